Context: an optimization exercise on an open-source flow, tuned for small area, a short achievable clock period and few clock cycles per item. The choices shown serve that exercise and are no tape-out recipe.
In this exercise RTL edits were held to simulation tests only and were not proved equivalent to the original.
Runs are listed by start time; runs that overlapped did not see each other's results, and the first one shown may already differ from the original design.
Not every run is shown, and edits may drop behaviour that the tests do not exercise.
Power figures rest on the tool's default switching activity, not on a simulated workload.

==> design.v <==
`timescale 1ns / 1ps
module evaluate(input wire [2:0] t0, input wire [2:0] t1, input wire [2:0] t2,
                input wire [2:0] t3, output wire [11:0] key);
function [9:0] w;  
  input [2:0] t;
  case (t)
    3'd7: w = {2'b10, 8'd0};
    3'd6: w = {2'b01, 8'd0};
    3'd5: w = {2'b00, 8'd32};
    3'd4: w = {2'b00, 8'd48};
    3'd3: w = {2'b00, 8'd8};
    3'd2: w = {2'b00, 8'd2};
    3'd1: w = {2'b00, 8'd1};
    default: w = 10'd0;
  endcase
endfunction
wire [9:0] w0 = w(t0), w1 = w(t1), w2 = w(t2), w3 = w(t3);
wire [2:0] n7 = w0[9] + w1[9] + w2[9] + w3[9];
wire [2:0] n6 = w0[8] + w1[8] + w2[8] + w3[8];
wire [7:0] low = w0[7:0] + w1[7:0] + w2[7:0] + w3[7:0];
reg [3:0] rank;
always @* begin
  case (n7)
    3'd0: rank = {1'b0, n6};
    3'd1: rank = 4'd5 + n6;
    3'd2: rank = 4'd9 + n6;
    3'd3: rank = 4'd12 + n6;
    default: rank = 4'd14;
  endcase
end
assign key = {rank, low};
endmodule
`timescale 1ns / 1ps
module judgeChessForm(input wire [7:0] h, input wire [7:0] a, output wire [2:0] tA, output wire [2:0] tH);
wire new_n23;
wire new_n24;
wire new_n25;
wire new_n26;
wire new_n27;
wire new_n28;
wire new_n29;
wire new_n30;
wire new_n31;
wire new_n32;
wire new_n33;
wire new_n34;
wire new_n35;
wire new_n36;
wire new_n37;
wire new_n38;
wire new_n39;
wire new_n40;
wire new_n41;
wire new_n42;
wire new_n43;
wire new_n44;
wire new_n45;
wire new_n46;
wire new_n47;
wire new_n48;
wire new_n49;
wire new_n50;
wire new_n51;
wire new_n52;
wire new_n53;
wire new_n54;
wire new_n55;
wire new_n56;
wire new_n57;
wire new_n58;
wire new_n59;
wire new_n60;
wire new_n61;
wire new_n62;
wire new_n63;
wire new_n64;
wire new_n65;
wire new_n66;
wire new_n67;
wire new_n68;
wire new_n69;
wire new_n70;
wire new_n71;
wire new_n72;
wire new_n73;
wire new_n74;
wire new_n75;
wire new_n76;
wire new_n77;
wire new_n78;
wire new_n79;
wire new_n80;
wire new_n81;
wire new_n82;
wire new_n83;
wire new_n84;
wire new_n85;
wire new_n86;
wire new_n87;
wire new_n88;
wire new_n89;
wire new_n90;
wire new_n91;
wire new_n92;
wire new_n93;
wire new_n94;
wire new_n95;
wire new_n96;
wire new_n97;
wire new_n98;
wire new_n99;
wire new_n100;
wire new_n101;
wire new_n102;
wire new_n103;
wire new_n104;
wire new_n105;
wire new_n106;
wire new_n107;
wire new_n108;
wire new_n109;
wire new_n110;
wire new_n111;
wire new_n112;
wire new_n113;
wire new_n114;
wire new_n115;
wire new_n116;
wire new_n117;
wire new_n118;
wire new_n119;
wire new_n120;
wire new_n121;
wire new_n122;
wire new_n123;
wire new_n124;
wire new_n125;
wire new_n126;
wire new_n127;
wire new_n128;
wire new_n129;
wire new_n130;
wire new_n131;
wire new_n132;
wire new_n133;
wire new_n134;
wire new_n135;
wire new_n136;
wire new_n137;
wire new_n138;
wire new_n139;
wire new_n140;
wire new_n141;
wire new_n142;
wire new_n143;
wire new_n144;
wire new_n145;
wire new_n146;
wire new_n147;
wire new_n148;
wire new_n149;
wire new_n150;
wire new_n151;
wire new_n152;
wire new_n153;
wire new_n154;
wire new_n155;
wire new_n156;
wire new_n157;
wire new_n158;
wire new_n159;
wire new_n160;
wire new_n161;
wire new_n162;
wire new_n163;
wire new_n164;
wire new_n165;
wire new_n166;
wire new_n167;
wire new_n168;
wire new_n169;
wire new_n170;
wire new_n171;
wire new_n172;
wire new_n173;
wire new_n174;
wire new_n175;
wire new_n176;
wire new_n177;
wire new_n178;
wire new_n179;
wire new_n180;
wire new_n181;
wire new_n182;
wire new_n183;
wire new_n185;
wire new_n186;
wire new_n187;
wire new_n188;
wire new_n189;
wire new_n190;
wire new_n191;
wire new_n192;
wire new_n193;
wire new_n194;
wire new_n195;
wire new_n196;
wire new_n197;
wire new_n198;
wire new_n199;
wire new_n200;
wire new_n201;
wire new_n202;
wire new_n203;
wire new_n204;
wire new_n206;
wire new_n208;
wire new_n209;
wire new_n210;
wire new_n211;
wire new_n212;
wire new_n213;
wire new_n214;
wire new_n215;
wire new_n216;
wire new_n217;
wire new_n218;
wire new_n219;
wire new_n220;
wire new_n221;
wire new_n222;
wire new_n223;
wire new_n224;
wire new_n225;
wire new_n226;
wire new_n227;
wire new_n228;
wire new_n229;
wire new_n230;
wire new_n231;
wire new_n232;
wire new_n233;
wire new_n234;
wire new_n235;
wire new_n236;
wire new_n237;
wire new_n238;
wire new_n239;
wire new_n240;
wire new_n241;
wire new_n242;
wire new_n243;
wire new_n244;
wire new_n245;
wire new_n246;
wire new_n247;
wire new_n248;
wire new_n249;
wire new_n250;
wire new_n251;
wire new_n252;
wire new_n253;
wire new_n254;
wire new_n255;
wire new_n256;
wire new_n257;
wire new_n258;
wire new_n259;
wire new_n260;
wire new_n261;
wire new_n262;
wire new_n263;
wire new_n264;
wire new_n265;
wire new_n266;
wire new_n267;
wire new_n268;
wire new_n269;
wire new_n270;
wire new_n271;
wire new_n272;
wire new_n273;
wire new_n274;
wire new_n275;
wire new_n276;
wire new_n277;
wire new_n278;
wire new_n279;
wire new_n280;
wire new_n281;
wire new_n282;
wire new_n283;
wire new_n284;
wire new_n285;
wire new_n286;
wire new_n287;
wire new_n288;
wire new_n289;
wire new_n290;
wire new_n291;
wire new_n292;
wire new_n293;
wire new_n294;
wire new_n295;
wire new_n296;
wire new_n297;
wire new_n298;
wire new_n299;
wire new_n300;
wire new_n301;
wire new_n302;
wire new_n303;
wire new_n304;
wire new_n305;
wire new_n306;
wire new_n307;
wire new_n308;
wire new_n309;
wire new_n310;
wire new_n311;
wire new_n312;
wire new_n313;
wire new_n314;
wire new_n315;
wire new_n316;
wire new_n317;
wire new_n318;
wire new_n319;
wire new_n320;
wire new_n321;
wire new_n322;
wire new_n323;
wire new_n324;
wire new_n325;
wire new_n326;
wire new_n327;
wire new_n328;
wire new_n329;
wire new_n330;
wire new_n331;
wire new_n332;
wire new_n333;
wire new_n334;
wire new_n335;
wire new_n336;
wire new_n337;
wire new_n338;
wire new_n339;
wire new_n340;
wire new_n341;
wire new_n342;
wire new_n343;
wire new_n344;
wire new_n345;
wire new_n346;
wire new_n347;
wire new_n348;
wire new_n349;
wire new_n350;
wire new_n351;
wire new_n352;
wire new_n353;
wire new_n354;
wire new_n355;
wire new_n357;
wire new_n358;
wire new_n359;
wire new_n360;
wire new_n361;
wire new_n362;
wire new_n363;
wire new_n364;
wire new_n365;
wire new_n366;
wire new_n367;
wire new_n368;
wire new_n369;
wire new_n370;
wire new_n371;
wire new_n372;
wire new_n373;
wire new_n374;
wire new_n376;
wire new_n377;
wire new_n378;
wire new_n379;
wire new_n380;
wire new_n381;
wire new_n382;
wire new_n383;
wire new_n384;
wire new_n385;
wire new_n386;
assign new_n23 = ~h[2] & ~h[3];
assign new_n24 = ~h[1] & new_n23;
assign new_n25 = h[0] & a[2];
assign new_n26 = new_n24 & ~new_n25;
assign new_n27 = ~h[5] & a[5];
assign new_n28 = ~h[2] & a[2];
assign new_n29 = ~new_n27 & ~new_n28;
assign new_n30 = ~h[4] & ~h[5];
assign new_n31 = new_n23 & new_n30;
assign new_n32 = ~new_n29 & new_n31;
assign new_n33 = ~h[6] & new_n30;
assign new_n34 = h[7] & a[5];
assign new_n35 = new_n33 & ~new_n34;
assign new_n36 = ~new_n32 & ~new_n35;
assign new_n37 = ~new_n26 & new_n36;
assign new_n38 = h[7] & a[6];
assign new_n39 = ~h[6] & ~new_n38;
assign new_n40 = ~h[3] & ~a[3];
assign new_n41 = h[0] & a[1];
assign new_n42 = ~h[1] & ~new_n41;
assign new_n43 = a[2] & ~new_n42;
assign new_n44 = new_n23 & ~new_n43;
assign new_n45 = ~new_n40 & ~new_n44;
assign new_n46 = new_n39 & ~new_n45;
assign new_n47 = ~a[2] & ~a[3];
assign new_n48 = h[1] & a[0];
assign new_n49 = ~a[1] & ~new_n48;
assign new_n50 = h[2] & ~new_n49;
assign new_n51 = new_n47 & ~new_n50;
assign new_n52 = ~new_n40 & ~new_n51;
assign new_n53 = new_n28 & ~new_n52;
assign new_n54 = a[1] & new_n24;
assign new_n55 = ~h[0] & a[0];
assign new_n56 = new_n24 & new_n55;
assign new_n57 = ~new_n54 & ~new_n56;
assign new_n58 = ~new_n53 & new_n57;
assign new_n59 = a[1] & a[3];
assign new_n60 = ~a[2] & ~new_n59;
assign new_n61 = ~new_n58 & ~new_n60;
assign new_n62 = ~h[7] & a[7];
assign new_n63 = new_n33 & new_n62;
assign new_n64 = a[4] & new_n63;
assign new_n65 = a[6] & new_n33;
assign new_n66 = ~h[4] & ~a[4];
assign new_n67 = new_n27 & new_n66;
assign new_n68 = ~new_n65 & ~new_n67;
assign new_n69 = ~new_n64 & new_n68;
assign new_n70 = a[4] & a[6];
assign new_n71 = ~a[5] & ~new_n70;
assign new_n72 = ~new_n69 & ~new_n71;
assign new_n73 = ~new_n61 & new_n72;
assign new_n74 = new_n46 & new_n73;
assign new_n75 = h[0] & ~h[1];
assign new_n76 = ~h[2] & ~new_n75;
assign new_n77 = ~new_n40 & ~new_n76;
assign new_n78 = h[1] & ~a[3];
assign new_n79 = new_n23 & new_n78;
assign new_n80 = ~new_n30 & ~new_n66;
assign new_n81 = ~new_n79 & ~new_n80;
assign new_n82 = ~new_n77 & new_n81;
assign new_n83 = new_n61 & new_n82;
assign new_n84 = ~new_n74 & ~new_n83;
assign new_n85 = ~new_n37 & ~new_n84;
assign new_n86 = ~new_n61 & ~new_n72;
assign new_n87 = ~new_n37 & ~new_n86;
assign new_n88 = new_n84 & ~new_n87;
assign new_n89 = ~new_n85 & ~new_n88;
assign new_n90 = ~new_n61 & ~new_n63;
assign new_n91 = new_n72 & ~new_n90;
assign new_n92 = a[2] & new_n54;
assign new_n93 = a[5] & new_n65;
assign new_n94 = ~new_n92 & ~new_n93;
assign new_n95 = ~a[1] & ~a[2];
assign new_n96 = new_n56 & ~new_n95;
assign new_n97 = new_n62 & new_n65;
assign new_n98 = ~new_n96 & ~new_n97;
assign new_n99 = new_n94 & new_n98;
assign new_n100 = ~new_n91 & new_n99;
assign new_n101 = ~new_n39 & new_n45;
assign new_n102 = ~new_n46 & ~new_n101;
assign new_n103 = ~new_n54 & new_n65;
assign new_n104 = ~new_n102 & new_n103;
assign new_n105 = a[4] & a[5];
assign new_n106 = ~new_n39 & new_n105;
assign new_n107 = ~new_n80 & ~new_n106;
assign new_n108 = ~new_n42 & ~new_n107;
assign new_n109 = new_n42 & new_n107;
assign new_n110 = ~new_n108 & ~new_n109;
assign new_n111 = new_n54 & ~new_n110;
assign new_n112 = ~new_n104 & ~new_n111;
assign new_n113 = ~new_n63 & ~new_n65;
assign new_n114 = new_n58 & new_n113;
assign new_n115 = new_n86 & ~new_n114;
assign new_n116 = new_n112 & new_n115;
assign new_n117 = new_n100 & ~new_n116;
assign new_n118 = ~new_n89 & new_n117;
assign new_n119 = ~h[4] & a[4];
assign new_n120 = ~h[3] & a[3];
assign new_n121 = ~new_n119 & ~new_n120;
assign new_n122 = new_n55 & new_n92;
assign new_n123 = a[5] & new_n97;
assign new_n124 = ~new_n122 & ~new_n123;
assign new_n125 = ~new_n92 & new_n102;
assign new_n126 = new_n92 & new_n110;
assign new_n127 = ~new_n94 & ~new_n126;
assign new_n128 = ~new_n125 & new_n127;
assign new_n129 = new_n124 & new_n128;
assign new_n130 = new_n121 & ~new_n129;
assign new_n131 = ~new_n118 & new_n130;
assign new_n132 = new_n73 & ~new_n102;
assign new_n133 = new_n119 & new_n120;
assign new_n134 = ~new_n28 & new_n120;
assign new_n135 = ~new_n27 & new_n119;
assign new_n136 = ~new_n134 & ~new_n135;
assign new_n137 = ~new_n133 & ~new_n136;
assign new_n138 = new_n61 & ~new_n110;
assign new_n139 = new_n137 & ~new_n138;
assign new_n140 = ~new_n132 & new_n139;
assign new_n141 = ~a[1] & new_n47;
assign new_n142 = ~new_n58 & ~new_n141;
assign new_n143 = new_n69 & ~new_n142;
assign new_n144 = h[1] & h[6];
assign new_n145 = new_n31 & ~new_n144;
assign new_n146 = ~h[2] & ~h[5];
assign new_n147 = ~h[5] & ~h[6];
assign new_n148 = h[7] & new_n147;
assign new_n149 = ~new_n146 & ~new_n148;
assign new_n150 = new_n82 & new_n149;
assign new_n151 = ~new_n145 & ~new_n150;
assign new_n152 = new_n143 & ~new_n151;
assign new_n153 = new_n140 & ~new_n152;
assign new_n154 = a[3] & new_n92;
assign new_n155 = ~new_n29 & new_n133;
assign new_n156 = new_n65 & new_n105;
assign new_n157 = ~new_n155 & ~new_n156;
assign new_n158 = ~new_n154 & new_n157;
assign new_n159 = ~new_n121 & ~new_n137;
assign new_n160 = new_n158 & new_n159;
assign new_n161 = ~new_n86 & new_n160;
assign new_n162 = new_n56 & new_n59;
assign new_n163 = a[6] & new_n64;
assign new_n164 = ~new_n162 & ~new_n163;
assign new_n165 = new_n94 & new_n164;
assign new_n166 = new_n137 & ~new_n165;
assign new_n167 = ~new_n155 & new_n164;
assign new_n168 = ~new_n94 & new_n155;
assign new_n169 = ~new_n136 & ~new_n168;
assign new_n170 = ~new_n167 & ~new_n169;
assign new_n171 = ~new_n166 & ~new_n170;
assign new_n172 = ~new_n161 & new_n171;
assign new_n173 = ~new_n45 & new_n107;
assign new_n174 = new_n37 & ~new_n173;
assign new_n175 = ~new_n37 & new_n173;
assign new_n176 = new_n160 & ~new_n175;
assign new_n177 = ~new_n174 & new_n176;
assign new_n178 = new_n45 & ~new_n107;
assign new_n179 = ~new_n158 & ~new_n178;
assign new_n180 = ~new_n173 & new_n179;
assign new_n181 = ~new_n177 & ~new_n180;
assign new_n182 = new_n172 & new_n181;
assign new_n183 = ~new_n153 & new_n182;
assign tA[0] = ~(~new_n131 & new_n183);
assign new_n185 = ~new_n84 & new_n137;
assign new_n186 = new_n160 & new_n175;
assign new_n187 = new_n124 & ~new_n179;
assign new_n188 = ~new_n186 & new_n187;
assign new_n189 = new_n172 & new_n188;
assign new_n190 = ~new_n185 & new_n189;
assign new_n191 = new_n86 & new_n173;
assign new_n192 = ~new_n112 & new_n191;
assign new_n193 = new_n100 & ~new_n192;
assign new_n194 = ~new_n85 & new_n193;
assign new_n195 = ~new_n128 & ~new_n194;
assign new_n196 = ~new_n177 & ~new_n195;
assign new_n197 = new_n190 & ~new_n196;
assign new_n198 = ~new_n37 & ~new_n151;
assign new_n199 = new_n143 & ~new_n198;
assign new_n200 = new_n165 & ~new_n199;
assign new_n201 = new_n140 & new_n200;
assign new_n202 = ~new_n158 & new_n173;
assign new_n203 = ~new_n170 & ~new_n202;
assign new_n204 = ~new_n201 & new_n203;
assign tA[1] = ~(~new_n197 & new_n204);
assign new_n206 = new_n128 & new_n173;
assign tA[2] = ~(new_n190 & ~new_n206);
assign new_n208 = h[3] & ~a[3];
assign new_n209 = h[4] & ~a[4];
assign new_n210 = ~new_n208 & ~new_n209;
assign new_n211 = h[2] & ~a[2];
assign new_n212 = h[1] & new_n141;
assign new_n213 = new_n211 & ~new_n212;
assign new_n214 = new_n208 & ~new_n213;
assign new_n215 = ~a[4] & ~a[5];
assign new_n216 = h[5] & new_n215;
assign new_n217 = new_n209 & ~new_n216;
assign new_n218 = new_n214 & ~new_n217;
assign new_n219 = h[6] & ~a[6];
assign new_n220 = new_n215 & new_n219;
assign new_n221 = h[4] & new_n220;
assign new_n222 = ~new_n217 & ~new_n221;
assign new_n223 = ~new_n214 & ~new_n222;
assign new_n224 = ~new_n218 & ~new_n223;
assign new_n225 = ~new_n210 & new_n224;
assign new_n226 = h[2] & new_n212;
assign new_n227 = new_n208 & ~new_n226;
assign new_n228 = ~new_n209 & new_n227;
assign new_n229 = new_n217 & ~new_n227;
assign new_n230 = ~new_n228 & ~new_n229;
assign new_n231 = ~new_n225 & new_n230;
assign new_n232 = h[2] & new_n47;
assign new_n233 = h[0] & ~a[0];
assign new_n234 = new_n141 & new_n233;
assign new_n235 = h[3] & ~new_n234;
assign new_n236 = new_n232 & ~new_n235;
assign new_n237 = ~new_n23 & new_n212;
assign new_n238 = ~new_n236 & ~new_n237;
assign new_n239 = ~a[6] & ~a[7];
assign new_n240 = h[7] & new_n239;
assign new_n241 = h[4] & ~new_n240;
assign new_n242 = new_n216 & ~new_n241;
assign new_n243 = ~new_n221 & ~new_n242;
assign new_n244 = new_n238 & new_n243;
assign new_n245 = h[5] & new_n220;
assign new_n246 = ~new_n235 & new_n237;
assign new_n247 = ~new_n245 & ~new_n246;
assign new_n248 = new_n215 & new_n240;
assign new_n249 = h[4] & new_n248;
assign new_n250 = h[6] & new_n249;
assign new_n251 = new_n247 & ~new_n250;
assign new_n252 = ~new_n244 & new_n251;
assign new_n253 = ~h[6] & ~a[6];
assign new_n254 = ~new_n239 & ~new_n253;
assign new_n255 = ~new_n52 & ~new_n254;
assign new_n256 = new_n52 & new_n254;
assign new_n257 = ~new_n255 & ~new_n256;
assign new_n258 = new_n238 & ~new_n257;
assign new_n259 = h[5] & new_n254;
assign new_n260 = new_n215 & ~new_n259;
assign new_n261 = ~new_n66 & ~new_n260;
assign new_n262 = new_n49 & ~new_n261;
assign new_n263 = ~new_n49 & new_n261;
assign new_n264 = ~new_n262 & ~new_n263;
assign new_n265 = ~new_n238 & ~new_n264;
assign new_n266 = ~new_n258 & ~new_n265;
assign new_n267 = new_n252 & new_n266;
assign new_n268 = ~new_n231 & ~new_n267;
assign new_n269 = ~h[3] & ~new_n212;
assign new_n270 = ~new_n235 & ~new_n269;
assign new_n271 = ~h[4] & new_n220;
assign new_n272 = ~new_n249 & ~new_n271;
assign new_n273 = ~new_n270 & new_n272;
assign new_n274 = ~new_n52 & ~new_n261;
assign new_n275 = a[0] & ~a[1];
assign new_n276 = a[5] & new_n275;
assign new_n277 = a[2] & ~a[6];
assign new_n278 = a[7] & new_n277;
assign new_n279 = ~a[2] & a[6];
assign new_n280 = a[1] & ~a[5];
assign new_n281 = new_n279 & new_n280;
assign new_n282 = ~new_n278 & ~new_n281;
assign new_n283 = ~new_n276 & new_n282;
assign new_n284 = new_n274 & new_n283;
assign new_n285 = new_n273 & new_n284;
assign new_n286 = ~new_n252 & ~new_n285;
assign new_n287 = new_n268 & ~new_n286;
assign new_n288 = new_n52 & new_n261;
assign new_n289 = ~new_n274 & ~new_n288;
assign new_n290 = new_n230 & ~new_n289;
assign new_n291 = ~new_n224 & ~new_n290;
assign new_n292 = ~new_n287 & new_n291;
assign new_n293 = new_n240 & new_n245;
assign new_n294 = h[4] & new_n293;
assign new_n295 = ~new_n209 & ~new_n233;
assign new_n296 = ~new_n227 & ~new_n295;
assign new_n297 = h[4] & new_n216;
assign new_n298 = ~new_n296 & ~new_n297;
assign new_n299 = ~new_n211 & ~new_n219;
assign new_n300 = new_n208 & ~new_n299;
assign new_n301 = ~new_n298 & new_n300;
assign new_n302 = ~new_n294 & ~new_n301;
assign new_n303 = new_n225 & ~new_n244;
assign new_n304 = new_n302 & ~new_n303;
assign new_n305 = ~new_n292 & new_n304;
assign new_n306 = a[1] & ~new_n23;
assign new_n307 = h[2] & a[0];
assign new_n308 = new_n47 & ~new_n307;
assign new_n309 = ~new_n306 & new_n308;
assign new_n310 = h[5] & a[7];
assign new_n311 = h[4] & a[6];
assign new_n312 = new_n215 & ~new_n311;
assign new_n313 = ~new_n310 & new_n312;
assign new_n314 = ~new_n309 & ~new_n313;
assign new_n315 = ~new_n274 & new_n314;
assign new_n316 = new_n274 & ~new_n314;
assign new_n317 = ~new_n315 & ~new_n316;
assign new_n318 = new_n225 & new_n317;
assign new_n319 = ~new_n262 & new_n314;
assign new_n320 = new_n262 & ~new_n314;
assign new_n321 = ~new_n238 & ~new_n320;
assign new_n322 = ~new_n319 & new_n321;
assign new_n323 = ~new_n147 & new_n248;
assign new_n324 = new_n216 & new_n232;
assign new_n325 = ~h[1] & ~h[2];
assign new_n326 = new_n234 & ~new_n325;
assign new_n327 = ~new_n324 & ~new_n326;
assign new_n328 = ~new_n323 & new_n327;
assign new_n329 = ~a[3] & ~new_n279;
assign new_n330 = ~new_n278 & new_n329;
assign new_n331 = a[3] & ~new_n239;
assign new_n332 = new_n216 & ~new_n331;
assign new_n333 = ~new_n330 & new_n332;
assign new_n334 = new_n328 & ~new_n333;
assign new_n335 = ~new_n322 & new_n334;
assign new_n336 = new_n226 & new_n233;
assign new_n337 = ~new_n293 & ~new_n336;
assign new_n338 = ~new_n247 & new_n337;
assign new_n339 = ~new_n335 & ~new_n338;
assign new_n340 = new_n246 & new_n264;
assign new_n341 = ~new_n246 & new_n257;
assign new_n342 = ~new_n340 & ~new_n341;
assign new_n343 = ~new_n247 & ~new_n342;
assign new_n344 = new_n220 & new_n257;
assign new_n345 = ~new_n220 & new_n234;
assign new_n346 = ~new_n212 & ~new_n248;
assign new_n347 = ~new_n345 & new_n346;
assign new_n348 = ~new_n344 & new_n347;
assign new_n349 = new_n212 & ~new_n264;
assign new_n350 = new_n244 & ~new_n349;
assign new_n351 = ~new_n348 & new_n350;
assign new_n352 = ~new_n343 & ~new_n351;
assign new_n353 = ~new_n339 & new_n352;
assign new_n354 = new_n210 & ~new_n353;
assign new_n355 = ~new_n318 & ~new_n354;
assign tH[0] = ~(new_n305 & new_n355);
assign new_n357 = new_n230 & ~new_n274;
assign new_n358 = ~new_n224 & ~new_n357;
assign new_n359 = ~new_n238 & ~new_n262;
assign new_n360 = new_n238 & ~new_n255;
assign new_n361 = ~new_n244 & ~new_n360;
assign new_n362 = ~new_n359 & new_n361;
assign new_n363 = new_n251 & ~new_n362;
assign new_n364 = ~new_n231 & new_n284;
assign new_n365 = new_n363 & ~new_n364;
assign new_n366 = ~new_n247 & new_n274;
assign new_n367 = new_n342 & new_n366;
assign new_n368 = new_n231 & new_n337;
assign new_n369 = ~new_n367 & new_n368;
assign new_n370 = ~new_n365 & ~new_n369;
assign new_n371 = ~new_n358 & ~new_n370;
assign new_n372 = new_n305 & new_n371;
assign new_n373 = ~new_n224 & ~new_n230;
assign new_n374 = new_n363 & new_n373;
assign tH[2] = ~new_n372 & ~new_n374;
assign new_n376 = new_n274 & new_n353;
assign new_n377 = new_n231 & ~new_n376;
assign new_n378 = ~new_n273 & ~new_n377;
assign new_n379 = ~new_n314 & ~new_n365;
assign new_n380 = ~new_n318 & new_n328;
assign new_n381 = ~new_n343 & new_n380;
assign new_n382 = ~new_n379 & new_n381;
assign new_n383 = ~new_n378 & new_n382;
assign new_n384 = ~tH[2] & ~new_n383;
assign new_n385 = ~new_n268 & new_n358;
assign new_n386 = new_n302 & ~new_n385;
assign tH[1] = ~(~new_n384 & new_n386);
endmodule
`timescale 1ns / 1ps
module aiGo(reset,clk,humanIn,enable,AIOut,finish,x,y);
input wire clk,enable;
input wire reset;
input wire [224:0] humanIn;
output wire [224:0] AIOut;
output wire finish;
output reg [3:0] x,y;
reg [224:0] AI;
reg firstIn, isFinished;
reg [3:0] row;               
reg [3:0] lastRow;           
reg [1:0] ph;                
reg [134:0] W;               
reg [134:0] AW;              
reg [32:0] bestA, bestD;     
assign AIOut = AI;
assign finish = isFinished;
wire busy = !firstIn && !isFinished;
wire start = !firstIn && isFinished;
genvar g, c, d, k;
wire [224:0] occ = humanIn | AI;
wire [14:0] rowAny;
generate
  for (g = 0; g < 15; g = g + 1) begin : ra
    assign rowAny[g] = |occ[g*15 +: 15];
  end
endgenerate
reg [3:0] lastNext;
integer j;
always @* begin
  lastNext = 4'd14;
  for (j = 0; j < 11; j = j + 1)
    if (rowAny[j]) lastNext = j + 4;
  if (rowAny[14:11] != 4'd0) lastNext = 4'd14;
end
reg [14:0] hIn, aIn;
always @* begin
  hIn = 15'h7fff;
  aIn = 15'h7fff;
  for (j = 0; j < 10; j = j + 1)
    if (row == j) begin
      hIn = humanIn[(j + 5)*15 +: 15];
      aIn = AI[(j + 5)*15 +: 15];
    end
end
wire [25*15-1:0] cls;
generate
  for (c = 0; c < 15; c = c + 1) begin : col
    wire [2:0] tA [0:3];
    wire [2:0] tH [0:3];
    for (d = 0; d < 4; d = d + 1) begin : dir
      wire [7:0] hl, al;
      for (k = 0; k < 8; k = k + 1) begin : cl
        localparam integer OFS = (k < 4) ? k - 4 : k - 3;
        localparam integer DI = (d == 0) ? 0 : 1;
        localparam integer DC = (d == 0) ? 1 : (d == 1) ? 0 : (d == 2) ? 1 : -1;
        localparam integer J = 4 + DI*OFS;
        localparam integer CC = c + DC*OFS;
        if (CC < 0 || CC > 14) begin : offb
          assign hl[k] = 1'b1;
          assign al[k] = 1'b1;
        end else begin : onb
          assign hl[k] = W[J*15 + CC];
          assign al[k] = AW[J*15 + CC];
        end
      end
      judgeChessForm jd(hl, al, tA[d], tH[d]);
    end
    wire emp = !W[4*15 + c] && !AW[4*15 + c];
    assign cls[c*25 +: 25] = {emp, tA[3], tA[2], tA[1], tA[0], tH[3], tH[2], tH[1], tH[0]};
  end
endgenerate
reg [15*25+4:0] CR;
always @(posedge clk)
  CR <= {busy && ph == 2'd0, row, cls};
wire [25*15-1:0] kp;
generate
  for (c = 0; c < 15; c = c + 1) begin : key
    wire [24:0] cc = CR[c*25 +: 25];
    wire [11:0] kA, kH;
    evaluate eA(cc[14:12], cc[17:15], cc[20:18], cc[23:21], kA);
    evaluate eH(cc[2:0], cc[5:3], cc[8:6], cc[11:9], kH);
    assign kp[c*25 +: 25] = {cc[24], kA, kH};
  end
endgenerate
wire [28:0] eA [0:14];
wire [28:0] eD [0:14];
generate
  for (c = 0; c < 15; c = c + 1) begin : ent
    wire [3:0] cc = c;
    assign eA[c] = {kp[c*25 + 24], kp[c*25 +: 24], cc};
    assign eD[c] = {kp[c*25 + 24], kp[c*25 +: 12], kp[c*25 + 12 +: 12], cc};
  end
endgenerate
wire [224:0] bA, bD;
generate
  for (c = 0; c < 15; c = c + 1) begin : pi
    for (k = 0; k < 15; k = k + 1) begin : pj
      if (c / 4 == k / 4 && c < k) begin : pr
        wire [24:0] pl = kp[c*25 +: 25];
        wire [24:0] pr = kp[k*25 +: 25];
        wire gtA = pr[23:12] > pl[23:12];
        wire eqA = pr[23:12] == pl[23:12];
        wire gtH = pr[11:0] > pl[11:0];
        wire eqH = pr[11:0] == pl[11:0];
        assign bA[c*15 + k] = pr[24] && (!pl[24] || gtA || (eqA && gtH));
        assign bD[c*15 + k] = pr[24] && (!pl[24] || gtH || (eqH && gtA));
      end else begin : np
        assign bA[c*15 + k] = 1'b0;
        assign bD[c*15 + k] = 1'b0;
      end
    end
  end
endgenerate
reg [14:0] wA, wD;
reg [28:0] gA [0:3];
reg [28:0] gD [0:3];
integer p, q;
always @* begin
  for (p = 0; p < 15; p = p + 1) begin
    wA[p] = 1'b1;
    wD[p] = 1'b1;
    for (q = 0; q < 15; q = q + 1)
      if (p / 4 == q / 4) begin
        if (q > p) begin
          wA[p] = wA[p] & !bA[p*15 + q];
          wD[p] = wD[p] & !bD[p*15 + q];
        end
        if (q < p) begin
          wA[p] = wA[p] & bA[q*15 + p];
          wD[p] = wD[p] & bD[q*15 + p];
        end
      end
  end
  for (q = 0; q < 4; q = q + 1) begin
    gA[q] = 29'd0;
    gD[q] = 29'd0;
  end
  for (p = 0; p < 15; p = p + 1) begin
    gA[p / 4] = gA[p / 4] | ({29{wA[p]}} & eA[p]);
    gD[p / 4] = gD[p / 4] | ({29{wD[p]}} & eD[p]);
  end
end
reg [8*29+4:0] GR;
always @(posedge clk)
  GR <= {CR[15*25+4:15*25], gA[0], gA[1], gA[2], gA[3], gD[0], gD[1], gD[2], gD[3]};
wire [28:0] qA [0:3];
wire [28:0] qD [0:3];
generate
  for (g = 0; g < 4; g = g + 1) begin : gq
    assign qA[g] = GR[(7-g)*29 +: 29];
    assign qD[g] = GR[(3-g)*29 +: 29];
  end
endgenerate
reg [15:0] hA, hD;
reg [3:0] vA, vD;
reg [28:0] rA, rD;
always @* begin
  hA = 16'd0;
  hD = 16'd0;
  for (p = 0; p < 4; p = p + 1)
    for (q = p + 1; q < 4; q = q + 1) begin
      hA[p*4 + q] = qA[q][28:4] > qA[p][28:4];
      hD[p*4 + q] = qD[q][28:4] > qD[p][28:4];
    end
  for (p = 0; p < 4; p = p + 1) begin
    vA[p] = 1'b1;
    vD[p] = 1'b1;
    for (q = 0; q < 4; q = q + 1) begin
      if (q > p) begin
        vA[p] = vA[p] & !hA[p*4 + q];
        vD[p] = vD[p] & !hD[p*4 + q];
      end
      if (q < p) begin
        vA[p] = vA[p] & hA[q*4 + p];
        vD[p] = vD[p] & hD[q*4 + p];
      end
    end
  end
  rA = 29'd0;
  rD = 29'd0;
  for (p = 0; p < 4; p = p + 1) begin
    rA = rA | ({29{vA[p]}} & qA[p]);
    rD = rD | ({29{vD[p]}} & qD[p]);
  end
end
reg [2*29+4:0] RW;
always @(posedge clk)
  RW <= {GR[8*29+4:8*29], rA, rD};
wire rwValid = RW[2*29+4];
wire [3:0] rwRow = RW[2*29 +: 4];
wire [28:0] rowA = RW[29 +: 29];
wire [28:0] rowD = RW[0 +: 29];
wire mA = rwValid && (rowA[28:4] > bestA[32:8]);
wire mD = rwValid && (rowD[28:4] > bestD[32:8]);
wire c_bb = bestA[31:20] > bestD[31:20];
wire c_br = bestA[31:20] > rowD[27:16];
wire c_rb = rowA[27:16] > bestD[31:20];
wire c_rr = rowA[27:16] > rowD[27:16];
wire useA = mA ? (mD ? c_rr : c_rb) : (mD ? c_br : c_bb);
wire [7:0] posA = mA ? {rowA[3:0], rwRow} : bestA[7:0];
wire [7:0] posD = mD ? {rowD[3:0], rwRow} : bestD[7:0];
wire [3:0] mvRow = useA ? posA[3:0] : posD[3:0];
wire [3:0] mvCol = useA ? posA[7:4] : posD[7:4];
wire [224:0] setMask;
generate
  for (g = 0; g < 225; g = g + 1) begin : dec
    assign setMask[g] = (mvRow == g / 15) && (mvCol == g % 15);
  end
endgenerate
wire play = enable && busy && ph == 2'd3;
always @(posedge clk or negedge reset)
begin
  if (!reset) begin
    firstIn <= 1'b1;
    AI <= 225'd0;
    AI[112] <= 1'b1;
    isFinished <= 1'b0;
  end else begin
    AI <= AI | (setMask & {225{play}});
    if (enable) begin
      if (firstIn) begin
        isFinished <= 1'b1;
        firstIn <= 1'b0;
      end else if (isFinished) begin
        isFinished <= 1'b0;
      end else if (ph == 2'd3) begin
        isFinished <= 1'b1;
      end
    end
  end
end
always @(posedge clk)
begin
  if (enable) begin
    if (firstIn) begin
      x <= 4'd7;
      y <= 4'd7;
    end else if (start) begin
      row <= 4'd0;
      ph <= 2'd0;
      lastRow <= lastNext;
      W <= {humanIn[74:0], {60{1'b1}}};
      AW <= {AI[74:0], {60{1'b1}}};
    end else if (busy) begin
      if (ph == 2'd0) begin
        W <= {hIn, W[134:15]};
        AW <= {aIn, AW[134:15]};
        if (row == lastRow) ph <= 2'd1;
        row <= row + 4'd1;
      end else if (ph != 2'd3) begin
        ph <= ph + 2'd1;
      end else begin
        x <= mvRow;
        y <= mvCol;
      end
    end
  end
end
always @(posedge clk)
begin
  if (enable && start) begin
    bestA <= 33'd0;
    bestD <= 33'd0;
  end else if (rwValid) begin
    if (rowA[28:4] > bestA[32:8]) bestA <= {rowA, rwRow};
    if (rowD[28:4] > bestD[32:8]) bestD <= {rowD, rwRow};
  end
end
endmodule
==> run.sh <==
#!/bin/bash
# synth_recipe.tcl (not shown) runs the flow's synth.tcl, then flattens the netlist and writes it again
# the make line also repeats each setting of config.mk as NAME=value (left out here)
make -C /OpenROAD-flow-scripts/flow DESIGN_CONFIG=/design/flow/config.mk WORK_HOME=/design/flow/orfs CLKGATE_MAP_FILE= SYNTH_SCRIPT=/design/flow/synth_recipe.tcl finish
==> config.mk <==
export PLATFORM = sky130hd
export DESIGN_NAME = aiGo
export DESIGN_NICKNAME = aiGo
export VERILOG_FILES = /design/flow/design.v
export SDC_FILE = /design/flow/constraint.sdc
export NUM_CORES = 4
export LEC_CHECK = 0
export ABC_AREA = 1
export CAP_MARGIN = 20
export CORE_MARGIN = 2
export CORE_UTILIZATION = 40
export PLACE_DENSITY = 0.6
export SLEW_MARGIN = 20
==> constraint.sdc <==
create_clock -name core_clock -period 15.0 [get_ports {clk}]
set_input_delay 3.0000 -clock core_clock [delete_from_list [all_inputs] [get_ports {clk}]]
set_output_delay 3.0000 -clock core_clock [all_outputs]
set_load 0.01 [all_outputs]
==> flow_metrics.py, run 1 <==
metrics = {
    "outcome": {
        "status": "complete, no violations",
    },
    "yosys": {
        "yosysTopAreaCellShare_pct": 13.7,
        "syn_avg_cell_area_sq_um": 6.08,
        "syn_nets": 28900,
        "ys_seq_area_share_pct": 17.8,
        "synth_ff_type": "dfxtp_1",
        "ys_top_cells_by_area": "nand2_1, ha_1, inv_1, dfxtp_1, nor2_1",
        "synth_warnings": 6,
        "synth_edf_count": 288,
        "synth.top_cells.by_count": "nand2_1, inv_1, nor2_1, o21ai_0, nand3_1",
        "synth_top_area_cell": "nand2_1",
        "synth_most_common_cell": "nand2_1",
        "synth_cells": 26900,
        "ys_ff_latch": 1251,
        "yosysUniqueCellTypes": 85,
        "synthArstFlopShare_pct": 18.1,
        "synth_area_sq_um": 164000,
    },
    "layout": {
        "final_util_pct": 44.9,
        "layout-drive-gt1-share_pct": 4.26,
        "design_area_sq_um": 182000,
        "syn_to_final_growth_pct": 11.5,
        "fillers": 43600,
        "nets": 29300,
    },
    "clock_network": {
        "numCtsBuffers": 169,
        "cts_num_sinks": 1251,
        "cts_tree": "yes",
        "clock-root-buffer": "clkbuf_16",
        "cts-hold-fix-buffers": 0,
        "ctsHtreeMaxLevel": 4,
        "cts_repair_resize_count": 0,
        "clock_latency_ps": 990,
        "cts.clk_slew.worst_paths_ps": 60,
        "clk_path_buf_depth": 4,
        "cts_setup_buffers": 0,
    },
    "sta": {
        "hold_viol_final": 0,
        "rsz0062_at_grt": "false",
        "fin_crit_sh_pct": 43.4,
        "tns_ps": 0,
        "setup_viol": 0,
        "fmax_mhz": 154,
        "slew_viol_final": 0,
        "tightest_slew_ps": 1390,
        "relSlewSlack_pct": 7.21,
        "skew_ps": 98.2,
        "fin_crit_ps": 6510,
    },
    "routing": {
        "drc": 0,
        "postRouteAntennaNets": 0,
        "via_per_inst": 6.28,
        "routed_wl_mm": 1070,
        "drt_iter0_drc": 31700,
        "vias": 208000,
        "dr.pass1.iters": 10,
        "wl_per_cell_microns": 32.2,
    },
    "worst_setup_path": {
        "end_kind": "flop",
        "max_stage_delay_ps": 1010,
        "cp_num_cells": 21,
        "crit_fanout": 26,
        "cp.required_ps": 15870,
        "cpLargestDelayFamily": "simple AND/OR/NAND/NOR gates",
        "crit_top_cell": "nand2_1",
        "critPathLaunchType": "flop",
        "crit_buf_inv": 3,
        "cp_cell_sequence": "inv_1 -> nor3_1 -> fa_1 -> fa_1 -> ha_1 -> fa_1 -> nand3_1 -> nand2_1 -> a21oi_1 -> o21ai_0 -> inv_1 -> ha_1 -> nand2_1 -> nor2_1 -> nand4_1 -> nand3b_1 -> nand2_1 -> nand2_1 -> inv_1 -> nand4_1 -> nand3_1",
        "rr_worst_depth": 21,
        "slowest_stage": "inv_1",
        "worst_ep_arrival_time_ps": 7370,
        "crit_type": "reg2reg",
    },
    "floorplan": {
        "placementRows": 234,
        "dieHeight_microns": 643,
        "die_area_sq_um": 414000,
        "die_w_microns": 643,
        "start_util_pct": 40.2,
        "coreArea_sq_um": 407000,
        "io_pins": 462,
    },
    "pwr": {
        "ir_drop_v": 0.000171,
        "power_w": 0.0357,
        "power_density_nw_per_um2": 196,
        "pwr-share-comb_pct": 71.4,
        "pwr-share-seq_pct": 16.1,
        "p_switching_w": 0.0219,
        "cellLeakagePower_nw": 90.0,
        "swShare_pct": 61.2,
        "p_int_w": 0.0138,
        "p_clk_share_pct": 12.5,
    },
    "placed_design": {
        "placed_area_sq_um": 176000,
        "portBuffers": 461,
        "gp_congestion": 1.15,
        "dpl.hpwl_mm": 867,
    },
    "run": {
        "cap_violations": 0,
    },
    "worst_hold_path": {
        "min_path_type": "reg2reg",
        "whs_path_depth": 0,
    },
    "global_routing": {
        "grt_pass1_vias": 189000,
        "grt_pass1_wl_mm": 1460,
        "antenna_found_initial": 233,
        "grt_max_degree": 119,
        "grt_use_total_pct": 49.2,
        "grt.overflow.total": 0,
    },
}
[worst paths after layout]
path | slack, ps | startpoint | to
worst max-delay path | 8490 | CR[10]$_DFF_P_ | GR[112]$_DFF_P_
worst min-delay path | 290 | CR[378]$_DFF_P_ | GR[235]$_DFF_P_
worst max register to register | 8490 | CR[10]$_DFF_P_ | GR[112]$_DFF_P_
worst min register to register | 290 | CR[378]$_DFF_P_ | GR[235]$_DFF_P_
max in group asynchronous | 10740 | reset | AI[57]$_DFF_PN0_
min in group asynchronous | 2020 | reset | AI[1]$_DFF_PN0_
[per-layer routing]
layer  track usage (%)  part of all wire (%)  vias up
met5            0.0694                 0.097        -
met4              45.8                    11      126
met3              19.7                    14     4366
met2              68.3                    39    16000
met1              57.4                    36    96500
li1                  -                     -    91300
[power by group through the flow]
stage	logic (W)	clock network (W)	registers, W
2_1_floorplan	0.0154	0	0.00483
3_3_place_gp	0.0238	0	0.00563
3_5_place_dp	0.0241	0	0.00565
4_1_cts	0.0242	0.00444	0.00558
5_1_grt	0.0272	0.00455	0.00576
6_report	0.0255	0.00445	0.00576
[area by class of cell]
cell class / instances / area (sq um) / area share, %
flip-flops and latches: 1251 / 29100 / 15.9
multi-input cells: 20300 / 114000 / 62.5
well taps: 5428 / 6790 / 3.72
repair buffers: 987 / 8670 / 4.75
inverters: 4609 / 17300 / 9.49
clock buffers: 205 / 4590 / 2.51
diodes: 348 / 871 / 0.477
clock inverters: 102 / 1180 / 0.649
[placed cells by master (no fill, tap or decap), types with 145 or more instances in the layout]
master | Yosys | final
a21oi_1 | 1538 | 1535
a31oi_1 | 162 | 161
buf_4 | 32 | 513
clkbuf_16 | 0 | 171
clkdlybuf4s50_1 | 0 | 460
dfrtp_1 | 225 | 225
dfxtp_1 | 736 | 733
diode_2 | 0 | 348
edfxtp_1 | 288 | 288
fa_1 | 330 | 330
ha_1 | 1421 | 1421
inv_1 | 4533 | 4532
nand2_1 | 5975 | 5975
nand3_1 | 1701 | 1701
nand4_1 | 827 | 827
nor2_1 | 2972 | 2950
nor3_1 | 818 | 816
nor4_1 | 189 | 186
o211ai_1 | 361 | 361
o21ai_0 | 1986 | 1959
o221ai_1 | 190 | 190
o22ai_1 | 207 | 205
xor2_1 | 145 | 145
[worst reg2reg max path, delay by kind of cell, from the launching register on]
family / cells / cell delay, ps
AO/OA/AOI/OAI: 2 / 710
adder cells (fa/ha/maj): 5 / 1840
buffers and inverters: 3 / 1310
flip-flops: 1 / 400
AND/OR/NAND/NOR: 11 / 2180
[per-stage QoR]
step                hold slack (ps)  instances  worst slack [ps]
floorplan                       310      26900              4100
global placement                310      32500              8550
finish                          289      33200              8490
CTS                             280      32800              8710
detailed placement              312      32500              8500
global route                    290      32900              8060
[flip-flops by register name, indices dropped and copies added, names as in the netlist, 33 cells and up]
| signal | count |
|---|---|
| bestA | 33 |
| GR | 227 |
| AI | 225 |
| W | 135 |
| RW | 63 |
| CR | 380 |
| AW | 135 |
| bestD | 33 |
[logic make-up after synthesis]
family | synth area share (%)
simple gates | 34.1
compound gates | 19.6
fa+ha+maj | 14.9
flops | 17.8
xor+xnor | 0.905
buf+inv | 12.7
Testbench counts, summed over its fixed seeds: cycles 49,049, moves 2,936.
==> run 2: changes to the inputs <==
==> design.v (replaced) <==
`timescale 1ns / 1ps
module evaluate(input wire [2:0] t0, input wire [2:0] t1, input wire [2:0] t2, input wire [2:0] t3, output wire [11:0] key);
wire new_n25;
wire new_n26;
wire new_n27;
wire new_n28;
wire new_n29;
wire new_n30;
wire new_n31;
wire new_n32;
wire new_n33;
wire new_n34;
wire new_n35;
wire new_n36;
wire new_n37;
wire new_n38;
wire new_n39;
wire new_n40;
wire new_n42;
wire new_n43;
wire new_n44;
wire new_n45;
wire new_n46;
wire new_n47;
wire new_n48;
wire new_n49;
wire new_n50;
wire new_n51;
wire new_n52;
wire new_n53;
wire new_n54;
wire new_n55;
wire new_n56;
wire new_n57;
wire new_n58;
wire new_n59;
wire new_n60;
wire new_n61;
wire new_n62;
wire new_n63;
wire new_n64;
wire new_n65;
wire new_n66;
wire new_n67;
wire new_n69;
wire new_n70;
wire new_n71;
wire new_n72;
wire new_n73;
wire new_n74;
wire new_n75;
wire new_n77;
wire new_n78;
wire new_n79;
wire new_n80;
wire new_n81;
wire new_n82;
wire new_n83;
wire new_n84;
wire new_n85;
wire new_n86;
wire new_n87;
wire new_n88;
wire new_n89;
wire new_n90;
wire new_n91;
wire new_n92;
wire new_n93;
wire new_n95;
wire new_n96;
wire new_n97;
wire new_n98;
wire new_n99;
wire new_n100;
wire new_n101;
wire new_n102;
wire new_n103;
wire new_n104;
wire new_n105;
wire new_n106;
wire new_n107;
wire new_n108;
wire new_n109;
wire new_n110;
wire new_n111;
wire new_n112;
wire new_n113;
wire new_n114;
wire new_n115;
wire new_n116;
wire new_n117;
wire new_n119;
wire new_n120;
wire new_n121;
wire new_n122;
wire new_n123;
wire new_n124;
wire new_n125;
wire new_n126;
wire new_n127;
wire new_n128;
wire new_n129;
wire new_n130;
wire new_n131;
wire new_n132;
wire new_n133;
wire new_n134;
wire new_n135;
wire new_n136;
wire new_n137;
wire new_n138;
wire new_n139;
wire new_n140;
wire new_n142;
wire new_n143;
wire new_n144;
wire new_n145;
wire new_n146;
wire new_n147;
wire new_n148;
wire new_n149;
wire new_n150;
wire new_n151;
wire new_n152;
wire new_n153;
wire new_n154;
wire new_n155;
wire new_n158;
wire new_n159;
wire new_n160;
wire new_n161;
wire new_n162;
wire new_n163;
wire new_n164;
wire new_n165;
wire new_n166;
wire new_n167;
wire new_n168;
wire new_n169;
wire new_n170;
wire new_n171;
wire new_n172;
wire new_n173;
wire new_n174;
wire new_n175;
wire new_n176;
wire new_n177;
wire new_n178;
wire new_n179;
wire new_n180;
wire new_n181;
wire new_n182;
wire new_n183;
wire new_n184;
wire new_n185;
wire new_n186;
wire new_n188;
wire new_n189;
wire new_n190;
wire new_n191;
wire new_n192;
wire new_n193;
wire new_n194;
wire new_n195;
wire new_n196;
wire new_n197;
wire new_n199;
wire new_n200;
wire new_n201;
wire new_n202;
wire new_n203;
wire new_n204;
wire new_n205;
wire new_n206;
wire new_n207;
wire new_n208;
wire new_n209;
wire new_n210;
wire new_n211;
wire new_n212;
wire new_n213;
wire new_n214;
wire new_n216;
wire new_n217;
wire new_n218;
assign new_n25 = ~t0[1] & ~t0[2];
assign new_n26 = t0[0] & new_n25;
assign new_n27 = t1[0] & ~t1[1];
assign new_n28 = ~t1[2] & new_n27;
assign new_n29 = ~new_n26 & new_n28;
assign new_n30 = new_n26 & ~new_n28;
assign new_n31 = ~new_n29 & ~new_n30;
assign new_n32 = t2[0] & ~t2[1];
assign new_n33 = ~t2[2] & new_n32;
assign new_n34 = ~new_n31 & new_n33;
assign new_n35 = new_n31 & ~new_n33;
assign new_n36 = ~new_n34 & ~new_n35;
assign new_n37 = t3[0] & ~t3[1];
assign new_n38 = ~t3[2] & new_n37;
assign new_n39 = ~new_n36 & new_n38;
assign new_n40 = new_n36 & ~new_n38;
assign key[0] = ~(~new_n39 & ~new_n40);
assign new_n42 = ~t2[0] & t2[1];
assign new_n43 = ~new_n31 & new_n32;
assign new_n44 = ~new_n42 & ~new_n43;
assign new_n45 = ~t2[2] & ~new_n44;
assign new_n46 = ~t1[0] & t1[1];
assign new_n47 = new_n25 & new_n27;
assign new_n48 = ~new_n46 & ~new_n47;
assign new_n49 = t0[0] & ~new_n48;
assign new_n50 = t0[1] & ~t0[2];
assign new_n51 = new_n46 & ~new_n50;
assign new_n52 = ~new_n49 & ~new_n51;
assign new_n53 = ~t1[2] & ~new_n52;
assign new_n54 = ~t1[2] & new_n46;
assign new_n55 = ~t0[0] & t0[1];
assign new_n56 = ~t0[2] & new_n55;
assign new_n57 = ~new_n54 & new_n56;
assign new_n58 = ~new_n53 & ~new_n57;
assign new_n59 = ~t3[0] & t3[1];
assign new_n60 = new_n36 & new_n37;
assign new_n61 = ~new_n59 & ~new_n60;
assign new_n62 = ~t3[2] & ~new_n61;
assign new_n63 = new_n58 & ~new_n62;
assign new_n64 = ~new_n58 & new_n62;
assign new_n65 = ~new_n63 & ~new_n64;
assign new_n66 = new_n45 & new_n65;
assign new_n67 = ~new_n45 & ~new_n65;
assign key[1] = ~new_n66 & ~new_n67;
assign new_n69 = new_n54 & new_n56;
assign new_n70 = ~new_n45 & ~new_n62;
assign new_n71 = ~new_n58 & ~new_n70;
assign new_n72 = new_n45 & new_n62;
assign new_n73 = ~new_n71 & ~new_n72;
assign new_n74 = ~new_n69 & new_n73;
assign new_n75 = new_n69 & ~new_n73;
assign key[2] = ~new_n74 & ~new_n75;
assign new_n77 = t3[0] & t3[1];
assign new_n78 = ~t3[2] & new_n77;
assign new_n79 = t2[0] & t2[1];
assign new_n80 = ~t2[2] & new_n79;
assign new_n81 = t1[0] & t1[1];
assign new_n82 = ~t1[2] & new_n81;
assign new_n83 = ~new_n80 & new_n82;
assign new_n84 = new_n80 & ~new_n82;
assign new_n85 = ~new_n83 & ~new_n84;
assign new_n86 = t0[0] & t0[1];
assign new_n87 = ~t0[2] & new_n86;
assign new_n88 = ~new_n85 & new_n87;
assign new_n89 = new_n85 & ~new_n87;
assign new_n90 = ~new_n88 & ~new_n89;
assign new_n91 = new_n78 & new_n90;
assign new_n92 = ~new_n78 & ~new_n90;
assign new_n93 = ~new_n75 & new_n92;
assign key[3] = ~new_n91 & ~new_n93;
assign new_n95 = ~t0[1] & t0[2];
assign new_n96 = ~t0[0] & new_n95;
assign new_n97 = ~new_n88 & ~new_n96;
assign new_n98 = ~t3[1] & t3[2];
assign new_n99 = ~t3[0] & new_n98;
assign new_n100 = ~new_n91 & ~new_n99;
assign new_n101 = ~t2[1] & t2[2];
assign new_n102 = ~t2[0] & new_n101;
assign new_n103 = t1[1] & ~t1[2];
assign new_n104 = new_n80 & new_n103;
assign new_n105 = ~new_n102 & ~new_n104;
assign new_n106 = t1[0] & ~new_n105;
assign new_n107 = ~t1[1] & t1[2];
assign new_n108 = new_n102 & new_n107;
assign new_n109 = ~t1[0] & new_n107;
assign new_n110 = ~new_n102 & ~new_n109;
assign new_n111 = ~new_n108 & ~new_n110;
assign new_n112 = ~new_n106 & ~new_n111;
assign new_n113 = new_n100 & ~new_n112;
assign new_n114 = ~new_n100 & new_n112;
assign new_n115 = ~new_n113 & ~new_n114;
assign new_n116 = new_n97 & new_n115;
assign new_n117 = ~new_n97 & ~new_n115;
assign key[4] = ~new_n116 & ~new_n117;
assign new_n119 = new_n101 & ~new_n107;
assign new_n120 = ~new_n101 & new_n107;
assign new_n121 = ~new_n119 & ~new_n120;
assign new_n122 = new_n95 & new_n121;
assign new_n123 = ~new_n95 & ~new_n121;
assign new_n124 = ~new_n122 & ~new_n123;
assign new_n125 = new_n98 & new_n124;
assign new_n126 = ~new_n98 & ~new_n124;
assign new_n127 = ~new_n125 & ~new_n126;
assign new_n128 = ~new_n100 & ~new_n112;
assign new_n129 = new_n102 & new_n109;
assign new_n130 = new_n100 & new_n112;
assign new_n131 = ~new_n97 & ~new_n130;
assign new_n132 = new_n129 & ~new_n131;
assign new_n133 = ~new_n128 & ~new_n132;
assign new_n134 = new_n127 & ~new_n133;
assign new_n135 = new_n127 & new_n131;
assign new_n136 = new_n97 & ~new_n128;
assign new_n137 = ~new_n130 & ~new_n136;
assign new_n138 = ~new_n127 & ~new_n137;
assign new_n139 = ~new_n135 & ~new_n138;
assign new_n140 = ~new_n129 & ~new_n139;
assign key[5] = ~(~new_n134 & ~new_n140);
assign new_n142 = ~new_n98 & new_n124;
assign new_n143 = new_n98 & ~new_n124;
assign new_n144 = ~new_n129 & ~new_n143;
assign new_n145 = ~new_n137 & new_n144;
assign new_n146 = ~new_n142 & ~new_n145;
assign new_n147 = ~new_n97 & new_n129;
assign new_n148 = ~new_n100 & new_n147;
assign new_n149 = new_n101 & new_n107;
assign new_n150 = ~new_n95 & ~new_n149;
assign new_n151 = ~new_n101 & ~new_n107;
assign new_n152 = ~new_n150 & ~new_n151;
assign new_n153 = ~new_n148 & new_n152;
assign new_n154 = new_n146 & new_n153;
assign new_n155 = ~new_n146 & ~new_n152;
assign key[6] = ~new_n154 & ~new_n155;
assign key[7] = new_n146 & new_n152;
assign new_n158 = t3[1] & t3[2];
assign new_n159 = ~t3[0] & new_n158;
assign new_n160 = t2[2] & new_n42;
assign new_n161 = new_n159 & ~new_n160;
assign new_n162 = ~new_n159 & new_n160;
assign new_n163 = ~new_n161 & ~new_n162;
assign new_n164 = t1[2] & new_n81;
assign new_n165 = t2[2] & new_n79;
assign new_n166 = new_n164 & new_n165;
assign new_n167 = t0[2] & new_n86;
assign new_n168 = t3[0] & new_n158;
assign new_n169 = new_n167 & new_n168;
assign new_n170 = ~new_n166 & ~new_n169;
assign new_n171 = ~new_n164 & ~new_n165;
assign new_n172 = ~new_n167 & ~new_n168;
assign new_n173 = ~new_n171 & ~new_n172;
assign new_n174 = ~new_n170 & new_n173;
assign new_n175 = new_n171 & new_n172;
assign new_n176 = ~new_n174 & ~new_n175;
assign new_n177 = new_n163 & ~new_n176;
assign new_n178 = ~new_n163 & new_n176;
assign new_n179 = ~new_n177 & ~new_n178;
assign new_n180 = t1[2] & new_n46;
assign new_n181 = t0[2] & new_n55;
assign new_n182 = new_n180 & ~new_n181;
assign new_n183 = ~new_n180 & new_n181;
assign new_n184 = ~new_n182 & ~new_n183;
assign new_n185 = ~new_n179 & ~new_n184;
assign new_n186 = new_n179 & new_n184;
assign key[8] = ~(~new_n185 & ~new_n186);
assign new_n188 = new_n166 & new_n169;
assign new_n189 = new_n159 & new_n160;
assign new_n190 = ~new_n178 & ~new_n189;
assign new_n191 = new_n180 & new_n181;
assign new_n192 = ~new_n179 & ~new_n191;
assign new_n193 = ~new_n180 & ~new_n181;
assign new_n194 = ~new_n192 & ~new_n193;
assign new_n195 = ~new_n190 & new_n194;
assign new_n196 = new_n190 & ~new_n194;
assign new_n197 = ~new_n195 & ~new_n196;
assign key[9] = ~(~new_n188 & ~new_n197);
assign new_n199 = new_n171 & ~new_n172;
assign new_n200 = ~new_n171 & new_n172;
assign new_n201 = ~new_n199 & ~new_n200;
assign new_n202 = ~new_n178 & new_n180;
assign new_n203 = ~new_n177 & new_n202;
assign new_n204 = ~new_n181 & ~new_n203;
assign new_n205 = ~new_n163 & ~new_n180;
assign new_n206 = new_n176 & new_n205;
assign new_n207 = new_n163 & ~new_n180;
assign new_n208 = ~new_n176 & new_n207;
assign new_n209 = ~new_n206 & ~new_n208;
assign new_n210 = ~new_n190 & new_n209;
assign new_n211 = ~new_n204 & new_n210;
assign new_n212 = new_n170 & ~new_n211;
assign new_n213 = ~new_n201 & ~new_n212;
assign new_n214 = new_n201 & new_n212;
assign key[10] = ~new_n213 & ~new_n214;
assign new_n216 = ~new_n172 & ~new_n212;
assign new_n217 = new_n171 & ~new_n216;
assign new_n218 = new_n172 & new_n212;
assign key[11] = ~new_n217 & ~new_n218;
endmodule
`timescale 1ns / 1ps
module judgeChessForm(input wire [7:0] h, input wire [7:0] a, output wire [2:0] tA, output wire [2:0] tH);
wire new_n23;
wire new_n24;
wire new_n25;
wire new_n26;
wire new_n27;
wire new_n28;
wire new_n29;
wire new_n30;
wire new_n31;
wire new_n32;
wire new_n33;
wire new_n34;
wire new_n35;
wire new_n36;
wire new_n37;
wire new_n38;
wire new_n39;
wire new_n40;
wire new_n41;
wire new_n42;
wire new_n43;
wire new_n44;
wire new_n45;
wire new_n46;
wire new_n47;
wire new_n48;
wire new_n49;
wire new_n50;
wire new_n51;
wire new_n52;
wire new_n53;
wire new_n54;
wire new_n55;
wire new_n56;
wire new_n57;
wire new_n58;
wire new_n59;
wire new_n60;
wire new_n61;
wire new_n62;
wire new_n63;
wire new_n64;
wire new_n65;
wire new_n66;
wire new_n67;
wire new_n68;
wire new_n69;
wire new_n70;
wire new_n71;
wire new_n72;
wire new_n73;
wire new_n74;
wire new_n75;
wire new_n76;
wire new_n77;
wire new_n78;
wire new_n79;
wire new_n80;
wire new_n81;
wire new_n82;
wire new_n83;
wire new_n84;
wire new_n85;
wire new_n86;
wire new_n87;
wire new_n88;
wire new_n89;
wire new_n90;
wire new_n91;
wire new_n92;
wire new_n93;
wire new_n94;
wire new_n95;
wire new_n96;
wire new_n97;
wire new_n98;
wire new_n99;
wire new_n100;
wire new_n101;
wire new_n102;
wire new_n103;
wire new_n104;
wire new_n105;
wire new_n106;
wire new_n107;
wire new_n108;
wire new_n109;
wire new_n110;
wire new_n111;
wire new_n112;
wire new_n113;
wire new_n114;
wire new_n115;
wire new_n116;
wire new_n117;
wire new_n118;
wire new_n119;
wire new_n120;
wire new_n121;
wire new_n122;
wire new_n123;
wire new_n124;
wire new_n125;
wire new_n126;
wire new_n127;
wire new_n128;
wire new_n129;
wire new_n130;
wire new_n131;
wire new_n132;
wire new_n133;
wire new_n134;
wire new_n135;
wire new_n136;
wire new_n137;
wire new_n138;
wire new_n139;
wire new_n140;
wire new_n141;
wire new_n142;
wire new_n143;
wire new_n144;
wire new_n145;
wire new_n146;
wire new_n147;
wire new_n148;
wire new_n149;
wire new_n150;
wire new_n151;
wire new_n152;
wire new_n153;
wire new_n154;
wire new_n155;
wire new_n156;
wire new_n157;
wire new_n158;
wire new_n159;
wire new_n160;
wire new_n161;
wire new_n162;
wire new_n163;
wire new_n164;
wire new_n165;
wire new_n166;
wire new_n167;
wire new_n168;
wire new_n169;
wire new_n170;
wire new_n171;
wire new_n172;
wire new_n173;
wire new_n174;
wire new_n175;
wire new_n176;
wire new_n177;
wire new_n178;
wire new_n179;
wire new_n181;
wire new_n182;
wire new_n183;
wire new_n184;
wire new_n185;
wire new_n186;
wire new_n187;
wire new_n188;
wire new_n189;
wire new_n190;
wire new_n191;
wire new_n192;
wire new_n193;
wire new_n194;
wire new_n195;
wire new_n196;
wire new_n197;
wire new_n198;
wire new_n199;
wire new_n201;
wire new_n203;
wire new_n204;
wire new_n205;
wire new_n206;
wire new_n207;
wire new_n208;
wire new_n209;
wire new_n210;
wire new_n211;
wire new_n212;
wire new_n213;
wire new_n214;
wire new_n215;
wire new_n216;
wire new_n217;
wire new_n218;
wire new_n219;
wire new_n220;
wire new_n221;
wire new_n222;
wire new_n223;
wire new_n224;
wire new_n225;
wire new_n226;
wire new_n227;
wire new_n228;
wire new_n229;
wire new_n230;
wire new_n231;
wire new_n232;
wire new_n233;
wire new_n234;
wire new_n235;
wire new_n236;
wire new_n237;
wire new_n238;
wire new_n239;
wire new_n240;
wire new_n241;
wire new_n242;
wire new_n243;
wire new_n244;
wire new_n245;
wire new_n246;
wire new_n247;
wire new_n248;
wire new_n249;
wire new_n250;
wire new_n251;
wire new_n252;
wire new_n253;
wire new_n254;
wire new_n255;
wire new_n256;
wire new_n257;
wire new_n258;
wire new_n259;
wire new_n260;
wire new_n261;
wire new_n262;
wire new_n263;
wire new_n264;
wire new_n265;
wire new_n266;
wire new_n267;
wire new_n268;
wire new_n269;
wire new_n270;
wire new_n271;
wire new_n272;
wire new_n273;
wire new_n274;
wire new_n275;
wire new_n276;
wire new_n277;
wire new_n278;
wire new_n279;
wire new_n280;
wire new_n281;
wire new_n282;
wire new_n283;
wire new_n284;
wire new_n285;
wire new_n286;
wire new_n287;
wire new_n288;
wire new_n289;
wire new_n290;
wire new_n291;
wire new_n292;
wire new_n293;
wire new_n294;
wire new_n295;
wire new_n296;
wire new_n297;
wire new_n298;
wire new_n299;
wire new_n300;
wire new_n301;
wire new_n302;
wire new_n303;
wire new_n304;
wire new_n305;
wire new_n306;
wire new_n307;
wire new_n308;
wire new_n309;
wire new_n310;
wire new_n311;
wire new_n312;
wire new_n313;
wire new_n314;
wire new_n315;
wire new_n316;
wire new_n317;
wire new_n318;
wire new_n319;
wire new_n320;
wire new_n321;
wire new_n322;
wire new_n323;
wire new_n324;
wire new_n325;
wire new_n326;
wire new_n327;
wire new_n328;
wire new_n329;
wire new_n330;
wire new_n331;
wire new_n332;
wire new_n333;
wire new_n334;
wire new_n335;
wire new_n336;
wire new_n337;
wire new_n338;
wire new_n339;
wire new_n340;
wire new_n341;
wire new_n342;
wire new_n343;
wire new_n344;
wire new_n345;
wire new_n346;
wire new_n347;
wire new_n348;
wire new_n349;
wire new_n350;
wire new_n351;
wire new_n352;
wire new_n353;
wire new_n355;
wire new_n356;
wire new_n357;
wire new_n358;
wire new_n359;
wire new_n360;
wire new_n361;
wire new_n362;
wire new_n363;
wire new_n364;
wire new_n365;
wire new_n366;
wire new_n367;
wire new_n368;
wire new_n369;
wire new_n370;
wire new_n371;
wire new_n372;
wire new_n374;
wire new_n375;
wire new_n376;
wire new_n377;
wire new_n378;
wire new_n379;
wire new_n380;
wire new_n381;
assign new_n23 = ~h[2] & ~h[3];
assign new_n24 = ~h[1] & new_n23;
assign new_n25 = a[1] & new_n24;
assign new_n26 = ~h[0] & ~h[1];
assign new_n27 = ~h[1] & ~a[1];
assign new_n28 = ~new_n26 & ~new_n27;
assign new_n29 = ~h[4] & ~h[5];
assign new_n30 = ~h[4] & ~a[4];
assign new_n31 = ~new_n29 & ~new_n30;
assign new_n32 = ~h[6] & ~h[7];
assign new_n33 = ~h[6] & ~a[6];
assign new_n34 = ~new_n32 & ~new_n33;
assign new_n35 = a[4] & a[5];
assign new_n36 = new_n34 & new_n35;
assign new_n37 = ~new_n31 & ~new_n36;
assign new_n38 = new_n28 & ~new_n37;
assign new_n39 = ~new_n28 & new_n37;
assign new_n40 = ~new_n38 & ~new_n39;
assign new_n41 = new_n25 & ~new_n40;
assign new_n42 = a[6] & new_n29;
assign new_n43 = a[2] & new_n28;
assign new_n44 = new_n23 & ~new_n43;
assign new_n45 = ~h[3] & ~a[3];
assign new_n46 = ~new_n44 & ~new_n45;
assign new_n47 = ~new_n34 & ~new_n46;
assign new_n48 = new_n34 & new_n46;
assign new_n49 = ~new_n47 & ~new_n48;
assign new_n50 = new_n42 & ~new_n49;
assign new_n51 = ~new_n25 & new_n50;
assign new_n52 = ~new_n41 & ~new_n51;
assign new_n53 = a[3] & new_n25;
assign new_n54 = a[2] & new_n23;
assign new_n55 = a[0] & new_n26;
assign new_n56 = a[3] & ~new_n55;
assign new_n57 = new_n54 & ~new_n56;
assign new_n58 = ~new_n53 & ~new_n57;
assign new_n59 = ~h[6] & new_n42;
assign new_n60 = a[5] & new_n29;
assign new_n61 = ~new_n59 & ~new_n60;
assign new_n62 = ~a[4] & ~a[5];
assign new_n63 = ~new_n61 & ~new_n62;
assign new_n64 = a[7] & new_n32;
assign new_n65 = new_n35 & ~new_n64;
assign new_n66 = new_n63 & ~new_n65;
assign new_n67 = new_n58 & ~new_n66;
assign new_n68 = new_n29 & new_n64;
assign new_n69 = ~new_n25 & ~new_n54;
assign new_n70 = ~h[4] & a[4];
assign new_n71 = new_n23 & ~new_n70;
assign new_n72 = new_n55 & new_n71;
assign new_n73 = new_n61 & ~new_n72;
assign new_n74 = new_n69 & new_n73;
assign new_n75 = ~new_n68 & new_n74;
assign new_n76 = new_n67 & ~new_n75;
assign new_n77 = new_n52 & new_n76;
assign new_n78 = ~h[5] & ~h[6];
assign new_n79 = h[7] & a[5];
assign new_n80 = new_n78 & ~new_n79;
assign new_n81 = ~new_n24 & ~new_n80;
assign new_n82 = ~new_n54 & ~new_n81;
assign new_n83 = ~new_n26 & ~new_n29;
assign new_n84 = ~a[2] & ~a[5];
assign new_n85 = new_n23 & ~new_n84;
assign new_n86 = ~new_n83 & new_n85;
assign new_n87 = ~new_n82 & ~new_n86;
assign new_n88 = new_n58 & new_n63;
assign new_n89 = new_n47 & new_n88;
assign new_n90 = h[0] & ~h[1];
assign new_n91 = ~h[2] & ~new_n90;
assign new_n92 = a[3] & ~new_n91;
assign new_n93 = h[1] & ~h[2];
assign new_n94 = ~a[3] & new_n93;
assign new_n95 = ~new_n31 & ~new_n94;
assign new_n96 = ~new_n92 & new_n95;
assign new_n97 = ~new_n58 & new_n96;
assign new_n98 = ~new_n89 & ~new_n97;
assign new_n99 = ~new_n87 & ~new_n98;
assign new_n100 = ~new_n67 & ~new_n87;
assign new_n101 = new_n98 & ~new_n100;
assign new_n102 = ~new_n99 & ~new_n101;
assign new_n103 = ~new_n58 & new_n60;
assign new_n104 = a[2] & new_n25;
assign new_n105 = a[5] & new_n59;
assign new_n106 = ~new_n104 & ~new_n105;
assign new_n107 = ~new_n61 & new_n64;
assign new_n108 = new_n55 & ~new_n69;
assign new_n109 = ~new_n107 & ~new_n108;
assign new_n110 = new_n106 & new_n109;
assign new_n111 = ~new_n103 & new_n110;
assign new_n112 = ~new_n102 & new_n111;
assign new_n113 = ~new_n77 & new_n112;
assign new_n114 = ~h[3] & a[3];
assign new_n115 = ~new_n70 & ~new_n114;
assign new_n116 = new_n55 & new_n104;
assign new_n117 = new_n64 & new_n105;
assign new_n118 = ~new_n116 & ~new_n117;
assign new_n119 = a[5] & ~new_n104;
assign new_n120 = new_n50 & new_n119;
assign new_n121 = ~new_n40 & new_n104;
assign new_n122 = ~new_n120 & ~new_n121;
assign new_n123 = new_n118 & ~new_n122;
assign new_n124 = new_n115 & ~new_n123;
assign new_n125 = ~new_n113 & new_n124;
assign new_n126 = new_n70 & new_n114;
assign new_n127 = ~h[2] & a[2];
assign new_n128 = ~h[5] & a[5];
assign new_n129 = ~new_n127 & ~new_n128;
assign new_n130 = new_n126 & ~new_n129;
assign new_n131 = new_n114 & ~new_n127;
assign new_n132 = new_n70 & ~new_n128;
assign new_n133 = ~new_n131 & ~new_n132;
assign new_n134 = new_n106 & ~new_n133;
assign new_n135 = new_n130 & ~new_n134;
assign new_n136 = a[4] & new_n68;
assign new_n137 = a[6] & new_n136;
assign new_n138 = new_n53 & new_n55;
assign new_n139 = ~new_n137 & ~new_n138;
assign new_n140 = new_n133 & ~new_n139;
assign new_n141 = ~new_n135 & ~new_n140;
assign new_n142 = a[3] & new_n104;
assign new_n143 = new_n35 & new_n59;
assign new_n144 = ~new_n130 & ~new_n143;
assign new_n145 = ~new_n142 & new_n144;
assign new_n146 = ~new_n126 & ~new_n133;
assign new_n147 = ~new_n115 & ~new_n146;
assign new_n148 = new_n145 & new_n147;
assign new_n149 = ~new_n67 & new_n148;
assign new_n150 = new_n106 & new_n139;
assign new_n151 = new_n146 & ~new_n150;
assign new_n152 = ~new_n149 & ~new_n151;
assign new_n153 = new_n141 & new_n152;
assign new_n154 = ~new_n49 & new_n88;
assign new_n155 = ~new_n40 & ~new_n58;
assign new_n156 = new_n146 & ~new_n155;
assign new_n157 = ~new_n154 & new_n156;
assign new_n158 = new_n74 & ~new_n136;
assign new_n159 = new_n23 & new_n29;
assign new_n160 = h[7] & new_n78;
assign new_n161 = ~h[3] & ~new_n160;
assign new_n162 = new_n96 & new_n161;
assign new_n163 = ~new_n159 & ~new_n162;
assign new_n164 = ~h[5] & h[6];
assign new_n165 = new_n93 & new_n164;
assign new_n166 = ~new_n163 & ~new_n165;
assign new_n167 = new_n158 & new_n166;
assign new_n168 = new_n157 & ~new_n167;
assign new_n169 = new_n37 & ~new_n46;
assign new_n170 = new_n87 & ~new_n169;
assign new_n171 = ~new_n87 & new_n169;
assign new_n172 = ~new_n170 & ~new_n171;
assign new_n173 = new_n148 & new_n172;
assign new_n174 = ~new_n37 & new_n46;
assign new_n175 = ~new_n145 & ~new_n174;
assign new_n176 = ~new_n169 & new_n175;
assign new_n177 = ~new_n173 & ~new_n176;
assign new_n178 = ~new_n168 & new_n177;
assign new_n179 = new_n153 & new_n178;
assign tA[0] = ~(~new_n125 & new_n179);
assign new_n181 = ~new_n98 & new_n146;
assign new_n182 = new_n148 & new_n171;
assign new_n183 = new_n118 & ~new_n175;
assign new_n184 = ~new_n182 & new_n183;
assign new_n185 = ~new_n181 & new_n184;
assign new_n186 = new_n153 & new_n185;
assign new_n187 = new_n67 & new_n169;
assign new_n188 = ~new_n52 & new_n187;
assign new_n189 = ~new_n99 & new_n111;
assign new_n190 = ~new_n188 & new_n189;
assign new_n191 = new_n122 & ~new_n190;
assign new_n192 = new_n82 & ~new_n163;
assign new_n193 = new_n158 & ~new_n192;
assign new_n194 = new_n157 & ~new_n193;
assign new_n195 = ~new_n173 & ~new_n194;
assign new_n196 = ~new_n191 & new_n195;
assign new_n197 = new_n186 & ~new_n196;
assign new_n198 = ~new_n145 & new_n169;
assign new_n199 = new_n141 & ~new_n198;
assign tA[1] = ~(~new_n197 & new_n199);
assign new_n201 = ~new_n122 & new_n169;
assign tA[2] = ~(new_n186 & ~new_n201);
assign new_n203 = h[3] & ~a[3];
assign new_n204 = h[4] & ~a[4];
assign new_n205 = ~new_n203 & ~new_n204;
assign new_n206 = ~a[2] & ~a[3];
assign new_n207 = h[1] & new_n206;
assign new_n208 = ~a[1] & new_n207;
assign new_n209 = h[2] & new_n208;
assign new_n210 = h[6] & ~a[6];
assign new_n211 = new_n62 & new_n210;
assign new_n212 = h[5] & new_n211;
assign new_n213 = ~new_n209 & ~new_n212;
assign new_n214 = ~a[0] & ~a[1];
assign new_n215 = h[0] & new_n214;
assign new_n216 = new_n206 & new_n215;
assign new_n217 = h[1] & new_n216;
assign new_n218 = h[3] & new_n217;
assign new_n219 = new_n213 & ~new_n218;
assign new_n220 = h[2] & new_n217;
assign new_n221 = ~a[6] & ~a[7];
assign new_n222 = h[7] & new_n62;
assign new_n223 = new_n221 & new_n222;
assign new_n224 = h[5] & new_n223;
assign new_n225 = h[6] & new_n224;
assign new_n226 = ~new_n220 & ~new_n225;
assign new_n227 = ~new_n219 & new_n226;
assign new_n228 = ~new_n33 & ~new_n221;
assign new_n229 = h[5] & new_n228;
assign new_n230 = new_n62 & ~new_n229;
assign new_n231 = ~new_n30 & ~new_n230;
assign new_n232 = ~new_n27 & ~new_n214;
assign new_n233 = ~new_n231 & ~new_n232;
assign new_n234 = h[5] & new_n62;
assign new_n235 = h[2] & a[0];
assign new_n236 = ~a[1] & ~new_n235;
assign new_n237 = ~new_n234 & ~new_n236;
assign new_n238 = new_n206 & ~new_n237;
assign new_n239 = h[5] & a[7];
assign new_n240 = h[4] & a[6];
assign new_n241 = new_n62 & ~new_n240;
assign new_n242 = ~new_n239 & new_n241;
assign new_n243 = ~new_n238 & ~new_n242;
assign new_n244 = new_n233 & ~new_n243;
assign new_n245 = h[3] & new_n208;
assign new_n246 = h[2] & new_n206;
assign new_n247 = h[3] & ~new_n215;
assign new_n248 = new_n246 & ~new_n247;
assign new_n249 = ~new_n245 & ~new_n248;
assign new_n250 = ~new_n233 & new_n243;
assign new_n251 = ~new_n249 & ~new_n250;
assign new_n252 = ~new_n244 & new_n251;
assign new_n253 = ~new_n78 & new_n223;
assign new_n254 = ~new_n215 & ~new_n234;
assign new_n255 = new_n246 & ~new_n254;
assign new_n256 = ~new_n217 & ~new_n255;
assign new_n257 = ~new_n253 & new_n256;
assign new_n258 = a[2] & ~a[6];
assign new_n259 = a[7] & new_n258;
assign new_n260 = ~a[2] & a[6];
assign new_n261 = ~a[3] & ~new_n260;
assign new_n262 = ~new_n259 & new_n261;
assign new_n263 = a[3] & ~new_n221;
assign new_n264 = new_n234 & ~new_n263;
assign new_n265 = ~new_n262 & new_n264;
assign new_n266 = new_n257 & ~new_n265;
assign new_n267 = ~new_n252 & new_n266;
assign new_n268 = ~new_n227 & ~new_n267;
assign new_n269 = h[2] & new_n232;
assign new_n270 = new_n206 & ~new_n269;
assign new_n271 = ~new_n45 & ~new_n270;
assign new_n272 = ~new_n228 & ~new_n271;
assign new_n273 = new_n228 & new_n271;
assign new_n274 = ~new_n272 & ~new_n273;
assign new_n275 = new_n211 & new_n274;
assign new_n276 = ~new_n211 & new_n216;
assign new_n277 = ~new_n208 & ~new_n223;
assign new_n278 = ~new_n276 & new_n277;
assign new_n279 = ~new_n275 & new_n278;
assign new_n280 = h[4] & new_n211;
assign new_n281 = ~h[4] & new_n234;
assign new_n282 = ~new_n280 & ~new_n281;
assign new_n283 = ~new_n224 & new_n282;
assign new_n284 = new_n249 & new_n283;
assign new_n285 = new_n231 & new_n232;
assign new_n286 = ~new_n233 & ~new_n285;
assign new_n287 = new_n207 & ~new_n286;
assign new_n288 = new_n284 & ~new_n287;
assign new_n289 = ~new_n279 & new_n288;
assign new_n290 = ~new_n268 & ~new_n289;
assign new_n291 = new_n209 & ~new_n286;
assign new_n292 = ~new_n209 & ~new_n274;
assign new_n293 = ~new_n291 & ~new_n292;
assign new_n294 = ~new_n219 & new_n293;
assign new_n295 = new_n290 & ~new_n294;
assign new_n296 = new_n205 & ~new_n295;
assign new_n297 = new_n204 & ~new_n234;
assign new_n298 = new_n203 & ~new_n246;
assign new_n299 = new_n297 & new_n298;
assign new_n300 = ~new_n297 & ~new_n298;
assign new_n301 = ~new_n245 & ~new_n280;
assign new_n302 = new_n300 & new_n301;
assign new_n303 = ~new_n299 & ~new_n302;
assign new_n304 = ~new_n205 & ~new_n303;
assign new_n305 = ~new_n284 & new_n304;
assign new_n306 = new_n203 & new_n204;
assign new_n307 = ~new_n300 & ~new_n306;
assign new_n308 = ~new_n304 & ~new_n307;
assign new_n309 = h[4] & new_n223;
assign new_n310 = h[6] & new_n309;
assign new_n311 = new_n219 & ~new_n310;
assign new_n312 = new_n249 & ~new_n282;
assign new_n313 = new_n274 & new_n312;
assign new_n314 = ~new_n249 & new_n286;
assign new_n315 = ~new_n313 & ~new_n314;
assign new_n316 = new_n311 & ~new_n315;
assign new_n317 = ~new_n308 & ~new_n316;
assign new_n318 = ~h[4] & new_n211;
assign new_n319 = ~new_n309 & ~new_n318;
assign new_n320 = ~h[3] & new_n208;
assign new_n321 = h[3] & new_n216;
assign new_n322 = ~new_n320 & ~new_n321;
assign new_n323 = new_n319 & new_n322;
assign new_n324 = ~new_n231 & ~new_n271;
assign new_n325 = a[1] & a[6];
assign new_n326 = new_n84 & new_n325;
assign new_n327 = a[0] & ~a[1];
assign new_n328 = a[5] & new_n327;
assign new_n329 = ~new_n259 & ~new_n328;
assign new_n330 = ~new_n326 & new_n329;
assign new_n331 = new_n324 & new_n330;
assign new_n332 = new_n323 & new_n331;
assign new_n333 = ~new_n284 & new_n311;
assign new_n334 = ~new_n332 & ~new_n333;
assign new_n335 = new_n317 & ~new_n334;
assign new_n336 = new_n231 & new_n271;
assign new_n337 = ~new_n324 & ~new_n336;
assign new_n338 = ~new_n307 & ~new_n337;
assign new_n339 = new_n303 & ~new_n338;
assign new_n340 = ~new_n335 & new_n339;
assign new_n341 = ~new_n305 & ~new_n340;
assign new_n342 = new_n243 & ~new_n324;
assign new_n343 = ~new_n243 & new_n324;
assign new_n344 = ~new_n342 & ~new_n343;
assign new_n345 = new_n304 & new_n344;
assign new_n346 = new_n213 & ~new_n300;
assign new_n347 = h[4] & new_n225;
assign new_n348 = h[3] & new_n220;
assign new_n349 = ~new_n306 & ~new_n348;
assign new_n350 = ~new_n347 & new_n349;
assign new_n351 = ~new_n346 & ~new_n350;
assign new_n352 = ~new_n345 & ~new_n351;
assign new_n353 = new_n341 & new_n352;
assign tH[0] = ~(~new_n296 & new_n353);
assign new_n355 = ~new_n307 & ~new_n324;
assign new_n356 = new_n303 & ~new_n355;
assign new_n357 = ~new_n317 & new_n356;
assign new_n358 = ~new_n351 & ~new_n357;
assign new_n359 = new_n272 & new_n312;
assign new_n360 = new_n233 & ~new_n249;
assign new_n361 = new_n311 & ~new_n360;
assign new_n362 = ~new_n359 & new_n361;
assign new_n363 = new_n307 & new_n362;
assign new_n364 = ~new_n308 & new_n331;
assign new_n365 = new_n362 & ~new_n364;
assign new_n366 = ~new_n219 & new_n324;
assign new_n367 = ~new_n293 & new_n366;
assign new_n368 = new_n226 & new_n308;
assign new_n369 = ~new_n367 & new_n368;
assign new_n370 = ~new_n365 & ~new_n369;
assign new_n371 = new_n358 & ~new_n370;
assign new_n372 = new_n341 & new_n371;
assign tH[2] = ~new_n363 & ~new_n372;
assign new_n374 = new_n290 & new_n324;
assign new_n375 = new_n308 & ~new_n374;
assign new_n376 = ~new_n323 & ~new_n375;
assign new_n377 = ~new_n243 & ~new_n365;
assign new_n378 = new_n257 & ~new_n345;
assign new_n379 = ~new_n377 & new_n378;
assign new_n380 = ~new_n376 & new_n379;
assign new_n381 = ~tH[2] & ~new_n380;
assign tH[1] = ~(new_n358 & ~new_n381);
endmodule
`timescale 1ns / 1ps
module aiGo(reset,clk,humanIn,enable,AIOut,finish,x,y);
input wire clk,enable;
input wire reset;
input wire [224:0] humanIn;
output wire [224:0] AIOut;
output wire finish;
output reg [3:0] x,y;
reg [224:0] AI;
reg firstIn, isFinished;
reg [3:0] row;               
reg [3:0] lastRow;           
reg [1:0] ph;                
reg [134:0] W;               
reg [134:0] AW;              
reg [32:0] bestA, bestD;     
assign AIOut = AI;
assign finish = isFinished;
wire busy = !firstIn && !isFinished;
wire start = !firstIn && isFinished;
genvar g, c, d, k;
wire [224:0] occ = humanIn | AI;
wire [14:0] rowAny;
generate
  for (g = 0; g < 15; g = g + 1) begin : ra
    assign rowAny[g] = |occ[g*15 +: 15];
  end
endgenerate
reg [3:0] lastNext;
integer j;
always @* begin
  lastNext = 4'd14;
  for (j = 0; j < 11; j = j + 1)
    if (rowAny[j]) lastNext = j + 4;
  if (rowAny[14:11] != 4'd0) lastNext = 4'd14;
end
reg [14:0] hIn, aIn;
always @* begin
  hIn = 15'h7fff;
  aIn = 15'h7fff;
  for (j = 0; j < 10; j = j + 1)
    if (row == j) begin
      hIn = humanIn[(j + 5)*15 +: 15];
      aIn = AI[(j + 5)*15 +: 15];
    end
end
wire [25*15-1:0] cls;
generate
  for (c = 0; c < 15; c = c + 1) begin : col
    wire [2:0] tA [0:3];
    wire [2:0] tH [0:3];
    for (d = 0; d < 4; d = d + 1) begin : dir
      wire [7:0] hl, al;
      for (k = 0; k < 8; k = k + 1) begin : cl
        localparam integer OFS = (k < 4) ? k - 4 : k - 3;
        localparam integer DI = (d == 0) ? 0 : 1;
        localparam integer DC = (d == 0) ? 1 : (d == 1) ? 0 : (d == 2) ? 1 : -1;
        localparam integer J = 4 + DI*OFS;
        localparam integer CC = c + DC*OFS;
        if (CC < 0 || CC > 14) begin : offb
          assign hl[k] = 1'b1;
          assign al[k] = 1'b1;
        end else begin : onb
          assign hl[k] = W[J*15 + CC];
          assign al[k] = AW[J*15 + CC];
        end
      end
      judgeChessForm jd(hl, al, tA[d], tH[d]);
    end
    wire emp = !W[4*15 + c] && !AW[4*15 + c];
    assign cls[c*25 +: 25] = {emp, tA[3], tA[2], tA[1], tA[0], tH[3], tH[2], tH[1], tH[0]};
  end
endgenerate
reg [15*25+4:0] CR;
always @(posedge clk)
  CR <= {busy && ph == 2'd0, row, cls};
wire [25*15-1:0] kp;
generate
  for (c = 0; c < 15; c = c + 1) begin : key
    wire [24:0] cc = CR[c*25 +: 25];
    wire [11:0] kA, kH;
    evaluate eA(cc[14:12], cc[17:15], cc[20:18], cc[23:21], kA);
    evaluate eH(cc[2:0], cc[5:3], cc[8:6], cc[11:9], kH);
    assign kp[c*25 +: 25] = {cc[24], kA, kH};
  end
endgenerate
reg [15*25+34:0] GR;
wire [14:0] wA, wD;
always @(posedge clk)
  GR <= {CR[15*25+4:15*25], kp, wA, wD};
wire [25*15-1:0] gk = GR[30 +: 25*15];
wire [14:0] gwA = GR[15 +: 15];
wire [14:0] gwD = GR[0 +: 15];
wire [28:0] eA [0:14];
wire [28:0] eD [0:14];
generate
  for (c = 0; c < 15; c = c + 1) begin : ent
    wire [3:0] cc = c;
    assign eA[c] = {gk[c*25 + 24], gk[c*25 +: 24], cc};
    assign eD[c] = {gk[c*25 + 24], gk[c*25 +: 12], gk[c*25 + 12 +: 12], cc};
  end
endgenerate
wire [224:0] bA, bD;
generate
  for (c = 0; c < 15; c = c + 1) begin : pi
    for (k = 0; k < 15; k = k + 1) begin : pj
      if (c / 4 == k / 4 && c < k) begin : pr
        wire [24:0] pl = kp[c*25 +: 25];
        wire [24:0] pr = kp[k*25 +: 25];
        wire gtA = pr[23:12] > pl[23:12];
        wire eqA = pr[23:12] == pl[23:12];
        wire gtH = pr[11:0] > pl[11:0];
        wire eqH = pr[11:0] == pl[11:0];
        assign bA[c*15 + k] = pr[24] && (!pl[24] || gtA || (eqA && gtH));
        assign bD[c*15 + k] = pr[24] && (!pl[24] || gtH || (eqH && gtA));
      end else begin : np
        assign bA[c*15 + k] = 1'b0;
        assign bD[c*15 + k] = 1'b0;
      end
    end
  end
endgenerate
reg [14:0] wAc, wDc;
integer p, q;
always @* begin
  for (p = 0; p < 15; p = p + 1) begin
    wAc[p] = 1'b1;
    wDc[p] = 1'b1;
    for (q = 0; q < 15; q = q + 1)
      if (p / 4 == q / 4) begin
        if (q > p) begin
          wAc[p] = wAc[p] & !bA[p*15 + q];
          wDc[p] = wDc[p] & !bD[p*15 + q];
        end
        if (q < p) begin
          wAc[p] = wAc[p] & bA[q*15 + p];
          wDc[p] = wDc[p] & bD[q*15 + p];
        end
      end
  end
end
assign wA = wAc;
assign wD = wDc;
reg [28:0] qA [0:3];
reg [28:0] qD [0:3];
always @* begin
  for (q = 0; q < 4; q = q + 1) begin
    qA[q] = 29'd0;
    qD[q] = 29'd0;
  end
  for (p = 0; p < 15; p = p + 1) begin
    qA[p / 4] = qA[p / 4] | ({29{gwA[p]}} & eA[p]);
    qD[p / 4] = qD[p / 4] | ({29{gwD[p]}} & eD[p]);
  end
end
reg [15:0] hA, hD;
reg [3:0] vA, vD;
reg [28:0] rA, rD;
always @* begin
  hA = 16'd0;
  hD = 16'd0;
  for (p = 0; p < 4; p = p + 1)
    for (q = p + 1; q < 4; q = q + 1) begin
      hA[p*4 + q] = qA[q][28:4] > qA[p][28:4];
      hD[p*4 + q] = qD[q][28:4] > qD[p][28:4];
    end
  for (p = 0; p < 4; p = p + 1) begin
    vA[p] = 1'b1;
    vD[p] = 1'b1;
    for (q = 0; q < 4; q = q + 1) begin
      if (q > p) begin
        vA[p] = vA[p] & !hA[p*4 + q];
        vD[p] = vD[p] & !hD[p*4 + q];
      end
      if (q < p) begin
        vA[p] = vA[p] & hA[q*4 + p];
        vD[p] = vD[p] & hD[q*4 + p];
      end
    end
  end
  rA = 29'd0;
  rD = 29'd0;
  for (p = 0; p < 4; p = p + 1) begin
    rA = rA | ({29{vA[p]}} & qA[p]);
    rD = rD | ({29{vD[p]}} & qD[p]);
  end
end
reg [2*29+4:0] RW;
always @(posedge clk)
  RW <= {GR[15*25+34:15*25+30], rA, rD};
wire rwValid = RW[2*29+4];
wire [3:0] rwRow = RW[2*29 +: 4];
wire [28:0] rowA = RW[29 +: 29];
wire [28:0] rowD = RW[0 +: 29];
wire mA = rwValid && (rowA[28:4] > bestA[32:8]);
wire mD = rwValid && (rowD[28:4] > bestD[32:8]);
wire c_bb = bestA[31:20] > bestD[31:20];
wire c_br = bestA[31:20] > rowD[27:16];
wire c_rb = rowA[27:16] > bestD[31:20];
wire c_rr = rowA[27:16] > rowD[27:16];
wire useA = mA ? (mD ? c_rr : c_rb) : (mD ? c_br : c_bb);
wire [7:0] posA = mA ? {rowA[3:0], rwRow} : bestA[7:0];
wire [7:0] posD = mD ? {rowD[3:0], rwRow} : bestD[7:0];
wire [3:0] mvRow = useA ? posA[3:0] : posD[3:0];
wire [3:0] mvCol = useA ? posA[7:4] : posD[7:4];
wire [224:0] setMask;
generate
  for (g = 0; g < 225; g = g + 1) begin : dec
    assign setMask[g] = (mvRow == g / 15) && (mvCol == g % 15);
  end
endgenerate
wire play = enable && busy && ph == 2'd3;
always @(posedge clk or negedge reset)
begin
  if (!reset) begin
    firstIn <= 1'b1;
    AI <= 225'd0;
    AI[112] <= 1'b1;
    isFinished <= 1'b0;
  end else begin
    AI <= AI | (setMask & {225{play}});
    if (enable) begin
      if (firstIn) begin
        isFinished <= 1'b1;
        firstIn <= 1'b0;
      end else if (isFinished) begin
        isFinished <= 1'b0;
      end else if (ph == 2'd3) begin
        isFinished <= 1'b1;
      end
    end
  end
end
always @(posedge clk)
begin
  if (enable) begin
    if (firstIn) begin
      x <= 4'd7;
      y <= 4'd7;
    end else if (start) begin
      row <= 4'd0;
      ph <= 2'd0;
      lastRow <= lastNext;
      W <= {humanIn[74:0], {60{1'b1}}};
      AW <= {AI[74:0], {60{1'b1}}};
    end else if (busy) begin
      if (ph == 2'd0) begin
        W <= {hIn, W[134:15]};
        AW <= {aIn, AW[134:15]};
        if (row == lastRow) ph <= 2'd1;
        row <= row + 4'd1;
      end else if (ph != 2'd3) begin
        ph <= ph + 2'd1;
      end else begin
        x <= mvRow;
        y <= mvCol;
      end
    end
  end
end
always @(posedge clk)
begin
  if (enable && start) begin
    bestA <= 33'd0;
    bestD <= 33'd0;
  end else if (rwValid) begin
    if (rowA[28:4] > bestA[32:8]) bestA <= {rowA, rwRow};
    if (rowD[28:4] > bestD[32:8]) bestD <= {rowD, rwRow};
  end
end
endmodule
--- a/config.mk
+++ b/config.mk
@@ -6,8 +6,8 @@
 export NUM_CORES = 4
 export LEC_CHECK = 0
 export ABC_AREA = 1
-export CAP_MARGIN = 20
+export CAP_MARGIN = 30
 export CORE_MARGIN = 2
 export CORE_UTILIZATION = 40
-export PLACE_DENSITY = 0.6
-export SLEW_MARGIN = 20
+export PLACE_DENSITY = 0.5
+export SLEW_MARGIN = 30
==> flow_metrics.py, run 2 <==
metrics = {
    "outcome": {
        "status": "complete, no violations",
    },
    "yosys": {
        "yosysUniqueCellTypes": 81,
        "synth_warnings": 5,
        "ys_seq_area_share_pct": 20.3,
        "ys_ff_latch": 1434,
        "synthArstFlopShare_pct": 15.8,
        "syn_nets": 28400,
        "ys_top_cells_by_area": "nand2_1, ha_1, dfxtp_1, inv_1, nor2_1",
        "synth_edf_count": 288,
        "yosysTopAreaCellShare_pct": 14.0,
        "syn_avg_cell_area_sq_um": 6.08,
        "synth.top_cells.by_count": "nand2_1, inv_1, nor2_1, o21ai_0, a21oi_1",
        "synth_top_area_cell": "nand2_1",
        "synth_ff_type": "dfxtp_1",
        "synth_most_common_cell": "nand2_1",
        "synth_area_sq_um": 162000,
        "synth_cells": 26500,
    },
    "worst_setup_path": {
        "crit_type": "in2reg",
        "critPathLaunchType": "input port",
        "crit_fanout": 114,
        "end_kind": "flop",
        "cp.required_ps": 15570,
        "worst_ep_arrival_time_ps": 6100,
    },
    "routing": {
        "postRouteAntennaNets": 0,
        "drc": 0,
        "via_per_inst": 5.96,
        "vias": 194000,
        "dr.pass1.iters": 10,
        "wl_per_cell_microns": 29.0,
        "drt_iter0_drc": 24500,
        "routed_wl_mm": 946,
    },
    "clock_network": {
        "clk_path_buf_depth": 4,
        "clock_latency_ps": 990,
        "cts_setup_buffers": 0,
        "cts_tree": "yes",
        "cts_repair_resize_count": 0,
        "clock-root-buffer": "clkbuf_16",
        "cts-hold-fix-buffers": 0,
        "ctsHtreeMaxLevel": 4,
        "numCtsBuffers": 188,
        "cts.clk_slew.worst_paths_ps": 60,
        "cts_num_sinks": 1434,
    },
    "pwr": {
        "power_density_nw_per_um2": 179,
        "ir_drop_v": 0.000147,
        "cellLeakagePower_nw": 86.9,
        "power_w": 0.0322,
    },
    "floorplan": {
        "io_pins": 462,
        "start_util_pct": 40.1,
        "dieHeight_microns": 639,
        "die_area_sq_um": 409000,
        "coreArea_sq_um": 402000,
        "die_w_microns": 639,
        "placementRows": 233,
    },
    "placed_design": {
        "gp_congestion": 1.11,
        "dpl.hpwl_mm": 771,
        "portBuffers": 461,
    },
    "sta": {
        "fmax_mhz": 181,
        "tightest_slew_ps": 1220,
        "slew_viol_final": 0,
        "relSlewSlack_pct": 17.7,
        "setup_viol": 0,
        "rsz0062_at_grt": "false",
        "hold_viol_final": 0,
        "fin_crit_ps": 5530,
        "fin_crit_sh_pct": 36.9,
        "tns_ps": 0,
        "skew_ps": 99.1,
    },
    "layout": {
        "top_register": "GR",
        "syn_to_final_growth_pct": 11.7,
        "layout-drive-gt1-share_pct": 3.82,
        "top_regs": "GR (410), CR (380), AI (225)",
        "nets": 28800,
        "layout_commonest_cell": "nand2_1",
        "largest_reg_flops": 410,
        "final_cell_mix": "nand2_1, inv_1, nor2_1, o21ai_0, a21oi_1",
        "fillers": 43400,
    },
    "global_routing": {
        "grt_max_degree": 115,
        "grt.overflow.total": 0,
        "antenna_found_initial": 175,
        "grt_pass1_vias": 178000,
        "grt_pass1_wl_mm": 1310,
        "grt_use_total_pct": 44.3,
    },
    "worst_hold_path": {
        "min_path_type": "reg2reg",
    },
    "run": {
        "cap_violations": 0,
    },
}
## run 2: changes by cell type in the layout (fill, tap and decap cells not counted), sizes merged, moves of 90 or more
cell,change
o22ai,+232
nor2,+111
nand3,-164
fa,-159
a22o,+103
o211ai,-93
dfxtp,+183
buf,-90
nand4,-481
## run 2: path summary, 6_finish.rpt
check                           slack [ps]       startpoint  depth (start not counted)             endpoint
worst max-delay path                  9470           enable                          8  W[30]$_SDFFCE_PP1P_
worst min-delay path                   330  CR[377]$_DFF_P_                          0      GR[407]$_DFF_P_
worst max register to register        9670  CR[254]$_DFF_P_                         21       GR[10]$_DFF_P_
worst min register to register         330  CR[377]$_DFF_P_                          0      GR[407]$_DFF_P_
max in group asynchronous            11000            reset                          3     AI[15]$_DFF_PN0_
min in group asynchronous             2050            reset                          1     AI[38]$_DFF_PN0_
## run 2: cells by family (layout without fill, tap and decap cells)
| kind of cell | after synthesis | after routing | synth area share, % |
|---|---|---|---|
| buffers and inverters | 5338 | 5862 | 12.7 |
| other | 0 | 289 | 0 |
| flip-flops | 1434 | 1434 | 20.3 |
| adder cells (fa/ha/maj) | 1652 | 1652 | 13.6 |
| XOR/XNOR | 234 | 234 | 1.27 |
| AND/OR/NAND/NOR | 12200 | 12200 | 31.6 |
| multiplexers | 2 | 2 | 0.0124 |
| AO/OA/AOI/OAI | 5686 | 5686 | 20.6 |
## run 2: area by class of cell
| type | instances | area (sq um) | share of cell area (%) |
|---|---|---|---|
| multi-input combinational | 19800 | 109000 | 60.1 |
| sequential | 1434 | 32700 | 18.1 |
| clock buffer | 255 | 5380 | 2.98 |
| timing repair buffer | 898 | 8040 | 4.45 |
| inverter | 4619 | 17300 | 9.61 |
| antenna | 289 | 723 | 0.401 |
| clock inverter | 90 | 1120 | 0.619 |
| tap | 5287 | 6620 | 3.67 |
## run 2: power by group
group	leakage, nW	total, W	internal, W	switching, W
Combinational	71.6	0.0214	0.00625	0.0151
Sequential	12.2	0.00594	0.00490	0.00104
Clock	3.17	0.00495	0.00284	0.00211
## run 2: metrics by stage
step                      hold WS, ps  std cells  util [%]  cell area (sq um)  worst slack [ps]
after CTS                         327      32400      44.6             180000              9510
after floorplan                   310      26500         -             162000              4100
after detailed placement          313      32000      43.0             173000              8570
final                             325      32600      44.9             180000              9470
after global routing              332      32500      44.8             180000              9320
after global placement            312      32000      43.0             173000              8620
## run 2: routing by layer
layer	global-route usage [%]	part of all wire [%]
met3	15.4	12
met5	0.969	0.13
met1	52.9	38
met2	63.7	40
met4	36.0	9.6
## run 2: critical path: stages
cell,delay [ps]
clkdlybuf4s50_1,560
inv_2,40
buf_4,340
nor2_1,250
inv_1,140
nor2_4,150
buf_12,460
buf_4,890
Testbench counts for the RTL of run 2, summed over its fixed seeds: cycles 49,049, moves 2,936.

port drivers added, routing unchanged:
In the flow no input, the clock included, has a driving cell. The finished layouts below were timed again as built, in two steps.
Step 1: set_driving_cell puts a clkbuf_16 on clk and a buf_2 on each other input, an assumption about the parent block.
Step 2 times the ports against the registers' clock, not the clock port: input delays grow and output delays shrink by t, the midpoint of the rising clock arrivals with the driver on.
a / b / c = ideal ports / drivers / drivers and shift; a / b = the first two.
run | shift t [ns] | setup WS [ns] | latest minus earliest clock arrival (ns) | worst slew at a driven data input, ns | cell pins on the clock port's net
run 1 | 1.061 | 8.492 / 8.492 / 8.310 | 0.101 / 0.102 | 0.34 | 1
run 2 | 1.083 | 9.471 / 9.366 / 8.494 | 0.106 / 0.106 | 0.17 | 1
After both steps setup and hold are still met in every run listed. For run 2, which loses most, drivers alone change the setup slack by -0.105 ns; drivers and shift together by -0.977 ns.
